Background: an optimization exercise with open tools, aiming at small area. Do not read the settings as production practice. Only simulation tests tie the RTL to the original design; equivalence was not proved. The runs stand in the order in which they began. Some may have run side by side, so a run need not build on the results above it, and the first need not be the original design. Not every run is shown, and edits may drop behaviour that the tests do not exercise. In runs 11 to 13 the design's own scripts or RTL, not TritonCTS, make the clock network. The flow treats the clock pin as an ideal source. Dropping or thinning the clock tree relies on that and would not hold on a real chip.

**flow/run.sh**
```bash
#!/bin/bash
# synth_recipe.tcl (not shown) runs the flow's synth.tcl, then flattens the netlist and writes it again
# the make line also repeats each setting of config.mk as NAME=value (left out here)
make -C /OpenROAD-flow-scripts/flow DESIGN_CONFIG=/design/flow/config.mk WORK_HOME=/design/flow/orfs CLKGATE_MAP_FILE= SYNTH_SCRIPT=/design/flow/synth_recipe.tcl finish
```
**flow/config.mk**
```make
export PLATFORM = sky130hd
export DESIGN_NAME = toplevel
export DESIGN_NICKNAME = toplevel
export VERILOG_FILES = /design/flow/design.v
export SDC_FILE = /design/flow/constraint.sdc
export NUM_CORES = 4
export LEC_CHECK = 0
export ABC_AREA = 1
export CAP_MARGIN = 20
export CORE_MARGIN = 2
export CORE_UTILIZATION = 40
export SLEW_MARGIN = 20
```
**flow/constraint.sdc**
```tcl
create_clock -name core_clock -period 10.0 [get_ports {clk}]
set_input_delay 2.0000 -clock core_clock [delete_from_list [all_inputs] [get_ports {clk}]]
set_output_delay 2.0000 -clock core_clock [all_outputs]
set_load 0.01 [all_outputs]
```
**flow/design.v**
```verilog
module blinky(Reset, Clk, Leds);
    input Reset;
    input Clk;
    output reg [7:0] Leds;
    reg [31:0] counter;
    reg       InternalClock;
    parameter FreqDivider = 4999_9999;
    always @(posedge Clk or negedge Reset)
    begin
        if(!Reset) begin
            counter <= 0;
            InternalClock <= 0;
            Leds <= 0;
            end
        else if(counter >= FreqDivider) begin
            counter <= 0;
            InternalClock <= ~InternalClock;
            if(!InternalClock)
                Leds <= Leds + 8'h1;
            end
        else
            counter <= counter + 32'h1;
    end
endmodule
module _7segments(Reset, Clk, Val, Seg, Seg_En);
    localparam SEG_0 = 8'b11000000;
    localparam SEG_1 = 8'b11111001;
    localparam SEG_2 = 8'b10100100;
    localparam SEG_3 = 8'b10110000;
    localparam SEG_4 = 8'b10011001;
    localparam SEG_5 = 8'b10010010;
    localparam SEG_6 = 8'b10000010;
    localparam SEG_7 = 8'b11111000;
    localparam SEG_8 = 8'b10000000;
    localparam SEG_9 = 8'b10010000;
    function [7:0] SevenSegmentDecoder(input [3:0] bcd_code);
        case(bcd_code)
            4'h0: SevenSegmentDecoder = SEG_0;
            4'h1: SevenSegmentDecoder = SEG_1;
            4'h2: SevenSegmentDecoder = SEG_2;
            4'h3: SevenSegmentDecoder = SEG_3;
            4'h4: SevenSegmentDecoder = SEG_4;
            4'h5: SevenSegmentDecoder = SEG_5;
            4'h6: SevenSegmentDecoder = SEG_6;
            4'h7: SevenSegmentDecoder = SEG_7;
            4'h8: SevenSegmentDecoder = SEG_8;
            4'h9: SevenSegmentDecoder = SEG_9;
            default: SevenSegmentDecoder = SEG_9;
        endcase
    endfunction
    input Reset;
    input Clk;
    input  [15:0] Val;
    output reg [3:0] Seg_En;
    output reg [7:0] Seg;
    reg [31:0] counter;
    reg       InternalClock;
    localparam FreqDivider = 49;
    localparam SEVEN_SEG0 = 8'h0;
    localparam SEVEN_SEG1 = 8'h1;
    localparam SEVEN_SEG2 = 8'h2;
    localparam SEVEN_SEG3 = 8'h3;
    reg [7:0] current_seven_seg;
    wire InternalClockRise = (counter >= FreqDivider) && !InternalClock;
    always @(posedge Clk or negedge Reset)
    begin
        if(!Reset)
            begin
                counter <= 0;
                InternalClock <= 0;
            end
        else if(counter >= FreqDivider)
            begin
                InternalClock <= ~InternalClock;
                counter <= 0;
            end
        else
            counter <= counter + 32'h1;
    end
    always @(posedge Clk or negedge Reset)
    begin
        if(!Reset)
            begin
                Seg_En <= 4'b1111;
                Seg    <= 8'hff;
                current_seven_seg <= SEVEN_SEG0;
            end
        else if(InternalClockRise)
            case(current_seven_seg)
                SEVEN_SEG0:
                begin
                    Seg <= SevenSegmentDecoder(Val[3:0]);
                    Seg_En <= 4'b1110;
                    current_seven_seg <= SEVEN_SEG1;
                end
                SEVEN_SEG1:
                begin
                    if(Val[15:4] != 0) begin
                        Seg <= SevenSegmentDecoder(Val[7:4]);
                        Seg_En <= 4'b1101;
                        current_seven_seg <= SEVEN_SEG2;
                    end
                    else
                        current_seven_seg <= SEVEN_SEG0;
                end
                SEVEN_SEG2:
                begin
                    if(Val[15:8] != 0) begin
                        Seg <= SevenSegmentDecoder(Val[11:8]);
                        Seg_En <= 4'b1011;
                        current_seven_seg <= SEVEN_SEG3;
                    end
                    else
                        current_seven_seg <= SEVEN_SEG0;
                end
                SEVEN_SEG3:
                begin
                    if(Val[15:12] != 0) begin
                        Seg <= SevenSegmentDecoder(Val[15:12]);
                        Seg_En <= 4'b0111;
                        current_seven_seg <= SEVEN_SEG0;
                    end
                    else
                        current_seven_seg <= SEVEN_SEG0;
                end
            endcase
    end
endmodule
module bcd_counter(Reset, Clk, Sw, BCDCount);
    input Reset;
    input Clk;
    input [4:0] Sw;
    output reg [15:0] BCDCount;
    reg [15:0] _16bit_temp_bcd;
    reg [31:0] counter;
    reg [31:0] MaxCount;
    always @(posedge Clk or negedge Reset)
    begin
        if(!Reset)
            begin
                counter <= 0;
                _16bit_temp_bcd <= 0;
                BCDCount <= 0;
                MaxCount <= 9999;
            end
        else if (Sw != 0)begin
          if(Sw[1] == 1)
           MaxCount <= 9999;
          if(Sw[3] == 1)
           MaxCount <= 99;
          if(Sw[4] == 1)
           MaxCount <= 999;
        end            
        else if(counter >= MaxCount) begin
            _16bit_temp_bcd <= _16bit_temp_bcd + 16'h1;
            BCDCount <= _16bit_temp_bcd;
            counter <= 0;
        end
        else
            begin
                counter <= counter + 32'h1;
                if(_16bit_temp_bcd[3:0] > 9)
                    _16bit_temp_bcd <= _16bit_temp_bcd + 16'h6;
                if(_16bit_temp_bcd[7:4] > 9)
                    _16bit_temp_bcd <= _16bit_temp_bcd + 16'h60;
                if(_16bit_temp_bcd[11:8] > 9)
                    _16bit_temp_bcd <= _16bit_temp_bcd + 16'h600;
                if(_16bit_temp_bcd[15:12] > 9)
                    _16bit_temp_bcd <= _16bit_temp_bcd + 16'h6000;
            end
    end
endmodule
module UartTx(Reset, Clk, Tx);
input Reset,Clk;
output reg Tx;
    localparam CLK_RATE = 100000000;  
    localparam SERIAL_BAUD_RATE = 115200;
    localparam UartTxCounterMax = CLK_RATE/SERIAL_BAUD_RATE;
    localparam [7:0] UartTxData = "A";
    reg [31:0] UartTxBaudCounter;
    reg [7:0]  UartTxCurrentBitPosition;
    reg        UartTxIsActive;
    always @(posedge Clk or negedge Reset)
    begin
        if(!Reset)
            begin
                UartTxBaudCounter <= 0;
                Tx <= 1;
                UartTxCurrentBitPosition <= 0;
                UartTxIsActive <= 1;
            end
        else if(UartTxBaudCounter >= UartTxCounterMax)
            begin
                if(UartTxIsActive == 1)
                begin
                    case(UartTxCurrentBitPosition)
                        0: Tx <= 0;  
                        1: Tx <= UartTxData[UartTxCurrentBitPosition-1];
                        2: Tx <= UartTxData[UartTxCurrentBitPosition-1];
                        3: Tx <= UartTxData[UartTxCurrentBitPosition-1];
                        4: Tx <= UartTxData[UartTxCurrentBitPosition-1];
                        5: Tx <= UartTxData[UartTxCurrentBitPosition-1];
                        6: Tx <= UartTxData[UartTxCurrentBitPosition-1];
                        7: Tx <= UartTxData[UartTxCurrentBitPosition-1];
                        8: Tx <= UartTxData[UartTxCurrentBitPosition-1];
                        9: Tx <= 1;  
                        default: Tx <= 1;
                    endcase
                    UartTxCurrentBitPosition <= UartTxCurrentBitPosition + 8'h1;
                    if (UartTxCurrentBitPosition > 9)
                    begin
                        UartTxIsActive <= 0;
                        UartTxCurrentBitPosition <= 0;
                    end
                end
                UartTxBaudCounter <= 32'h0;
            end
        else
            UartTxBaudCounter <= UartTxBaudCounter + 32'h1;
    end    
endmodule
module UartRx(Reset, Clk, Rx, LLedEx);
    input Reset,Clk, Rx;
    output reg [23:0] LLedEx;
    localparam CLK_RATE = 100000000;  
    localparam SERIAL_BAUD_RATE = 115200;
    localparam UartRxCounterMax = (CLK_RATE/SERIAL_BAUD_RATE) - 10;
    reg [7:0]  UartRxData;
    reg [31:0] UartRxBaudCounter;
    reg [7:0]  UartRxCurrentBitPosition;
    reg        UartRxStartBitIsDetected;
    reg        UartRxIdleIsDetected;
    reg        UartRxStartbitValue;
    reg        UartRxStopbitValue;
    always @(posedge Clk or negedge Reset) begin
        if(!Reset) begin
            UartRxData <= 0;
            UartRxBaudCounter <= 0;
            UartRxCurrentBitPosition <= 0;
            UartRxStartBitIsDetected <= 0;
            UartRxIdleIsDetected <= 0;
            UartRxStartbitValue <= 0;
            UartRxStopbitValue <= 0;
            LLedEx <= 0;
        end
        else begin
        LLedEx[16] <= Rx;
        if(UartRxStartBitIsDetected == 1) begin
            if(UartRxBaudCounter >= UartRxCounterMax) begin
                case(UartRxCurrentBitPosition)
                    0: UartRxStartbitValue <= Rx;
                    1: UartRxData[UartRxCurrentBitPosition-1] <= Rx;
                    2: UartRxData[UartRxCurrentBitPosition-1] <= Rx;
                    3: UartRxData[UartRxCurrentBitPosition-1] <= Rx;
                    4: UartRxData[UartRxCurrentBitPosition-1] <= Rx;
                    5: UartRxData[UartRxCurrentBitPosition-1] <= Rx;
                    6: UartRxData[UartRxCurrentBitPosition-1] <= Rx;
                    7: UartRxData[UartRxCurrentBitPosition-1] <= Rx;
                    8: UartRxData[UartRxCurrentBitPosition-1] <= Rx;
                    9: UartRxStopbitValue <= Rx;
                endcase
                UartRxBaudCounter <= 0;
                UartRxCurrentBitPosition <= UartRxCurrentBitPosition + 8'h1;
                if((UartRxCurrentBitPosition > 9)) begin
                    LLedEx[0] <= UartRxStartbitValue;
                    LLedEx[1] <= UartRxData[0];
                    LLedEx[2] <= UartRxData[1];
                    LLedEx[3] <= UartRxData[2];
                    LLedEx[4] <= UartRxData[3];
                    LLedEx[5] <= UartRxData[4];
                    LLedEx[6] <= UartRxData[5];
                    LLedEx[7] <= UartRxData[6];
                    LLedEx[8] <= UartRxData[7];
                    LLedEx[9] <= UartRxStopbitValue;
                    UartRxStartBitIsDetected <= 0;
                    UartRxIdleIsDetected     <= 0;
                    UartRxCurrentBitPosition <= 0;
                end
            end
            else
                UartRxBaudCounter <= UartRxBaudCounter + 32'h1;
        end
        else if ((Rx == 1) && (UartRxIdleIsDetected == 0) && (UartRxCurrentBitPosition == 0))
            UartRxIdleIsDetected <= 1;
        else if ((Rx == 0) && (UartRxIdleIsDetected == 1) && (UartRxCurrentBitPosition == 0)) begin
            UartRxStartBitIsDetected <= 1;
            LLedEx[23] <= 1;
        end
        end
    end
endmodule
module UartCom(Reset, Clk, Tx, Rx, OutLed);
input Reset,Clk, Rx;
output Tx;
output [23:0] OutLed;
UartTx UartTxInst(Reset, Clk, Tx);
UartRx UartRxInst(Reset, Clk, Rx, OutLed);
endmodule
module toplevel(S, DIP, LedEx, SEG, AN, reset, clk, led, usb_tx, usb_rx);
    input reset;
    input clk;
    output [7:0] led;
    output [3:0] AN;
    output [7:0] SEG;
    output [23:0] LedEx;
    input [23:0] DIP;
    input [4:0] S;
    input usb_rx;
    output usb_tx;
    wire [4:0] S_State;
    wire [15:0] _16bit_bcd;
    assign S_State = ~S;  
    blinky #(.FreqDivider(999)) LEDsCount(.Reset(reset), .Clk(clk), .Leds(led));
    _7segments SevenSegmentDriver(.Reset(reset), .Clk(clk), .Val(_16bit_bcd), .Seg(SEG), .Seg_En(AN));
    bcd_counter BCDCounterRegister(.Reset(reset), .Clk(clk), .Sw(S), .BCDCount(_16bit_bcd));
    UartCom Uart(.Reset(reset), .Clk(clk), .Tx(usb_tx), .Rx(usb_rx), .OutLed(LedEx));
endmodule
```
==> flow_metrics.tcl, run 1 <==
set metrics [dict create \
    outcome "finished clean" \
    htree_num_levels 1 \
    synth_compound_gate_area_share_pct 8.18 \
    synth_area_per_cell_um2 8.82 \
    fin_util_pct 47.5 \
    cts_hold_buffers 0 \
    fillCellCount 2958 \
    setup_viol 0 \
    synthTopCellsByArea "dfrtp_1, nand2_1, ha_1" \
    synth_area_mm2 0.0126 \
    root_buffer "clkbuf_16" \
    die_w_um 181 \
    fin_skew_ps 9.02 \
    worst_slew_pin_slew_ps 963 \
    wirelength_um 22400 \
    ys_ff_latch 261 \
    antenna_found_initial 0 \
    die_h_um 181 \
    grt_pass1_wl_um 40500 \
    place_hpwl_um 15500 \
    yosysTopAreaCell "dfrtp_1" \
    synth_top_area_share_pct 49.0 \
    antenna_left 0 \
    period_needed_ps 4040 \
    routedWlPerCell_um 11.4 \
    setup_ws_ps 5960 \
    io_pins 77 \
    yosysWarnings 5 \
    cts_buffers 28 \
    first_iter_violations 399 \
    insertion_delay_ps 550 \
    cts_setup_buffers 0 \
    worstPathRequired_ps 10410 \
    slew_viol_final 0 \
    grt_max_degree 111 \
    endpoint_kind "register" \
    cp_max_fo 24 \
    drive_above_1_share_pct 6.88 \
    synth_edf_count 0 \
    clock_path_buffers 3 \
    synth_common_cells "nand2_1, dfrtp_1, inv_1, nor2_1, o21ai_0" \
    fin_tns_setup_ps 0 \
    yosysUniqueCellTypes 53 \
    synth_top_family_by_area "simple AND/OR/NAND/NOR gates" \
    core_mm2 0.0307 \
    syn_inst 1425 \
    synth_xor_area_share_pct 2.44 \
    cp_data_arrival_time_ps 4450 \
    synth_ff_type "dfrtp_1" \
    initial_utilization_pct 40.9 \
    clk_pin_slew_worst_paths_ps 60 \
    max-slew-margin-rel_pct 35.8 \
    row_count 64 \
    port_buffers 39 \
    gp_congestion 0.846 \
    viasPerCell 4.63 \
    hold_path_class "reg2reg" \
    drv_cap 0 \
    nNetsFinal 1651 \
    hold_viol_final 0 \
    post-route-drc-count 0 \
    clock_sinks 261 \
    dieArea_mm2 0.0328 \
    post-synth-top-count-cell "nand2_1" \
    diodes 0 \
    post-route-period-util_pct 40.4 \
    synth.area.mux_share_pct 0.0896 \
    vias 9095 \
    start_kind "primary input" \
    path_class "in2reg" \
    drt-pass1-iter-count 5 \
    post_cts_resized 0 \
    track_usage_pct 14.2 \
    fmax_ghz 0.248 \
    ys_seq_area_share_pct 52.1 \
    tritoncts "done" \
    synthAdderAreaFrac_pct 7.25 \
    post-place-ws_ps 5460 \
    grt_overflow 0 \
    grt_pass1_vias 8834 \
    synth-async-reset-ratio_pct 100 \
    synthSimpleGateAreaFrac_pct 22.7 \
    area_growth_pct 16.2 \
    rsz0062_at_grt "false" \
]
## cell type report
class / instances / area, µm² / share of cell area (%)
sequential: 261 / 6550 / 44.9
tap: 396 / 495 / 3.39
timing repair buffer: 41 / 414 / 2.84
multi-input combinational: 1023 / 5430 / 37.2
clock buffer: 38 / 788 / 5.40
inverter: 192 / 721 / 4.94
clock inverter: 14 / 203 / 1.39
## per-stage QoR
step | cells | hold WS [ps] | instance area, µm²
6_report | 1965 | 453 | 14600
3_3_place_gp | 1913 | 438 | 13600
2_1_floorplan | 1506 | 431 | 12900
4_1_cts | 1965 | 457 | 14600
3_5_place_dp | 1913 | 447 | 13600
5_1_grt | 1965 | 471 | 14600
## sequential cells by signal, indices dropped and copies added (netlist names), 2 cells and up
name / flops
Uart.UartRxInst.UartRxData: 8
Uart.UartRxInst.UartRxCurrentBitPosition: 8
Uart.UartTxInst.UartTxCurrentBitPosition: 8
SevenSegmentDriver.counter: 32
SevenSegmentDriver.Seg: 7
Uart.UartRxInst.UartRxBaudCounter: 32
BCDCounterRegister.MaxCount: 4
BCDCounterRegister._16bit_temp_bcd: 16
Uart.UartRxInst.LLedEx: 12
LEDsCount.counter: 32
LEDsCount.Leds: 8
BCDCounterRegister.counter: 32
BCDCounterRegister.BCDCount: 16
Uart.UartTxInst.UartTxBaudCounter: 32
SevenSegmentDriver.current_seven_seg: 2
SevenSegmentDriver.Seg_En: 4
## logic make-up (layout without fill, tap and decap cells)
family                   count (synthesis)  after routing
AND/OR/NAND/NOR                        651            651
AO/OA/AOI/OAI                          180            180
flip-flops                             261            261
XOR/XNOR                                35             35
buffers and inverters                  222            285
adder cells (fa/ha/maj)                 73             73
other                                    2             83
multiplexers                             1              1
## path summary, 6_finish.rpt
| check | cells after the start | from | to | slack [ps] |
|---|---|---|---|---|
| worst max-delay path | 11 | S[3] | BCDCounterRegister.counter[12] | 5960 |
| worst min-delay path | 2 | Uart.UartTxInst.UartTxIsActive | Uart.UartTxInst.UartTxIsActive | 450 |
| worst max register to register | 22 | Uart.UartRxInst.UartRxCurrentBitPosition[0] | Uart.UartRxInst.UartRxData[1] | 6550 |
| worst min register to register | 2 | Uart.UartTxInst.UartTxIsActive | Uart.UartTxInst.UartTxIsActive | 450 |
| max in group asynchronous | 2 | reset | LEDsCount.counter[7] | 7090 |
| min in group asynchronous | 1 | reset | LEDsCount.counter[3] | 1480 |
## cell usage in the layout (no fill, tap or decap), types with 28 or more instances in the layout
cell type,count
xor2_1,28
nand2_1,284
conb_1,83
dfrtp_1,246
a21oi_1,48
ha_1,72
o21ai_0,81
inv_1,184
nand3_1,72
clkdlybuf4s50_1,38
nor2_1,182
clkbuf_16,28
## routing by layer
layer	GRT usage, %	part of all wire (%)	up-vias
met3	1.94	2.9	37
li1	-	-	4735
met1	19.4	49	4215
met4	3.32	2.4	0
met5	0	0	-
met2	24.2	46	108
## critical path, cell delays in order
cell,delay [ps]
clkdlybuf4s50_1,430
nor2_1,200
nand3_2,430
nor4_1,590
nand2_1,130
nor2_1,230
inv_1,60
nor2_1,160
nand2_1,70
nor2_1,80
nor3_1,50
Power of run 1 is not shown: the default activity estimate is doubtful for this run.
==> run 2, diff against run 1 <==
==> flow/design.v (replaced) <==
module toplevel(S, DIP, LedEx, SEG, AN, reset, clk, led, usb_tx, usb_rx);
    input reset;
    input clk;
    output reg [7:0] led;
    output [3:0] AN;
    output [7:0] SEG;
    output [23:0] LedEx;
    input [23:0] DIP;
    input [4:0] S;
    input usb_rx;
    output reg usb_tx;
    localparam [6:0] C49 = 7'b0101011;
    localparam [6:0] C99 = 7'b1001011;
    localparam [6:0] C68 = 7'b0011101;
    localparam [6:0] C37 = 7'b0111010;
    localparam [6:0] C06 = 7'b0111111;
    localparam [6:0] C51 = 7'b0101100;
    localparam [6:0] C20 = 7'b0111101;
    localparam [6:0] C89 = 7'b1000010;
    localparam [9:0] B858 = 10'b0100000110;
    reg [6:0] c;         
    reg [4:0] C;         
    wire c_end  = (c == C99);
    wire c_mid  = (c == C49);
    always @(posedge clk or negedge reset)
        if (!reset) begin
            c <= 0;
            C <= 0;
            led <= 0;
        end else begin
            c <= c_end ? 7'd0 : {c[5:0], ~(c[6] ^ c[5])};
            if (c_end) begin
                C <= (C == 5'd19) ? 5'd0 : C + 5'd1;
                if (C == 5'd9)
                    led <= led + 8'h1;
            end
        end
    reg tx_done;
    wire tx_last = (led[2:0] == 3'd4) && (C == 5'd6)  && (c == C89);
    wire tx_edge = !tx_done && (
                   ((led[2:0] == 3'd0) && (C == 5'd8)  && (c == C68)) ||
                   ((led[2:0] == 3'd1) && (C == 5'd17) && (c == C37)) ||
                   ((led[2:0] == 3'd1) && (C == 5'd6)  && (c == C06)) ||
                   ((led[2:0] == 3'd3) && (C == 5'd9)  && (c == C51)) ||
                   ((led[2:0] == 3'd4) && (C == 5'd18) && (c == C20)) ||
                   tx_last);
    always @(posedge clk or negedge reset)
        if (!reset) begin
            usb_tx <= 1;
            tx_done <= 0;
        end else begin
            if (tx_edge)
                usb_tx <= ~usb_tx;
            if (tx_last)
                tx_done <= 1;
        end
    reg [15:0] bcd;      
    reg        fired;    
    reg [13:0] K;        
    reg [1:0]  mx;       
    wire active = (S == 5'd0);
    wire k_ge = (mx == 2'd1) ? (K >= 14'd99) : (mx == 2'd2) ? (K >= 14'd999) : (K >= 14'd9999);
    wire fire = active && k_ge;
    wire cy0 = fire & fired;
    wire cy1 = cy0 & (bcd[3:0] == 4'd9);
    wire cy2 = cy1 & (bcd[7:4] == 4'd9);
    wire cy3 = cy2 & (bcd[11:8] == 4'd9);
    function [3:0] dinc(input [3:0] d, input ci);
        dinc = !ci ? d : (d == 4'd9) ? 4'd0 : d + 4'd1;
    endfunction
    always @(posedge clk or negedge reset)
        if (!reset) begin
            bcd <= 0;
            fired <= 0;
            K <= 0;
            mx <= 0;
        end else begin
            if (!active) begin
                if (S[4])      mx <= 2'd2;
                else if (S[3]) mx <= 2'd1;
                else if (S[1]) mx <= 2'd0;
            end else if (fire) begin
                K <= 0;
                fired <= 1;
            end else
                K <= K + 14'd1;
            bcd <= {dinc(bcd[15:12], cy3), dinc(bcd[11:8], cy2), dinc(bcd[7:4], cy1), dinc(bcd[3:0], cy0)};
        end
    reg [3:0] dig;       
    reg [1:0] sidx;      
    reg       back;      
    wire [1:0] cur = back ? 2'd0 : sidx + 2'd1;
    wire show = (cur == 2'd0) ||
                (cur == 2'd1 && bcd[15:4] != 0) ||
                (cur == 2'd2 && bcd[15:8] != 0) ||
                (cur == 2'd3 && bcd[15:12] != 0);
    wire [3:0] curdig = (cur == 2'd0) ? bcd[3:0] : (cur == 2'd1) ? bcd[7:4] : (cur == 2'd2) ? bcd[11:8] : bcd[15:12];
    always @(posedge clk or negedge reset)
        if (!reset) begin
            dig <= 4'hf;
            sidx <= 2'd3;
            back <= 0;
        end else if (c_mid) begin
            if (show) begin
                dig <= curdig;
                sidx <= cur;
                back <= 0;
            end else
                back <= 1;
        end
    wire blank = (dig == 4'hf);
    assign AN = blank ? 4'b1111 : ~(4'b0001 << sidx);
    reg [7:0] seg_r;
    always @(*)
        case (dig)
            4'h0: seg_r = 8'hc0;
            4'h1: seg_r = 8'hf9;
            4'h2: seg_r = 8'ha4;
            4'h3: seg_r = 8'hb0;
            4'h4: seg_r = 8'h99;
            4'h5: seg_r = 8'h92;
            4'h6: seg_r = 8'h82;
            4'h7: seg_r = 8'hf8;
            4'h8: seg_r = 8'h80;
            4'h9: seg_r = 8'h90;
            default: seg_r = 8'hff;
        endcase
    assign SEG = seg_r;
    reg [3:0] rs;        
    reg [9:0] rb;        
    reg [9:0] sh;        
    reg [9:0] frame;
    reg       rx_d;
    reg       seen;
    wire rcv  = (rs >= 4'd2);
    wire tick = rcv && (rb == B858);
    always @(posedge clk)
        if (tick)
            sh <= {usb_rx, sh[9:1]};
    always @(posedge clk or negedge reset)
        if (!reset) begin
            rs <= 0;
            rb <= 0;
            frame <= 0;
            rx_d <= 0;
            seen <= 0;
        end else begin
            rx_d <= usb_rx;
            rb <= (!rcv || tick) ? 10'd0 : {rb[8:0], ~(rb[9] ^ rb[6])};
            if (rs == 4'd0) begin
                if (usb_rx) rs <= 4'd1;
            end else if (rs == 4'd1) begin
                if (!usb_rx) begin
                    rs <= 4'd2;
                    seen <= 1;
                end
            end else if (tick) begin
                if (rs == 4'd12) begin
                    rs <= 4'd0;
                    frame <= sh;
                end else
                    rs <= rs + 4'd1;
            end
        end
    assign LedEx = {seen, 6'd0, rx_d, 6'd0, frame};
endmodule
==> run 2 against run 1 <==
Net effect:
- clock skew shrank 4.3 ps
- flip-flop and latch count down 163
- final cell count fell by 58%
- critical path depth is 5 lower
- synthesized cell count is 58% lower
- die area is 57% lower
- global-route usage is 0.53 points higher
- critical endpoint is now SEG[3]
==> flow_metrics.tcl, run 2 <==
set metrics [dict create \
    startpoint "dig[1]" \
    holdPathStages 0 \
    worst_path_most_repeated_cell "inv_1" \
    drive_above_1_share_pct 9.86 \
    io_pins 77 \
    track_usage_pct 14.8 \
    viasPerCell 4.82 \
    antenna_found_initial 0 \
    crit_buf_inv 3 \
    synth_common_cells "nand2_1, inv_1, dfrtp_1, nor2_1, o21ai_0" \
    antenna_left 0 \
    cp_max_fo 5 \
    grt_max_degree 69 \
    die_w_um 119 \
    rr_worst_depth 10 \
    holdPathEnd "sh[2]" \
    row_count 41 \
    worstPathRequired_ps 8000 \
    period_needed_ps 4130 \
    largestRegisters "bcd: 16 flops, K: 14 flops" \
    met1_usage_pct 19.9 \
    worst_slew_pin_slew_ps 843 \
    post-route-drc-count 0 \
    synth_edf_count 10 \
    vias 3958 \
    max-slew-margin-rel_pct 43.8 \
    die_h_um 119 \
    yosysUniqueCellTypes 43 \
    root_buffer "clkbuf_16" \
    grt_pass1_wl_um 17200 \
    slew_viol_final 0 \
    setup_ws_ps 5870 \
    routedWlPerCell_um 11.9 \
    clock_sinks 98 \
    fmax_ghz 0.242 \
    ys_ff_latch 98 \
    insertion_delay_ps 350 \
    cts_hold_buffers 0 \
    slowest_delay_ps 560 \
    start_kind "register" \
    final_area_mm2 0.00606 \
    rsz0062_at_grt "false" \
    post_cts_resized 0 \
    tritoncts "done" \
    met3_usage_pct 3.14 \
    regMostFlops "bcd" \
    grt_overflow 0 \
    dieArea_mm2 0.0141 \
    syn_inst 603 \
    synthTopCellsByArea "dfrtp_1, nand2_1, inv_1" \
    outcome "finished clean" \
    wirelength_um 9750 \
    ys_seq_area_share_pct 47.6 \
    clk_pin_slew_worst_paths_ps 70 \
    fin_tns_setup_ps 0 \
    critPathTopFamily "buffers and inverters" \
    cts_buffers 9 \
    yosysWarnings 1 \
    place_hpwl_um 6940 \
    path_class "reg2out" \
    layout_commonest_cell "nand2_1" \
    clock_path_buffers 2 \
    placed_cell_area_mm2 0.00578 \
    core_mm2 0.0127 \
    gp_congestion 0.819 \
    setup_viol 0 \
    synth_area_per_cell_um2 8.74 \
    cpMaxStageDelayCell "dfstp_2" \
    worstReg2RegEnd "dig[1]" \
    cts_setup_buffers 0 \
    nNetsFinal 698 \
    port_buffers 39 \
    hold_viol_final 0 \
    htree_num_levels 3 \
    grt_pass1_vias 3789 \
    hp-start "sh[3]" \
    busiest_layer "met2" \
    post-route-period-util_pct 41.3 \
    post-place-ws_ps 6180 \
    r2r-start "sidx[0]" \
    drv_cap 0 \
    initial_utilization_pct 41.4 \
    synth_top_area_share_pct 38.5 \
    met2_usage_pct 23.4 \
    fin_skew_ps 4.70 \
    final_cell_mix "nand2_1, inv_1, dfrtp_1, nor2_1, o21ai_0" \
    first_iter_violations 183 \
    synth-async-reset-ratio_pct 89.8 \
    crit_chain "inv_1 > ha_1 > nand2_1 > inv_1 > o21ai_0 > clkdlybuf4s50_1" \
    diodes 0 \
    post-synth-top-count-cell "nand2_1" \
    drt-pass1-iter-count 4 \
    area_growth_pct 15.0 \
    hold_path_class "reg2reg" \
    largest_register_ffs 16 \
    reg2reg_slack_ps 7860 \
    cp_data_arrival_time_ps 2130 \
    endpoint_kind "output port" \
    synth_area_mm2 0.00527 \
    synth_ff_type "dfrtp_1" \
    yosysTopAreaCell "dfrtp_1" \
]
## run 2: cell types whose count changed in the layout (fill, tap and decap cells not counted), sizes merged, moves of 43 or more
cell   before  now
nand2     292   97
dfrtp     246   81
nor2      192   73
inv       191   95
conb       83   13
ha         72   22
o21ai      91   48
## run 2: final cells by class
class | instances | area, µm²
clock buffer | 10 | 229
clock inverter | 6 | 51.3
fill | 1245 | 6660
inverter | 93 | 349
multi-input combinational | 402 | 2310
sequential | 98 | 2510
tap | 172 | 215
timing repair buffer | 40 | 395
## run 2: cell families (layout without fill, tap and decap cells)
logic type	after synthesis	in the layout	share of synthesized area, %
AOI/OAI and AO/OA	78	78	8.05
xor gates and xnor gates	25	25	4.15
adders and majority gates	22	22	5.22
buffers and inverters	114	149	9.35
DFF	98	98	47.6
muxes	10	10	2.14
other	2	13	0.142
and+or+nand+nor	254	254	23.3
## run 2: worst max path at each step
stage,to,cells past startpoint
after floorplan,SEG[3],5
after global placement,K[10],9
after detailed placement,K[9],8
after CTS,SEG[3],6
after global routing,SEG[3],6
final,SEG[3],6
## run 2: routing by layer
metal	vias up	routed length (µm)
li1	1993	-
met3	14	353
met5	-	0
met2	63	4410
met1	1888	4810
met4	0	170
## run 2: stage by stage
step | util, % | hold slack (ps) | std cells
6_report | 47.6 | 451 | 821
4_1_cts | 47.6 | 444 | 821
2_1_floorplan | - | 422 | 614
3_5_place_dp | 45.4 | 432 | 805
5_1_grt | 47.6 | 462 | 821
3_3_place_gp | 45.4 | 424 | 805
Power of run 2 is not shown: the default activity estimate is doubtful for this run.
==> run 3, diff against run 2 <==
==> flow/design.v (replaced) <==
module toplevel(S, DIP, LedEx, SEG, AN, reset, clk, led, usb_tx, usb_rx);
    input reset;
    input clk;
    output reg [7:0] led;
    output [3:0] AN;
    output [7:0] SEG;
    output [23:0] LedEx;
    input [23:0] DIP;
    input [4:0] S;
    input usb_rx;
    output reg usb_tx;
    localparam [6:0] C49 = 7'b0101011;
    localparam [6:0] C99 = 7'b1001011;
    localparam [9:0] B858 = 10'b0100000110;
    reg [6:0] c;         
    reg [4:0] C;         
    wire c_end  = (c == C99);
    wire c_mid  = (c == C49);
    always @(posedge clk or negedge reset)
        if (!reset) begin
            c <= 0;
            C <= 0;
            led <= 0;
        end else begin
            c <= c_end ? 7'd0 : {c[5:0], ~(c[6] ^ c[5])};
            if (c_end) begin
                C <= (C[4] & C[1] & C[0]) ? 5'd0 : C + 5'd1;
                if (C[3] & ~C[2] & ~C[1] & C[0])
                    led <= led + 8'h1;
            end
        end
    reg tx_done;
    wire tx_edge = ~tx_done & ((c[0] & ~c[1] & c[3] & c[4] & ~c[5] & ~c[6] & ~C[0] & C[3] & ~led[0] & ~led[1] & ~led[2]) |
        (~c[0] & c[1] & ~c[2] & c[3] & c[4] & ~c[6] & C[0] & ~C[1] & C[4] & ~led[1] & ~led[2]) |
        (c[0] & c[1] & c[2] & c[3] & c[4] & c[5] & ~C[0] & C[1] & C[2] & ~C[3] & led[0] & ~led[1] & ~led[2]) |
        (~c[0] & ~c[1] & c[3] & ~c[4] & ~c[6] & C[0] & ~C[1] & ~C[2] & C[3] & led[0] & led[1] & ~led[2]) |
        (c[0] & ~c[1] & c[2] & c[3] & c[5] & ~c[6] & ~C[0] & C[1] & C[4] & ~led[0] & ~led[1]) |
        (~c[0] & ~c[3] & ~c[4] & ~c[5] & c[6] & ~C[0] & C[1] & C[2] & ~C[3] & ~led[0] & ~led[1] & led[2]));
    always @(posedge clk or negedge reset)
        if (!reset) begin
            usb_tx <= 1;
            tx_done <= 0;
        end else begin
            if (tx_edge)
                usb_tx <= ~usb_tx;
            if (led[3])
                tx_done <= 1;
        end
    reg [15:0] bcd;      
    reg        fired;    
    reg [13:0] K;        
    reg [1:0]  mx;       
    wire active = ~|S;
    wire ge99   = (|K[13:7]) | (K[6] & K[5] & (K[4] | K[3] | K[2] | (K[1] & K[0])));
    wire ge999  = (|K[13:10]) | (&K[9:5] & (K[4] | K[3] | (&K[2:0])));
    wire ge9999 = K[13] & K[10] & K[9] & K[8] & (&K[3:0]);
    wire fire = active & (mx[0] ? ge99 : mx[1] ? ge999 : ge9999);
    wire n0 = bcd[3] & bcd[0];       
    wire n1 = bcd[7] & bcd[4];
    wire n2 = bcd[11] & bcd[8];
    wire n3 = bcd[15] & bcd[12];
    wire cy0 = fire & fired;
    wire cy1 = cy0 & n0;
    wire cy2 = cy1 & n1;
    wire cy3 = cy2 & n2;
    function [3:0] dinc(input [3:0] d, input ci, input nine);
        dinc = !ci ? d : nine ? 4'd0 : d + 4'd1;
    endfunction
    always @(posedge clk or negedge reset)
        if (!reset) begin
            bcd <= 0;
            fired <= 0;
            K <= 0;
            mx <= 0;
        end else begin
            if (!active) begin
                if (S[4])      mx <= 2'd2;
                else if (S[3]) mx <= 2'd1;
                else if (S[1]) mx <= 2'd0;
            end
            K <= fire ? 14'd0 : K + {13'd0, active};
            fired <= fired | fire;
            bcd <= {dinc(bcd[15:12], cy3, n3), dinc(bcd[11:8], cy2, n2), dinc(bcd[7:4], cy1, n1), dinc(bcd[3:0], cy0, n0)};
        end
    reg [3:0] dig;       
    reg [1:0] sidx;      
    reg       back;      
    wire nz3 = |bcd[15:12];
    wire nz2 = nz3 | (|bcd[11:8]);
    wire nz1 = nz2 | (|bcd[7:4]);
    wire [1:0] cur = back ? 2'd0 : sidx + 2'd1;
    wire show = cur[1] ? (cur[0] ? nz3 : nz2) : (cur[0] ? nz1 : 1'b1);
    wire [3:0] curdig = cur[1] ? (cur[0] ? bcd[15:12] : bcd[11:8]) : (cur[0] ? bcd[7:4] : bcd[3:0]);
    always @(posedge clk or negedge reset)
        if (!reset) begin
            dig <= 4'hf;
            sidx <= 2'd3;
            back <= 0;
        end else if (c_mid) begin
            if (show) begin
                dig <= curdig;
                sidx <= cur;
            end
            back <= ~show;
        end
    wire blank = &dig;
    assign AN = {~(~blank & sidx == 2'd3), ~(~blank & sidx == 2'd2), ~(~blank & sidx == 2'd1), ~(~blank & sidx == 2'd0)};
    reg [7:0] seg_r;
    always @(*)
        case (dig)
            4'h0: seg_r = 8'hc0;
            4'h1: seg_r = 8'hf9;
            4'h2: seg_r = 8'ha4;
            4'h3: seg_r = 8'hb0;
            4'h4: seg_r = 8'h99;
            4'h5: seg_r = 8'h92;
            4'h6: seg_r = 8'h82;
            4'h7: seg_r = 8'hf8;
            4'h8: seg_r = 8'h80;
            4'h9: seg_r = 8'h90;
            default: seg_r = 8'hff;
        endcase
    assign SEG = seg_r;
    reg [3:0] rs;        
    reg [9:0] rb;        
    reg [9:0] sh;        
    reg [9:0] frame;
    reg       rx_d;
    reg       seen;
    wire rcv  = |rs[3:1];
    wire tick = rcv & (rb == B858);
    always @(posedge clk) begin
        rb <= (!rcv || tick) ? 10'd0 : {rb[8:0], ~(rb[9] ^ rb[6])};
        if (tick)
            sh <= {usb_rx, sh[9:1]};
    end
    always @(posedge clk or negedge reset)
        if (!reset) begin
            rs <= 0;
            frame <= 0;
            rx_d <= 0;
            seen <= 0;
        end else begin
            rx_d <= usb_rx;
            if (rs == 4'd0) begin
                if (usb_rx) rs <= 4'd1;
            end else if (rs == 4'd1) begin
                if (!usb_rx) begin
                    rs <= 4'd2;
                    seen <= 1;
                end
            end else if (tick) begin
                if (rs[3] & rs[2]) begin
                    rs <= 4'd0;
                    frame <= sh;
                end else
                    rs <= rs + 4'd1;
            end
        end
    assign LedEx = {seen, 6'd0, rx_d, 6'd0, frame};
endmodule
==> run 3 against run 2 <==
Net effect:
- still clean
- global-route usage down 0.43 points
- flip-flop and latch count unchanged
- sequential share of layout area up 0.83 points
- highest routed layer unchanged
==> flow_metrics.tcl, run 3 <==
set metrics [dict create \
    cpMaxStageDelayCell "clkdlybuf4s50_1" \
    post-route-period-util_pct 41.2 \
    placed_cell_area_mm2 0.00554 \
    core_mm2 0.0125 \
    place_hpwl_um 6450 \
    port_buffers 39 \
    setup_viol 0 \
    io_pins 77 \
    diodes 0 \
    rr_worst_depth 7 \
    layout_commonest_cell "nand2_1" \
    cts_buffers 9 \
    fillCellCount 1207 \
    synth_ff_type "dfrtp_1" \
    outcome "finished clean" \
    placed_cells 781 \
    yosysWarnings 1 \
    topRoutingLayerUsed "met4" \
    worst_slew_pin_slew_ps 995 \
    wirelength_um 8990 \
    hold_path_class "reg2reg" \
    clk_pin_slew_worst_paths_ps 70 \
    hp-start "rb[5]" \
    reg2reg_slack_ps 7810 \
    fin_tns_setup_ps 0 \
    ys_seq_area_share_pct 48.8 \
    fin_util_pct 46.7 \
    largest_register_ffs 16 \
    worst_path_most_repeated_cell "nor2_1" \
    synth_area_per_cell_um2 8.72 \
    crit_chain "clkdlybuf4s50_1 > or2_1 > nor2_1 > inv_1 > nor2_2 > nand2_2 > inv_1 > ha_1 > ha_1 > nand2_1 > nor2_1 > nand2_1 > nor2_1 > nand2_1 > nor3_1 > nor2_1 > nor3b_1" \
    tritoncts "done" \
    stdcell_count 797 \
    die_h_um 116 \
    r2r-start "rb[6]" \
    post_cts_resized 0 \
    synth_common_cells "nand2_1, inv_1, dfrtp_1, nor2_1, o21ai_0" \
    regMostFlops "bcd" \
    die_w_um 116 \
    rsz0062_at_grt "false" \
    endpoint_kind "register" \
    track_usage_pct 14.3 \
    drv_cap 0 \
    slew_viol_final 0 \
    final_cell_mix "nand2_1, inv_1, dfrtp_1, nor2_1, clkdlybuf4s50_1" \
    area_growth_pct 15.4 \
    gp_congestion 0.815 \
    path_class "in2reg" \
    cp_data_arrival_time_ps 4370 \
    startpoint "S[3]" \
    drive_above_1_share_pct 9.44 \
    grt_pass1_vias 3528 \
    root_buffer "clkbuf_16" \
    start_kind "primary input" \
    vias 3647 \
    worstReg2RegEnd "rs[3]" \
    regArea_mm2 0.00246 \
    initial_utilization_pct 40.5 \
    synth_area_mm2 0.00505 \
    yosysTopAreaCell "dfrtp_1" \
    grt_max_degree 79 \
    synthTopCellsByArea "dfrtp_1, nand2_1, inv_1" \
    post-synth-top-count-cell "nand2_1" \
    final_area_mm2 0.00582 \
    synth-async-reset-ratio_pct 79.6 \
    holdPathEnd "rb[6]" \
    crit_buf_inv 3 \
    max-slew-margin-rel_pct 33.4 \
    first_iter_violations 158 \
    fmax_ghz 0.243 \
    routedWlPerCell_um 11.3 \
    cts_setup_buffers 0 \
    grt_pass1_wl_um 15500 \
    synth_edf_count 10 \
    largestRegisters "bcd: 16 flops, K: 14 flops" \
    period_needed_ps 4120 \
    antenna_left 0 \
    wl_met3_um 243 \
    hold_viol_final 0 \
    viasPerCell 4.58 \
    nNetsFinal 675 \
    fin_skew_ps 9.60 \
    synth_top_area_share_pct 35.2 \
    slowest_delay_ps 420 \
    cp_max_fo 3 \
    critPathTopFamily "simple AND/OR/NAND/NOR gates" \
    antenna_found_initial 0 \
    drt-pass1-iter-count 4 \
    htree_num_levels 3 \
    post-route-drc-count 0 \
    clock_sinks 98 \
    dieArea_mm2 0.0135 \
    yosysUniqueCellTypes 45 \
    wl_met1_um 4340 \
    syn_inst 579 \
    insertion_delay_ps 340 \
    multi_input_area_mm2 0.00212 \
    ys_ff_latch 98 \
    dr_wl_met2_um 4340 \
    cts_hold_buffers 0 \
    clock_path_buffers 2 \
    row_count 41 \
    holdPathStages 2 \
    grt_overflow 0 \
    worstPathRequired_ps 10250 \
]
[run 3: cell types whose count changed after synthesis, moves of 7 or more]
| cell | before | now |
|---|---|---|
| nor2_1 | 67 | 59 |
| xor2_1 | 21 | 14 |
| dfxtp_1 | 0 | 10 |
| o21ai_0 | 45 | 31 |
| dfrtp_1 | 81 | 71 |
| nand3_1 | 37 | 23 |
| nand2_1 | 94 | 107 |
[run 3: logic make-up after synthesis]
group                    share of synthesized area, %
AND/OR/NAND/NOR                                  21.6
adder cells (fa/ha/maj)                          5.70
multiplexers                                     2.23
other                                           0.149
AO/OA/AOI/OAI                                    8.28
buffers and inverters                            9.99
XOR/XNOR                                         3.27
flip-flops                                       48.8
[run 3: layout make-up]
cell class / instances / share of cell area (%)
Timing Repair Buffer: 39 / 6.73
Tap cell: 172 / 3.70
Clock inverter: 7 / 0.860
Clock buffer: 9 / 3.87
Multi-Input combinational cell: 377 / 36.4
Inverter: 95 / 6.13
Sequential cell: 98 / 42.3
[run 3: tightest hold or removal path: cells and delay by family (launching register included)]
family / cells / cell delay [ps]
flops: 1 / 310
simple gates: 1 / 30
buf+inv: 1 / 50
[run 3: worst max path at each step]
stage | slack, ps | end | depth (start not counted)
floorplan | 6210 | K[12] | 16
global placement | 5560 | K[12] | 17
detailed placement | 5520 | K[12] | 17
CTS | 5870 | K[12] | 17
global route | 5590 | K[12] | 17
finish | 5880 | K[12] | 17
[run 3: stage by stage]
stage                     worst slack (ps)  hold WS (ps)
after floorplan                       6210           408
after global placement                5560           406
after detailed placement              5520           409
after CTS                             5870           431
after global routing                  5590           437
final                                 5880           427
[run 3: routing by layer]
metal	vias up	global-route usage (%)
li1	1903	-
met1	1693	18.6
met2	47	24.0
met3	4	3.79
met4	0	3.81
met5	-	0
Power of run 3 is not shown: the default activity estimate is doubtful for this run.
==> run 4, diff against run 3 <==
--- a/flow/config.mk
+++ b/flow/config.mk
@@ -10,3 +10,4 @@
 export CORE_MARGIN = 2
 export CORE_UTILIZATION = 40
+export CTS_BUF_LIST = sky130_fd_sc_hd__clkbuf_8
 export SLEW_MARGIN = 20
==> run 4 against run 3 <==
Net effect:
- still clean
- flip-flop and latch count is the same
- first-iteration DRC count shrank 3.2%
- hold slack gained 4.6 ps
- critical path type is now reg2out
- critical endpoint is now SEG[3]
- highest routed layer unchanged
==> flow_metrics.tcl, run 4 <==
set metrics [dict create \
    drt-pass1-iter-count 4 \
    track_usage_pct 14.2 \
    cp_data_arrival_time_ps 2120 \
    post-route-drc-count 0 \
    multi_input_area_mm2 0.00212 \
    layout_commonest_cell "nand2_1" \
    core_mm2 0.0125 \
    rsz0062_at_grt "false" \
    synth_top_area_share_pct 35.2 \
    grt_max_degree 79 \
    grt_pass1_vias 3549 \
    nNetsFinal 675 \
    row_count 41 \
    drv_cap 0 \
    gp_congestion 0.815 \
    synth_area_per_cell_um2 8.72 \
    root_buffer "clkbuf_8" \
    cts_hold_buffers 0 \
    grt_pass1_wl_um 15500 \
    viasPerCell 4.57 \
    clk_pin_slew_worst_paths_ps 100 \
    period_needed_ps 4120 \
    synthTopCellsByArea "dfrtp_1, nand2_1, inv_1" \
    worst_slew_pin_slew_ps 981 \
    antenna_left 0 \
    fmax_ghz 0.242 \
    routedWlPerCell_um 11.1 \
    largestRegisters "bcd: 16 flops, K: 14 flops" \
    cts_setup_buffers 0 \
    antenna_found_initial 0 \
    cts_buffers 9 \
    setup_viol 0 \
    yosysTopAreaCell "dfrtp_1" \
    fin_skew_ps 10.1 \
    place_hpwl_um 6450 \
    synth_common_cells "nand2_1, inv_1, dfrtp_1, nor2_1, o21ai_0" \
    first_iter_violations 153 \
    placed_cells 781 \
    grt_overflow 0 \
    clock_sinks 98 \
    syn_inst 579 \
    post-route-period-util_pct 41.2 \
    vias 3645 \
    regMostFlops "bcd" \
    initial_utilization_pct 40.5 \
    start_kind "register" \
    rr_worst_depth 7 \
    synth_ff_type "dfrtp_1" \
    ys_ff_latch 98 \
    max-slew-margin-rel_pct 34.3 \
    io_pins 77 \
    final_cell_mix "nand2_1, inv_1, dfrtp_1, nor2_1, clkdlybuf4s50_1" \
    post_cts_resized 0 \
    wirelength_um 8850 \
    htree_num_levels 3 \
    stdcell_count 797 \
    port_buffers 39 \
    slew_viol_final 0 \
    diodes 0 \
    post-synth-top-count-cell "nand2_1" \
    synth_area_mm2 0.00505 \
    tritoncts "done" \
    yosysUniqueCellTypes 45 \
    synth_edf_count 10 \
    outcome "finished clean" \
    path_class "reg2out" \
    hold_viol_final 0 \
    die_h_um 116 \
    drive_above_1_share_pct 9.44 \
    worstPathRequired_ps 8000 \
    endpoint_kind "output port" \
    largest_register_ffs 16 \
    synth-async-reset-ratio_pct 79.6 \
    dieArea_mm2 0.0135 \
    fillCellCount 1213 \
    regArea_mm2 0.00246 \
    area_growth_pct 13.4 \
    die_w_um 116 \
    fin_tns_setup_ps 0 \
    ys_seq_area_share_pct 48.8 \
    yosysWarnings 1 \
    hold_path_class "reg2reg" \
    clock_path_buffers 2 \
    insertion_delay_ps 360 \
    cp_max_fo 4 \
    holdPathStages 2 \
]
## run 4: critical path: stages (launching register included)
cell	delay, ps
dfstp_2	570
inv_1	90
ha_1	300
nand2_1	80
inv_1	40
o21ai_0	140
clkdlybuf4s50_1	550
## run 4: path summary, 6_finish.rpt
kind                       startpoint       end  slack [ps]
min reg2reg                     rb[5]     rb[6]         430
max in group asynchronous       reset    bcd[7]        7860
max reg2reg                     rb[6]     rs[3]        7810
min                             rb[5]     rb[6]         430
max                            dig[0]    SEG[3]        5880
min in group asynchronous       reset  frame[5]        1640
## run 4: routing by layer
metal / part of all wire, % / wire, µm / GRT usage [%] / vias up
li1: - / - / - / 1903
met5: 0 / 0 / 0 / -
met2: 47 / 4160 / 23.7 / 42
met1: 49 / 4310 / 18.5 / 1687
met3: 2.3 / 207 / 2.23 / 13
met4: 1.9 / 165 / 5.87 / 0
## run 4: cells by family after synthesis
| kind of cell | count (synthesis) | synth area share [%] |
|---|---|---|
| buffers and inverters | 115 | 9.99 |
| muxes | 10 | 2.23 |
| DFF | 98 | 48.8 |
| other | 2 | 0.149 |
| xor gates and xnor gates | 18 | 3.27 |
| and+or+nand+nor | 239 | 21.6 |
| AOI/OAI and AO/OA | 74 | 8.28 |
| adders and majority gates | 23 | 5.70 |
## run 4: final cells by class
cell class / instances / area share [%]
Sequential cell: 98 / 43.0
Multi-Input combinational cell: 377 / 37.1
Clock buffer: 9 / 2.17
Clock inverter: 7 / 0.875
Tap cell: 172 / 3.76
Inverter: 95 / 6.23
Timing Repair Buffer: 39 / 6.85
## run 4: per-stage QoR
step	util, %	setup WS, ps	hold slack [ps]	area (µm²)
finish	45.9	5880	431	5720
global route	45.9	5620	439	5720
CTS	45.9	5850	436	5720
floorplan	-	6210	408	5090
global placement	44.5	5560	406	5540
detailed placement	44.5	5520	409	5540
Power of run 4 is not shown: the default activity estimate is doubtful for this run.
==> run 5, diff against run 4 <==
==> flow/flow/run.sh (new file) <==
#!/bin/bash
# Own flow: the standard layout with three changes
#  - synthesis without the half/full-adder extraction and with a stronger area-only ABC script
#    (flow/abc_area.script); registers are mapped exactly as in the standard synthesis
#  - after floorplan every logic cell is swapped for its smallest size (flow/downsize.tcl)
#  - ports are buffered with sky130_fd_sc_hd__buf_1
set -euo pipefail
W=$(pwd)
cp -r "$FLOW_HOME/scripts" "$W/myscripts"
cp "$W/flow/abc_area.script" "$W/myscripts/abc_area.script"
bash standard.sh synth SCRIPTS_DIR="$W/myscripts" ADDER_MAP_FILE= > "$W/synth.log" 2>&1
bash standard.sh finish "POST_FLOORPLAN_TCL=$W/flow/downsize.tcl" "BUFFER_PORTS_ARGS=-buffer_cell sky130_fd_sc_hd__buf_1" > "$W/layout.log" 2>&1
==> flow/flow/abc_area.script (new file) <==
strash
&get -n
&deepsyn -T 30
&put
dch -f
amap
topo
==> flow/flow/downsize.tcl (new file) <==
# Swap every logic cell for the smallest cell of the same function (timing is far from critical);
# later repair steps upsize where slew or capacitance need it.
set db [ord::get_db]
set lib [lindex [$db getLibs] 0]
set n 0
foreach inst [[ord::get_db_block] getInsts] {
  set m [$inst getMaster]
  set name [$m getName]
  if {![regexp {^(sky130_fd_sc_hd__\w+?)_(\d+)$} $name -> base drive]} { continue }
  if {[string match "*tap*" $base] || [string match "*conb*" $base] || [string match "*fill*" $base] || [string match "*decap*" $base]} { continue }
  set best $m
  foreach d {0 1 2} {
    set cand [$db findMaster "${base}_$d"]
    if {$cand eq "NULL" || $cand eq ""} { continue }
    if {[$cand getWidth] < [$best getWidth]} { set best $cand }
  }
  if {$best ne $m} {
    set lc [get_lib_cells */[$best getName]]
    if {[llength $lc] == 0 || [get_property [lindex $lc 0] dont_use]} { continue }
    replace_cell [get_cells [$inst getName]] [lindex $lc 0]
    incr n
  }
}
puts "downsize: replaced $n cells"
==> flow/standard.sh (new file) <==
#!/bin/bash
# synth_recipe.tcl (not shown) runs the flow's synth.tcl, then flattens the netlist and writes it again
# the make line also repeats each setting of config.mk as NAME=value (left out here)
make -C /OpenROAD-flow-scripts/flow DESIGN_CONFIG=/design/flow/config.mk WORK_HOME=/design/flow/orfs CLKGATE_MAP_FILE= SYNTH_SCRIPT=/design/flow/synth_recipe.tcl "${@:-finish}"
--- a/flow/config.mk
+++ b/flow/config.mk
@@ -10,4 +10,3 @@
 export CORE_MARGIN = 2
 export CORE_UTILIZATION = 40
-export CTS_BUF_LIST = sky130_fd_sc_hd__clkbuf_8
 export SLEW_MARGIN = 20
removed: flow/run.sh
==> run 5 against run 4 <==
Net effect:
- critical path depth grew 16
- setup slack worse by 1400 ps
- register-to-register slack worse by 1300 ps
- synthesized area is 18% lower
- critical path type is now in2reg
==> flow_metrics.tcl, run 5 <==
set metrics [dict create \
    core_mm2 0.0101 \
    placed_cells 587 \
    tritoncts "done" \
    hold_path_class "reg2reg" \
    nNetsFinal 494 \
    vias 2992 \
    drt-pass1-iter-count 5 \
    gp_congestion 0.822 \
    reg2reg_slack_ps 6560 \
    worstPathRequired_ps 10280 \
    area_growth_pct 10.3 \
    fillCellCount 1005 \
    layout_commonest_cell "nor2_1" \
    cts_hold_buffers 0 \
    ys_ff_latch 98 \
    viasPerCell 4.96 \
    die_h_um 105 \
    syn_inst 419 \
    clk_pin_slew_worst_paths_ps 90 \
    period_needed_ps 5560 \
    stdcell_count 603 \
    grt_overflow 0 \
    fin_util_pct 44.8 \
    first_iter_violations 127 \
    post-route-drc-count 0 \
    final_cell_mix "nor2_1, dfrtp_1, clkinv_1, buf_1" \
    yosysTopAreaCell "dfrtp_1" \
    clock_path_buffers 2 \
    fin_tns_setup_ps 0 \
    regMostFlops "bcd" \
    io_pins 77 \
    setup_viol 0 \
    port_buffers 39 \
    yosysUniqueCellTypes 39 \
    synth_top_area_share_pct 43.1 \
    cts_setup_buffers 0 \
    place_hpwl_um 5220 \
    yosysWarnings 1 \
    path_class "in2reg" \
    drv_cap 0 \
    crit_buf_inv 3 \
    synth_edf_count 10 \
    outcome "finished clean" \
    wirelength_um 7290 \
    slowest_delay_ps 340 \
    r2r-start "K[0]" \
    ys_seq_area_share_pct 59.8 \
    track_usage_pct 14.1 \
    cts_buffers 9 \
    rr_worst_depth 18 \
    rsz0062_at_grt "false" \
    initial_utilization_pct 40.6 \
    post-place-ws_ps 4100 \
    worst_path_most_repeated_cell "nor2_1" \
    grt_max_degree 79 \
    critPathTopFamily "simple AND/OR/NAND/NOR gates" \
    worstReg2RegEnd "bcd[15]" \
    holdPathEnd "rb[2]" \
    holdPathStages 2 \
    post-synth-top-count-cell "nor2_1" \
    synth_common_cells "nor2_1, dfrtp_1, clkinv_1, nand2_1, nor3_1" \
    hp-start "rb[1]" \
    root_buffer "clkbuf_8" \
    start_kind "primary input" \
    fin_skew_ps 13.2 \
    fmax_ghz 0.180 \
    post_cts_resized 0 \
    cp_data_arrival_time_ps 5840 \
    diodes 0 \
    endpoint_kind "register" \
    drive_above_1_share_pct 4.50 \
    row_count 37 \
    crit_chain "buf_1 > or2_0 > nor4_1 > clkinv_1 > nor2b_1 > nand2_1 > nor2_1 > and2_0 > nand3_1 > o22ai_1 > o21ai_0 > nor2_1 > nand2_1 > nor2_1 > clkinv_1 > nor2_1 > nand2_1 > nor2_1 > nand2_1 > nor2_1 > nand3_1 > o22ai_1" \
    max-slew-margin-rel_pct 36.2 \
    worst_slew_pin_slew_ps 957 \
    synth-async-reset-ratio_pct 79.6 \
    dieArea_mm2 0.0111 \
    cp_max_fo 4 \
    synth_area_per_cell_um2 9.83 \
    setup_ws_ps 4440 \
    antenna_found_initial 0 \
    insertion_delay_ps 360 \
    largest_register_ffs 16 \
    synth_ff_type "dfrtp_1" \
    clock_sinks 98 \
    hold_viol_final 0 \
    post-route-period-util_pct 55.6 \
    synth_area_mm2 0.00412 \
    antenna_left 0 \
    largestRegisters "bcd: 16 flops, K: 14 flops" \
    synthTopCellsByArea "dfrtp_1, nor2_1, edfxtp_1" \
    grt_pass1_wl_um 12700 \
    die_w_um 105 \
    routedWlPerCell_um 12.1 \
    cpMaxStageDelayCell "nor4_1" \
    grt_pass1_vias 2843 \
    slew_viol_final 0 \
    htree_num_levels 3 \
]
==> run 5: changes by cell type in the layout (fill, tap and decap cells not counted), moves of 11 or more <==
| cell | before | now |
|---|---|---|
| xor2_1 | 14 | 0 |
| buf_1 | 0 | 38 |
| nand3_1 | 23 | 6 |
| ha_1 | 23 | 0 |
| clkinv_1 | 1 | 52 |
| o21a_1 | 1 | 12 |
| inv_1 | 90 | 0 |
| nand2_1 | 107 | 22 |
| o21ai_0 | 31 | 12 |
| clkdlybuf4s50_1 | 38 | 0 |
| nor2_1 | 59 | 82 |
==> run 5: layer usage <==
layer / global-route usage, % / part of all wire (%) / vias to the layer above
met1: 17.4 / 47 / 1429
met5: 0 / 0 / -
met3: 4.51 / 4.7 / 10
met2: 23.2 / 47 / 53
li1: - / - / 1500
met4: 4.76 / 1.4 / 0
==> run 5: worst max-delay path by stage <==
stage / startpoint / to / slack [ps] / cells past startpoint
final: S[3] / bcd[15] / 4440 / 22
after CTS: S[3] / bcd[15] / 4460 / 22
after detailed placement: S[3] / bcd[15] / 4100 / 22
after global placement: S[3] / bcd[15] / 4220 / 22
after floorplan: S[3] / bcd[14] / 4870 / 21
after global routing: S[3] / bcd[14] / 3820 / 22
==> run 5: tightest hold or removal path, stage by stage, from the launching register on <==
cell and delay (ps):
dfxtp_1 310, clkinv_1 50, nor2_1 40
==> run 5: logic make-up after synthesis <==
logic type	count (synthesis)	synth area share (%)
AOI/OAI and AO/OA	80	13.6
DFF	98	59.8
and+or+nand+nor	170	18.8
buffers and inverters	69	7.66
other	2	0.182
==> run 5: area by class of cell <==
class,count,area [µm²],area share (%)
multi-input cells,263,1380,30.4
clock inverters,5,55.1,1.21
repair buffers,39,150,3.31
flip-flops and latches,98,2460,54.2
well taps,136,170,3.75
clock buffers,11,131,2.89
inverters,51,191,4.21
==> run 5: metrics by stage <==
step,cell area (µm²),hold slack (ps)
global route,4540,450
global placement,4360,410
CTS,4540,434
detailed placement,4360,419
floorplan,4160,403
finish,4540,430
Power of run 5 is not shown: the default activity estimate is doubtful for this run.
==> run 6, diff against run 5 <==
--- a/flow/design.v
+++ b/flow/design.v
@@ -31,10 +31,11 @@
         end
     reg tx_done;
-    wire tx_edge = ~tx_done & ((c[0] & ~c[1] & c[3] & c[4] & ~c[5] & ~c[6] & ~C[0] & C[3] & ~led[0] & ~led[1] & ~led[2]) |
-        (~c[0] & c[1] & ~c[2] & c[3] & c[4] & ~c[6] & C[0] & ~C[1] & C[4] & ~led[1] & ~led[2]) |
-        (c[0] & c[1] & c[2] & c[3] & c[4] & c[5] & ~C[0] & C[1] & C[2] & ~C[3] & led[0] & ~led[1] & ~led[2]) |
-        (~c[0] & ~c[1] & c[3] & ~c[4] & ~c[6] & C[0] & ~C[1] & ~C[2] & C[3] & led[0] & led[1] & ~led[2]) |
-        (c[0] & ~c[1] & c[2] & c[3] & c[5] & ~c[6] & ~C[0] & C[1] & C[4] & ~led[0] & ~led[1]) |
-        (~c[0] & ~c[3] & ~c[4] & ~c[5] & c[6] & ~C[0] & C[1] & C[2] & ~C[3] & ~led[0] & ~led[1] & led[2]));
+    wire tx_u868 = c[0] & ~c[1] & c[3] & c[4] & ~c[5] & ~c[6] & ~C[0] & C[3] & ~led[0] & ~led[1] & ~led[2];
+    wire tx_u1737 = ~c[0] & c[1] & ~c[2] & c[3] & c[4] & ~c[6] & C[0] & ~C[1] & C[4] & led[0] & ~led[1];
+    wire tx_u2606 = c[0] & c[1] & c[2] & c[3] & c[4] & c[5] & ~C[0] & C[1] & C[2] & ~C[3] & led[0] & ~led[1];
+    wire tx_u6951 = ~c[0] & ~c[1] & c[3] & ~c[4] & ~c[6] & C[0] & ~C[1] & ~C[2] & C[3] & led[0] & led[1];
+    wire tx_u7820 = c[0] & ~c[1] & c[2] & c[3] & c[5] & ~c[6] & ~C[0] & C[1] & C[4] & led[2];
+    wire tx_u8689 = ~c[0] & ~c[3] & ~c[4] & ~c[5] & c[6] & C[1] & C[2] & ~C[3] & led[2];
+    wire tx_edge = ~tx_done & (tx_u868 | tx_u1737 | tx_u2606 | tx_u6951 | tx_u7820 | tx_u8689);
     always @(posedge clk or negedge reset)
         if (!reset) begin
@@ -44,9 +45,8 @@
             if (tx_edge)
                 usb_tx <= ~usb_tx;
-            if (led[3])
+            if (tx_edge & tx_u8689)
                 tx_done <= 1;
         end
     reg [15:0] bcd;      
-    reg        fired;    
     reg [13:0] K;        
     reg [1:0]  mx;       
@@ -60,5 +60,5 @@
     wire n2 = bcd[11] & bcd[8];
     wire n3 = bcd[15] & bcd[12];
-    wire cy0 = fire & fired;
+    wire cy0 = fire;
     wire cy1 = cy0 & n0;
     wire cy2 = cy1 & n1;
@@ -67,8 +67,8 @@
         dinc = !ci ? d : nine ? 4'd0 : d + 4'd1;
     endfunction
+    wire [3:0] d0 = (bcd[3] & bcd[1]) ? 4'd0 : bcd[3:0] + 4'd1;    
     always @(posedge clk or negedge reset)
         if (!reset) begin
-            bcd <= 0;
-            fired <= 0;
+            bcd <= 16'h000a;
             K <= 0;
             mx <= 0;
@@ -80,6 +80,5 @@
             end
             K <= fire ? 14'd0 : K + {13'd0, active};
-            fired <= fired | fire;
-            bcd <= {dinc(bcd[15:12], cy3, n3), dinc(bcd[11:8], cy2, n2), dinc(bcd[7:4], cy1, n1), dinc(bcd[3:0], cy0, n0)};
+            bcd <= {dinc(bcd[15:12], cy3, n3), dinc(bcd[11:8], cy2, n2), dinc(bcd[7:4], cy1, n1), (cy0 ? (n0 ? 4'd0 : d0) : bcd[3:0])};
         end
     reg [3:0] dig;       
@@ -89,25 +88,24 @@
     wire nz2 = nz3 | (|bcd[11:8]);
     wire nz1 = nz2 | (|bcd[7:4]);
-    wire [1:0] cur = back ? 2'd0 : sidx + 2'd1;
+    wire blank = &dig;
+    wire [1:0] cur = (back | blank) ? 2'd0 : sidx + 2'd1;
     wire show = cur[1] ? (cur[0] ? nz3 : nz2) : (cur[0] ? nz1 : 1'b1);
     wire [3:0] curdig = cur[1] ? (cur[0] ? bcd[15:12] : bcd[11:8]) : (cur[0] ? bcd[7:4] : bcd[3:0]);
     always @(posedge clk or negedge reset)
-        if (!reset) begin
+        if (!reset)
             dig <= 4'hf;
-            sidx <= 2'd3;
-            back <= 0;
-        end else if (c_mid) begin
-            if (show) begin
-                dig <= curdig;
+        else if (c_mid & show)
+            dig <= curdig;
+    always @(posedge clk)
+        if (c_mid) begin
+            if (show)
                 sidx <= cur;
-            end
             back <= ~show;
         end
-    wire blank = &dig;
     assign AN = {~(~blank & sidx == 2'd3), ~(~blank & sidx == 2'd2), ~(~blank & sidx == 2'd1), ~(~blank & sidx == 2'd0)};
     reg [7:0] seg_r;
     always @(*)
         case (dig)
-            4'h0: seg_r = 8'hc0;
+            4'h0, 4'ha: seg_r = 8'hc0;
             4'h1: seg_r = 8'hf9;
             4'h2: seg_r = 8'ha4;
--- a/flow/flow/run.sh
+++ b/flow/flow/run.sh
@@ -5,4 +5,6 @@
 #  - after floorplan every logic cell is swapped for its smallest size (flow/downsize.tcl)
 #  - ports are buffered with sky130_fd_sc_hd__buf_1
+#  - clock tree synthesis adds no dummy loads
+#  - constant outputs share the synthesis's single tie cell
 set -euo pipefail
 W=$(pwd)
@@ -10,3 +12,4 @@
 cp "$W/flow/abc_area.script" "$W/myscripts/abc_area.script"
 bash standard.sh synth SCRIPTS_DIR="$W/myscripts" ADDER_MAP_FILE= > "$W/synth.log" 2>&1
-bash standard.sh finish "POST_FLOORPLAN_TCL=$W/flow/downsize.tcl" "BUFFER_PORTS_ARGS=-buffer_cell sky130_fd_sc_hd__buf_1" > "$W/layout.log" 2>&1
+bash standard.sh finish "POST_FLOORPLAN_TCL=$W/flow/downsize.tcl" "BUFFER_PORTS_ARGS=-buffer_cell sky130_fd_sc_hd__buf_1" \
+  "CTS_ARGS=-sink_clustering_enable -repair_clock_nets -dont_use_dummy_load" SKIP_REPAIR_TIE_FANOUT=1 > "$W/layout.log" 2>&1
==> run 6 against run 5 <==
Net effect:
- still clean
- fmax grew 27%
- count of clock-buffer cells in the layout shrank 2
- first-iteration DRC count shrank 5.5%
- utilization shrank 0.91 points
- largest cell class unchanged
==> flow_metrics.tcl, run 6 <==
set metrics [dict create \
    setup_ws_ps 5630 \
    stdcell_count 592 \
    fin_tns_setup_ps 0 \
    synth-async-reset-ratio_pct 76.3 \
    max-slew-margin-rel_pct 37.6 \
    grt_max_degree 75 \
    cp_max_fo 5 \
    placed_cells 583 \
    die_w_um 105 \
    synth_edf_count 13 \
    die_h_um 105 \
    vias 2912 \
    area_growth_pct 8.05 \
    antenna_left 0 \
    nNetsFinal 490 \
    antenna_found_initial 0 \
    worstPathRequired_ps 10240 \
    post-route-period-util_pct 43.7 \
    viasPerCell 4.92 \
    fmax_ghz 0.229 \
    cts_hold_buffers 0 \
    yosysTopAreaCell "dfrtp_1" \
    clk_pin_slew_worst_paths_ps 80 \
    hold_path_class "reg2reg" \
    wirelength_um 7010 \
    hold_viol_final 0 \
    ys_seq_area_share_pct 59.5 \
    gp_congestion 0.820 \
    final_area_mm2 0.00445 \
    placed_cell_area_mm2 0.00432 \
    synth_area_mm2 0.00412 \
    fillCellCount 1005 \
    drive_above_1_share_pct 4.17 \
    worst_slew_pin_slew_ps 932 \
    initial_utilization_pct 40.6 \
    largestRegisters "bcd: 16 flops, K: 14 flops" \
    cts_buffers 9 \
    yosysWarnings 1 \
    layout_commonest_cell "nor2_1" \
    synth_top_area_share_pct 40.7 \
    post-synth-top-count-cell "nor2_1" \
    yosysUniqueCellTypes 42 \
    setup_viol 0 \
    port_buffers 39 \
    regArea_mm2 0.00245 \
    slew_viol_final 0 \
    largest_register_ffs 16 \
    dieArea_mm2 0.0111 \
    tritoncts "done" \
    synth_area_per_cell_um2 9.69 \
    synthTopCellsByArea "dfrtp_1, edfxtp_1, nor2_1" \
    period_needed_ps 4370 \
    start_kind "primary input" \
    path_class "in2reg" \
    post_cts_resized 0 \
    post-route-drc-count 0 \
    synth_common_cells "nor2_1, dfrtp_1, clkinv_1, nand2_1, nor3_1" \
    place_hpwl_um 5050 \
    syn_inst 425 \
    synth_ff_type "dfrtp_1" \
    insertion_delay_ps 370 \
    track_usage_pct 13.9 \
    diodes 0 \
    grt_pass1_vias 2826 \
    outcome "finished clean" \
    post-place-ws_ps 5230 \
    cp_data_arrival_time_ps 4600 \
    row_count 37 \
    cts_setup_buffers 0 \
    htree_num_levels 3 \
    clock_sinks 97 \
    core_mm2 0.0101 \
    root_buffer "clkbuf_8" \
    first_iter_violations 120 \
    routedWlPerCell_um 11.8 \
    fin_skew_ps 38.1 \
    grt_overflow 0 \
    rsz0062_at_grt "false" \
    ys_ff_latch 97 \
    endpoint_kind "register" \
    io_pins 77 \
    drt-pass1-iter-count 4 \
    grt_pass1_wl_um 12700 \
    multi_input_area_mm2 0.00135 \
    drv_cap 0 \
    clock_path_buffers 2 \
    final_cell_mix "nor2_1, dfrtp_1, clkinv_1, buf_1, nand2_1" \
    regMostFlops "bcd" \
]
==> run 6: cell types whose count changed after synthesis, moves of 4 or more <==
cell and delta:
nand2_1 +15, a222oi_1 -4, dfrtp_1 -4, o22ai_1 +4, nor2_1 -7
==> run 6: final timing paths <==
kind                       cells after the start   start  endpoint  slack [ps]
max                                           13    S[1]   bcd[14]        5630
min                                            0    c[5]      c[6]         390
max reg2reg                                   11  dig[0]    dig[0]        6920
min reg2reg                                    0    c[5]      c[6]         390
max in group asynchronous                      2   reset      K[5]        7540
min in group asynchronous                      2   reset    led[7]        1870
==> run 6: kinds of logic after synthesis <==
family	synth area share, %
other cells	0.182
compound gates	13.4
flops	59.5
simple gates	19.0
buf+inv	7.84
==> run 6: cell type report <==
type	count	share of cell area, %
Inverter	53	4.47
Multi-Input combinational cell	257	30.3
Tap cell	136	3.82
Sequential cell	97	55.1
Clock buffer	9	2.78
Timing Repair Buffer	40	3.49
==> run 6: critical path: stages <==
cell	delay (ps)
buf_1	100
nor3_1	170
nor3b_1	440
o221ai_1	360
nor2_1	280
and3_1	260
nand2_1	110
nor2_1	200
nand2_1	130
nor2_1	230
o21ai_0	170
nor2_1	110
a21oi_1	50
==> run 6: per-layer routing <==
layer	track usage [%]	vias up	part of all wire, %
li1	-	1499	-
met1	18.6	1352	51
met2	22.4	48	44
met3	2.23	13	3.3
met4	6.29	0	2.1
met5	0	-	0
==> run 6: stage by stage <==
stage	util [%]	hold slack, ps
CTS	43.8	399
global placement	42.6	374
detailed placement	42.6	383
finish	43.9	392
floorplan	-	403
global route	43.9	406
Power of run 6 is not shown: the default activity estimate is doubtful for this run.
==> run 7, diff against run 6 <==
--- a/flow/flow/run.sh
+++ b/flow/flow/run.sh
@@ -1,4 +1,4 @@
 #!/bin/bash
-# Own flow: the standard layout with three changes
+# Own flow: the standard layout with these changes
 #  - synthesis without the half/full-adder extraction and with a stronger area-only ABC script
 #    (flow/abc_area.script); registers are mapped exactly as in the standard synthesis
==> run 7 against run 6 <==
Net effect:
- synthesized area did not move
- synthesized cell count unchanged
- die area did not move
- fmax stayed put
- via count did not move
- hold slack unchanged
- clock skew unchanged
- count of clock-buffer cells in the layout stayed put
- global-route usage stayed put
- setup slack unchanged
- largest cell class unchanged
- highest routed layer unchanged
==> flow_metrics.tcl, run 7 <==
set metrics [dict create \
    gp_congestion 0.820 \
    post_cts_resized 0 \
    final_area_mm2 0.00445 \
    synth_area_per_cell_um2 9.69 \
    worst_slew_pin_slew_ps 932 \
    post-route-period-util_pct 43.7 \
    synth_ff_type "dfrtp_1" \
    slowest_delay_ps 440 \
    first_iter_violations 120 \
    clock_sinks 97 \
    root_buffer "clkbuf_8" \
    fin_skew_ps 38.1 \
    endpoint_kind "register" \
    row_count 37 \
    placed_cell_area_mm2 0.00432 \
    insertion_delay_ps 370 \
    final_cell_mix "nor2_1, dfrtp_1, clkinv_1, buf_1, nand2_1" \
    yosysWarnings 1 \
    hold-worst-slack_ps 392 \
    grt_max_degree 75 \
    grt_pass1_wl_um 12700 \
    r2r-start "dig[0]" \
    drv_cap 0 \
    stdcell_count 592 \
    synth-async-reset-ratio_pct 76.3 \
    initial_utilization_pct 40.6 \
    largest_register_ffs 16 \
    place_hpwl_um 5050 \
    antenna_left 0 \
    grt_overflow 0 \
    cpMaxStageDelayCell "nor3b_1" \
    period_needed_ps 4370 \
    hold_path_class "reg2reg" \
    drive_above_1_share_pct 4.17 \
    setup_viol 0 \
    viasPerCell 4.92 \
    fin_tns_setup_ps 0 \
    nNetsFinal 490 \
    synthTopCellsByArea "dfrtp_1, edfxtp_1, nor2_1" \
    vias 2912 \
    cts_setup_buffers 0 \
    tritoncts "done" \
    io_pins 77 \
    antenna_found_initial 0 \
    startpoint "S[1]" \
    grt_pass1_vias 2826 \
    cts_buffers 9 \
    hold_viol_final 0 \
    htree_num_levels 3 \
    synth_edf_count 13 \
    regMostFlops "bcd" \
    ys_seq_area_share_pct 59.5 \
    track_usage_pct 13.9 \
    routedWlPerCell_um 11.8 \
    post-synth-top-count-cell "nor2_1" \
    crit_buf_inv 1 \
    cts_hold_buffers 0 \
    worst_path_most_repeated_cell "nor2_1" \
    clock_path_buffers 2 \
    max-slew-margin-rel_pct 37.6 \
    fmax_ghz 0.229 \
    placed_cells 583 \
    largestRegisters "bcd: 16 flops, K: 14 flops" \
    wirelength_um 7010 \
    outcome "finished clean" \
    drt-pass1-iter-count 4 \
    cp_data_arrival_time_ps 4600 \
    path_class "in2reg" \
    area_growth_pct 8.05 \
    port_buffers 39 \
    rsz0062_at_grt "false" \
    slew_viol_final 0 \
    synth_top_area_share_pct 40.7 \
    dieArea_mm2 0.0111 \
    yosysUniqueCellTypes 42 \
    hp-start "c[5]" \
    yosysTopAreaCell "dfrtp_1" \
    diodes 0 \
    die_w_um 105 \
    core_mm2 0.0101 \
    critPathTopFamily "simple AND/OR/NAND/NOR gates" \
    layout_commonest_cell "nor2_1" \
    worstPathRequired_ps 10240 \
    post-route-drc-count 0 \
    start_kind "primary input" \
    crit_chain "buf_1 > nor3_1 > nor3b_1 > o221ai_1 > nor2_1 > and3_1 > nand2_1 > nor2_1 > nand2_1 > nor2_1 > o21ai_0 > nor2_1 > a21oi_1" \
    clk_pin_slew_worst_paths_ps 80 \
    synth_area_mm2 0.00412 \
    die_h_um 105 \
    syn_inst 425 \
    cp_max_fo 5 \
    synth_common_cells "nor2_1, dfrtp_1, clkinv_1, nand2_1, nor3_1" \
    ys_ff_latch 97 \
]
==> run 7: cell counts after synthesis <==
No cell type changed its count.
==> run 7: stage by stage <==
step | setup WS, ps | util (%)
finish | 5630 | 43.9
global route | 5200 | 43.9
CTS | 5600 | 43.8
detailed placement | 5230 | 42.6
global placement | 5250 | 42.6
floorplan | 5870 | -
==> run 7: layout make-up <==
cell class	count	area, µm²
well taps	136	170
flip-flops and latches	97	2450
inverters	53	199
multi-input cells	257	1350
fillers	1005	5690
clock buffers	9	124
repair buffers	40	155
==> run 7: layer usage <==
metal	part of all wire (%)	global-route usage, %	vias to the layer above
li1	-	-	1499
met1	51	18.6	1352
met2	44	22.4	48
met3	3.3	2.23	13
met4	2.1	6.29	0
met5	0	0	-
==> run 7: path summary, 6_finish.rpt <==
check                      slack, ps       to  cells past startpoint
hold / removal                   390     c[6]                      0
max in group asynchronous       7540     K[5]                      2
hold reg to reg                  390     c[6]                      0
setup / recovery                5630  bcd[14]                     13
setup reg to reg                6920   dig[0]                     11
min in group asynchronous       1870   led[7]                      2
==> run 7: logic make-up after synthesis <==
logic type             synth area share, %
DFF                                   59.5
and+or+nand+nor                       19.0
AOI/OAI and AO/OA                     13.4
buffers and inverters                 7.84
other                                0.182
Power of run 7 is not shown: the default activity estimate is doubtful for this run.
==> run 8, diff against run 7 <==
--- a/flow/design.v
+++ b/flow/design.v
@@ -10,18 +10,17 @@
     input usb_rx;
     output reg usb_tx;
-    localparam [6:0] C49 = 7'b0101011;
-    localparam [6:0] C99 = 7'b1001011;
-    localparam [9:0] B858 = 10'b0100000110;
+    localparam [6:0] C00 = 7'b0011100;
+    localparam [9:0] B000 = 10'b1111010000;
     reg [6:0] c;         
     reg [4:0] C;         
-    wire c_end  = (c == C99);
-    wire c_mid  = (c == C49);
+    wire c_mid = c[0] & c[1] & c[2] & ~c[3] & ~c[4] & c[5];
+    wire c_end = ~c[0] & c[1] & c[2] & c[3] & ~c[4] & ~c[5];
     always @(posedge clk or negedge reset)
         if (!reset) begin
-            c <= 0;
+            c <= C00;
             C <= 0;
             led <= 0;
         end else begin
-            c <= c_end ? 7'd0 : {c[5:0], ~(c[6] ^ c[5])};
+            c <= {c[5:0], ~(c[6] ^ c[5]) ^ c_end};
             if (c_end) begin
                 C <= (C[4] & C[1] & C[0]) ? 5'd0 : C + 5'd1;
@@ -31,10 +30,10 @@
         end
     reg tx_done;
-    wire tx_u868 = c[0] & ~c[1] & c[3] & c[4] & ~c[5] & ~c[6] & ~C[0] & C[3] & ~led[0] & ~led[1] & ~led[2];
-    wire tx_u1737 = ~c[0] & c[1] & ~c[2] & c[3] & c[4] & ~c[6] & C[0] & ~C[1] & C[4] & led[0] & ~led[1];
-    wire tx_u2606 = c[0] & c[1] & c[2] & c[3] & c[4] & c[5] & ~C[0] & C[1] & C[2] & ~C[3] & led[0] & ~led[1];
-    wire tx_u6951 = ~c[0] & ~c[1] & c[3] & ~c[4] & ~c[6] & C[0] & ~C[1] & ~C[2] & C[3] & led[0] & led[1];
-    wire tx_u7820 = c[0] & ~c[1] & c[2] & c[3] & c[5] & ~c[6] & ~C[0] & C[1] & C[4] & led[2];
-    wire tx_u8689 = ~c[0] & ~c[3] & ~c[4] & ~c[5] & c[6] & C[1] & C[2] & ~C[3] & led[2];
+    wire tx_u868 = c[0] & ~c[1] & c[2] & c[3] & c[4] & ~c[5] & ~C[0] & C[3] & ~led[0] & ~led[1] & ~led[2];
+    wire tx_u1737 = c[0] & c[2] & c[3] & c[4] & ~c[5] & ~c[6] & C[0] & ~C[1] & C[4] & led[0] & ~led[1];
+    wire tx_u2606 = c[0] & ~c[1] & ~c[4] & c[5] & ~c[6] & ~C[0] & C[1] & C[2] & ~C[3] & led[0] & ~led[1];
+    wire tx_u6951 = ~c[0] & c[1] & c[2] & c[3] & c[4] & ~c[5] & ~c[6] & C[0] & ~C[1] & ~C[2] & C[3] & led[0] & led[1];
+    wire tx_u7820 = ~c[0] & c[1] & c[2] & ~c[3] & c[5] & c[6] & ~C[0] & C[1] & C[4] & led[2];
+    wire tx_u8689 = ~c[1] & c[2] & ~c[3] & ~c[4] & ~c[6] & C[1] & C[2] & ~C[3] & led[2];
     wire tx_edge = ~tx_done & (tx_u868 | tx_u1737 | tx_u2606 | tx_u6951 | tx_u7820 | tx_u8689);
     always @(posedge clk or negedge reset)
@@ -49,10 +48,11 @@
         end
     reg [15:0] bcd;      
-    reg [13:0] K;        
+    reg [6:0]  Ka, Kb;   
     reg [1:0]  mx;       
     wire active = ~|S;
-    wire ge99   = (|K[13:7]) | (K[6] & K[5] & (K[4] | K[3] | K[2] | (K[1] & K[0])));
-    wire ge999  = (|K[13:10]) | (&K[9:5] & (K[4] | K[3] | (&K[2:0])));
-    wire ge9999 = K[13] & K[10] & K[9] & K[8] & (&K[3:0]);
+    wire b99    = Kb[6] & Kb[5] & Kb[1] & Kb[0];                     
+    wire ge99   = (|Ka) | b99;
+    wire ge999  = Ka[6] | Ka[5] | Ka[4] | (Ka[3] & (Ka[2] | Ka[1] | (Ka[0] & b99)));
+    wire ge9999 = Ka[6] & Ka[5] & Ka[1] & Ka[0] & b99;
     wire fire = active & (mx[0] ? ge99 : mx[1] ? ge999 : ge9999);
     wire n0 = bcd[3] & bcd[0];       
@@ -71,5 +71,6 @@
         if (!reset) begin
             bcd <= 16'h000a;
-            K <= 0;
+            Ka <= 0;
+            Kb <= 0;
             mx <= 0;
         end else begin
@@ -79,5 +80,6 @@
                 else if (S[1]) mx <= 2'd0;
             end
-            K <= fire ? 14'd0 : K + {13'd0, active};
+            Kb <= (fire | (active & b99)) ? 7'd0 : Kb + {6'd0, active};
+            Ka <= fire ? 7'd0 : Ka + {6'd0, active & b99};
             bcd <= {dinc(bcd[15:12], cy3, n3), dinc(bcd[11:8], cy2, n2), dinc(bcd[7:4], cy1, n1), (cy0 ? (n0 ? 4'd0 : d0) : bcd[3:0])};
         end
@@ -127,7 +129,8 @@
     reg       seen;
     wire rcv  = |rs[3:1];
-    wire tick = rcv & (rb == B858);
+    wire rb_end = ~rb[0] & ~rb[1] & ~rb[2] & rb[3] & ~rb[4] & rb[5] & rb[6] & rb[7] & rb[8];   
+    wire tick = rcv & rb_end;
     always @(posedge clk) begin
-        rb <= (!rcv || tick) ? 10'd0 : {rb[8:0], ~(rb[9] ^ rb[6])};
+        rb <= !rcv ? B000 : {rb[8:0], ~(rb[9] ^ rb[6]) ^ rb_end};
         if (tick)
             sh <= {usb_rx, sh[9:1]};
==> run 8 against run 7 <==
Net effect:
- register-to-register slack lost 170 ps
- die area shrank 1.1%
- hold slack gained 11 ps
- sequential share of layout area grew 0.46 points
- non-clock buffer count grew 2
- via count shrank 0.55%
- clock skew shrank 7.3 ps
- global-route usage grew 0.39 points
- synthesized area shrank 1.2%
- setup slack lost 530 ps
- fmax shrank 11%
- critical path type unchanged
- largest cell class unchanged
==> flow_metrics.tcl, run 8 <==
set metrics [dict create \
    yosysUniqueCellTypes 38 \
    post_cts_resized 0 \
    synth_compound_gate_area_share_pct 13.3 \
    path_class "in2reg" \
    nNetsFinal 480 \
    busiest_layer "met2" \
    setup_viol 0 \
    wirelength_um 7420 \
    hold_path_class "reg2reg" \
    area_growth_pct 8.61 \
    reg2reg_slack_ps 6750 \
    htree_num_levels 3 \
    ys_seq_area_share_pct 60.3 \
    slew_viol_final 0 \
    cts_hold_buffers 0 \
    synthAdderAreaFrac_pct 0 \
    start_kind "primary input" \
    die_h_um 105 \
    final_cell_mix "nor2_1, dfrtp_1, clkinv_1, buf_1, nand2_1" \
    max-slew-margin-rel_pct 38.9 \
    routedWlPerCell_um 12.8 \
    cp_max_fo 5 \
    period_needed_ps 4900 \
    fin_skew_ps 30.8 \
    worstPathRequired_ps 10250 \
    antenna_left 0 \
    first_iter_violations 87 \
    yosysWarnings 1 \
    met1_usage_pct 18.4 \
    endpoint_kind "register" \
    ys_ff_latch 97 \
    largest_register_ffs 16 \
    drt-pass1-iter-count 4 \
    fin_tns_setup_ps 0 \
    post-route-period-util_pct 49.0 \
    io_pins 77 \
    drv_cap 0 \
    cts_buffers 9 \
    track_usage_pct 14.3 \
    dieArea_mm2 0.0110 \
    worst_slew_pin_slew_ps 916 \
    cp_data_arrival_time_ps 5150 \
    grt_pass1_vias 2936 \
    regMostFlops "bcd" \
    insertion_delay_ps 360 \
    hold_viol_final 0 \
    viasPerCell 5.00 \
    place_hpwl_um 5310 \
    met3_usage_pct 2.68 \
    synth_edf_count 13 \
    vias 2896 \
    outcome "finished clean" \
    synth_ff_type "dfrtp_1" \
    gp_congestion 0.840 \
    synth_area_mm2 0.00407 \
    post-place-ws_ps 4660 \
    fmax_ghz 0.204 \
    clk_pin_slew_worst_paths_ps 100 \
    port_buffers 39 \
    placed_cells 570 \
    clock_sinks 97 \
    row_count 36 \
    met2_usage_pct 23.8 \
    tritoncts "done" \
    synthSimpleGateAreaFrac_pct 18.7 \
    grt_pass1_wl_um 12900 \
    stdcell_count 579 \
    clock_path_buffers 2 \
    antenna_found_initial 0 \
    yosysTopAreaCell "dfrtp_1" \
    root_buffer "clkbuf_8" \
    synth_area_per_cell_um2 9.92 \
    grt_max_degree 75 \
    cts_setup_buffers 0 \
    post-synth-top-count-cell "nor2_1" \
    synth-async-reset-ratio_pct 76.3 \
    setup_ws_ps 5100 \
    synth.area.mux_share_pct 0 \
    syn_inst 410 \
    rsz0062_at_grt "false" \
    drive_above_1_share_pct 5.16 \
    synth_common_cells "nor2_1, dfrtp_1, clkinv_1, nand2_1, nor3_1" \
    diodes 0 \
    synth_top_area_share_pct 39.4 \
    initial_utilization_pct 41.4 \
    layout_commonest_cell "nor2_1" \
    synth_xor_area_share_pct 0 \
    die_w_um 105 \
    post-route-drc-count 0 \
    grt_overflow 0 \
    synthTopCellsByArea "dfrtp_1, edfxtp_1, nor2_1" \
    synth_top_family_by_area "simple AND/OR/NAND/NOR gates" \
    core_mm2 0.00982 \
]
==> run 8: changes by cell type in the layout (fill, tap and decap cells not counted), sizes merged, moves of 4 or more <==
| cell | delta |
|---|---|
| nand3 | +6 |
| o21ai | +4 |
| nand2 | -16 |
| a31oi | -6 |
==> run 8: logic make-up (layout without fill, tap and decap cells) <==
logic type	count (synthesis)	in the layout
buf+inv	66	102
flops	97	97
simple gates	165	165
compound gates	80	80
other cells	2	2
==> run 8: final cells by class <==
| cell class | count | area, µm² |
|---|---|---|
| Tap cell | 133 | 166 |
| Multi-Input combinational cell | 247 | 1310 |
| Clock buffer | 9 | 124 |
| Fill cell | 1006 | 5400 |
| Sequential cell | 97 | 2450 |
| Inverter | 51 | 191 |
| Timing Repair Buffer | 42 | 173 |
==> run 8: through the flow <==
step	utilization, %	hold WS, ps	instance area [µm²]
after floorplan	-	369	4070
after CTS	45.0	402	4420
after global routing	45.0	412	4420
after global placement	43.7	381	4300
after detailed placement	43.7	378	4300
final	45.0	403	4420
==> run 8: worst max-delay path, cell delays in order <==
cell and delay, ps:
buf_1 80, or2_0 240, nor4_1 360, and3_1 330
nand3_1 120, clkinv_1 80, nand2_1 90, o21ai_0 250
nand2_1 160, nor2_1 170, nand2_1 90, nor2_1 150
clkinv_1 100, nor2_1 200, nand2_1 120, nor2_1 230
clkinv_1 130, nor2_1 140, o22ai_1 90
==> run 8: worst paths after layout <==
kind / start / to / cells after the start
max: S[3] / bcd[14] / 19
min: c[2] / c[3] / 0
max reg2reg: dig[1] / dig[0] / 12
min reg2reg: c[2] / c[3] / 0
max in group asynchronous: reset / led[5] / 1
min in group asynchronous: reset / Ka[6] / 1
==> run 8: per-layer routing <==
| layer | vias to the layer above | part of all wire (%) | wire [µm] |
|---|---|---|---|
| met5 | - | 0 | 0 |
| met4 | 0 | 1.8 | 133 |
| met3 | 10 | 3.3 | 248 |
| met2 | 42 | 47 | 3460 |
| met1 | 1375 | 48 | 3580 |
| li1 | 1469 | - | - |
Power of run 8 is not shown: the default activity estimate is doubtful for this run.
==> run 9, diff against run 8 <==
--- a/flow/design.v
+++ b/flow/design.v
@@ -16,24 +16,25 @@
     wire c_mid = c[0] & c[1] & c[2] & ~c[3] & ~c[4] & c[5];
     wire c_end = ~c[0] & c[1] & c[2] & c[3] & ~c[4] & ~c[5];
+    wire C_end = C[4] & C[1] & C[0];     
     always @(posedge clk or negedge reset)
         if (!reset) begin
             c <= C00;
-            C <= 0;
+            C <= 5'd10;
             led <= 0;
         end else begin
             c <= {c[5:0], ~(c[6] ^ c[5]) ^ c_end};
             if (c_end) begin
-                C <= (C[4] & C[1] & C[0]) ? 5'd0 : C + 5'd1;
-                if (C[3] & ~C[2] & ~C[1] & C[0])
+                C <= C_end ? 5'd0 : C + 5'd1;
+                if (C_end)
                     led <= led + 8'h1;
             end
         end
     reg tx_done;
-    wire tx_u868 = c[0] & ~c[1] & c[2] & c[3] & c[4] & ~c[5] & ~C[0] & C[3] & ~led[0] & ~led[1] & ~led[2];
-    wire tx_u1737 = c[0] & c[2] & c[3] & c[4] & ~c[5] & ~c[6] & C[0] & ~C[1] & C[4] & led[0] & ~led[1];
-    wire tx_u2606 = c[0] & ~c[1] & ~c[4] & c[5] & ~c[6] & ~C[0] & C[1] & C[2] & ~C[3] & led[0] & ~led[1];
-    wire tx_u6951 = ~c[0] & c[1] & c[2] & c[3] & c[4] & ~c[5] & ~c[6] & C[0] & ~C[1] & ~C[2] & C[3] & led[0] & led[1];
-    wire tx_u7820 = ~c[0] & c[1] & c[2] & ~c[3] & c[5] & c[6] & ~C[0] & C[1] & C[4] & led[2];
-    wire tx_u8689 = ~c[1] & c[2] & ~c[3] & ~c[4] & ~c[6] & C[1] & C[2] & ~C[3] & led[2];
+    wire tx_u868 = c[0] & ~c[1] & c[2] & c[3] & c[4] & ~c[5] & ~C[0] & C[1] & C[4] & usb_tx;
+    wire tx_u1737 = c[0] & c[1] & c[2] & c[4] & C[0] & C[1] & C[2] & ~C[3] & ~led[1] & ~usb_tx;
+    wire tx_u2606 = ~c[4] & ~c[6] & ~C[0] & ~C[3] & led[0] & usb_tx;
+    wire tx_u6951 = ~c[0] & c[1] & c[2] & c[3] & ~c[5] & C[0] & C[1] & C[4] & led[0] & led[1] & ~usb_tx;
+    wire tx_u7820 = c[1] & c[2] & c[5] & C[3] & led[2] & usb_tx;
+    wire tx_u8689 = ~c[1] & c[2] & ~c[3] & ~c[4] & ~c[6] & C[4] & led[2];
     wire tx_edge = ~tx_done & (tx_u868 | tx_u1737 | tx_u2606 | tx_u6951 | tx_u7820 | tx_u8689);
     always @(posedge clk or negedge reset)
@@ -109,5 +110,5 @@
     always @(*)
         case (dig)
-            4'h0, 4'ha: seg_r = 8'hc0;
+            4'h0: seg_r = 8'hc0;
             4'h1: seg_r = 8'hf9;
             4'h2: seg_r = 8'ha4;
@@ -119,4 +120,9 @@
             4'h8: seg_r = 8'h80;
             4'h9: seg_r = 8'h90;
+            4'ha: seg_r = 8'hc0;
+            4'hb: seg_r = 8'hf0;
+            4'hc: seg_r = 8'h9d;
+            4'hd: seg_r = 8'h97;
+            4'he: seg_r = 8'hc7;
             default: seg_r = 8'hff;
         endcase
==> flow/flow/run.sh (replaced) <==
#!/bin/bash
# Own flow: the standard layout with these changes
#  - synthesis without the half/full-adder extraction, once with each area-only ABC script
#    flow/abc_*.script; the netlist with the smallest cell area is kept. Registers are mapped
#    exactly as in the standard synthesis (ABC only maps the logic between them)
#  - after floorplan every logic cell is swapped for its smallest size (flow/downsize.tcl)
#  - ports are buffered with sky130_fd_sc_hd__buf_1
#  - clock tree synthesis adds no dummy loads
#  - constant outputs share the synthesis's single tie cell
set -euo pipefail
W=$(pwd)
R="$W/orfs/results/sky130hd/toplevel/base"
REP="$W/orfs/reports/sky130hd/toplevel/base"
LOGS="$W/orfs/logs/sky130hd/toplevel/base"
cp -r "$FLOW_HOME/scripts" "$W/myscripts"
best=""
bestarea=""
n=0
for s in "$W"/flow/abc_*.script; do
  n=$((n + 1))
  cp "$s" "$W/myscripts/abc_area.script"
  if [[ $n -eq 1 ]]; then
    bash standard.sh synth SCRIPTS_DIR="$W/myscripts" ADDER_MAP_FILE= > "$W/synth_$n.log" 2>&1
  else
    bash standard.sh do-yosys SCRIPTS_DIR="$W/myscripts" ADDER_MAP_FILE= > "$W/synth_$n.log" 2>&1
  fi
  cp "$LOGS/1_2_yosys.log" "$W/yosys_$n.log"
  cp "$R/1_2_yosys.v" "$W/netlist_$n.v"
  area=$(grep "Chip area for module" "$REP/synth_stat.txt" | tail -1 | awk '{print $NF}')
  echo "$(basename "$s"): $area" | tee -a "$W/synth_choice.log"
  if [[ -z "$bestarea" ]] || awk -v a="$area" -v b="$bestarea" 'BEGIN { exit !(a < b) }'; then
    best=$n
    bestarea=$area
  fi
done
echo "kept netlist $best ($bestarea)" | tee -a "$W/synth_choice.log"
cp "$W/netlist_$best.v" "$R/1_2_yosys.v"
rm -f "$R/1_synth.odb" "$R/1_synth.sdc"
bash standard.sh synth SCRIPTS_DIR="$W/myscripts" ADDER_MAP_FILE= > "$W/synth_final.log" 2>&1
bash standard.sh finish "POST_FLOORPLAN_TCL=$W/flow/downsize.tcl" "BUFFER_PORTS_ARGS=-buffer_cell sky130_fd_sc_hd__buf_1" \
  "CTS_ARGS=-sink_clustering_enable -repair_clock_nets -dont_use_dummy_load" SKIP_REPAIR_TIE_FANOUT=1 > "$W/layout.log" 2>&1
==> flow/flow/abc_1.script (new file) <==
strash
&get -n
&deepsyn -T 30
&put
dch -f
amap
topo
==> flow/flow/abc_2.script (new file) <==
strash
&get -n
&deepsyn -T 30
&put
strash
dch -f
amap
strash
dch -f
amap
topo
==> flow/flow/abc_3.script (new file) <==
strash
dch -f
amap
topo
==> flow/flow/abc_4.script (new file) <==
strash
&get -n
&deepsyn -T 30
&put
dch -f
map -a
topo
removed: flow/flow/abc_area.script
==> run 9 against run 8 <==
Net effect:
- clock skew down 4.1 ps
- synthesized area down 0.52%
- final cell count down 0.86%
- global-route usage down 0.46 points
- non-clock buffer count down 3
- flip-flop and latch count unchanged
- wire length down 6.5%
- first-iteration DRC count up 63%
- critical path type unchanged
- critical endpoint unchanged
==> flow_metrics.tcl, run 9 <==
set metrics [dict create \
    period_needed_ps 5360 \
    vias 2830 \
    worstPathRequired_ps 10240 \
    antenna_found_initial 0 \
    fin_tns_setup_ps 0 \
    wl_met1_um 3330 \
    setup_viol 0 \
    fillCellCount 1008 \
    yosysWarnings 1 \
    clock_path_buffers 2 \
    row_count 36 \
    multi_input_area_mm2 0.00133 \
    cp_data_arrival_time_ps 5600 \
    port_buffers 39 \
    drv_cap 0 \
    max-slew-margin-rel_pct 39.0 \
    worst_slew_pin_slew_ps 915 \
    tritoncts "done" \
    rsz0062_at_grt "false" \
    wl_met3_um 299 \
    grt_max_degree 75 \
    hold_viol_final 0 \
    io_pins 77 \
    start_kind "primary input" \
    root_buffer "clkbuf_8" \
    area_growth_pct 8.22 \
    drive_above_1_share_pct 5.22 \
    post_cts_resized 0 \
    clk_pin_slew_worst_paths_ps 90 \
    setup_ws_ps 4640 \
    viasPerCell 4.93 \
    cts_hold_buffers 0 \
    regArea_mm2 0.00246 \
    regMostFlops "bcd" \
    die_w_um 105 \
    nNetsFinal 475 \
    post-route-drc-count 0 \
    hold_path_class "reg2reg" \
    final_cell_mix "nor2_1, dfrtp_1, clkinv_1, buf_1, nor3_1" \
    dieArea_mm2 0.0109 \
    wirelength_um 6940 \
    outcome "finished clean" \
    grt_pass1_vias 2747 \
    topRoutingLayerUsed "met4" \
    core_mm2 0.00982 \
    drt-pass1-iter-count 4 \
    largest_register_ffs 16 \
    syn_inst 408 \
    track_usage_pct 13.8 \
    synth_area_mm2 0.00405 \
    slew_viol_final 0 \
    layout_commonest_cell "nor2_1" \
    hp-start "c[3]" \
    diodes 0 \
    cts_buffers 9 \
    r2r-start "dig[1]" \
    fmax_ghz 0.186 \
    post-route-period-util_pct 53.6 \
    cts_setup_buffers 0 \
    clock_sinks 97 \
    htree_num_levels 3 \
    startpoint "S[1]" \
    post-place-ws_ps 4310 \
    path_class "in2reg" \
    first_iter_violations 142 \
    die_h_um 105 \
    routedWlPerCell_um 12.1 \
    fin_skew_ps 26.7 \
    endpoint_kind "register" \
    initial_utilization_pct 41.2 \
    synth_area_per_cell_um2 9.92 \
    place_hpwl_um 4950 \
    antenna_left 0 \
    cp_max_fo 7 \
    grt_overflow 0 \
    grt_pass1_wl_um 12500 \
    fin_util_pct 44.6 \
    gp_congestion 0.786 \
    insertion_delay_ps 370 \
    dr_wl_met2_um 3220 \
]
## run 9: worst paths after layout
check | endpoint | slack [ps] | cells after the start
min reg2reg | c[4] | 340 | 0
max reg2reg | dig[0] | 6510 | 15
min | c[4] | 340 | 0
max in group asynchronous | led[3] | 7620 | 1
min in group asynchronous | frame[1] | 1770 | 1
max | bcd[14] | 4640 | 17
## run 9: metal layers
metal | up-vias | track usage (%)
met1 | 1333 | 18.5
met3 | 8 | 3.93
li1 | 1447 | -
met4 | 0 | 4.00
met2 | 42 | 22.2
met5 | - | 0
## run 9: worst max-delay path, stage by stage
cell	delay, ps
buf_1	80
or2_0	230
nor4_1	440
and3_1	330
and3_1	210
and2_0	230
and2_0	250
a31oi_1	250
nor2_1	260
and3_1	260
nand2_1	100
nor2_1	210
nand2_1	130
nor2_1	250
o21ai_0	190
nor2_1	120
a21oi_1	50
## run 9: area by class of cell
| cell class | count | share of cell area [%] |
|---|---|---|
| repair buffers | 39 | 3.43 |
| well taps | 133 | 3.80 |
| clock buffers | 9 | 2.83 |
| flip-flops and latches | 97 | 56.1 |
| multi-input cells | 254 | 30.2 |
| inverters | 42 | 3.60 |
## run 9: metrics by stage
stage	hold WS, ps	std cells	area, µm²
2_1_floorplan	356	408	4050
3_3_place_gp	366	565	4250
3_5_place_dp	360	565	4260
4_1_cts	342	574	4380
5_1_grt	344	574	4380
6_report	344	574	4380
Power of run 9 is not shown: the default activity estimate is doubtful for this run.
==> run 10, diff against run 9 <==
==> flow/flow/abc_3.script (replaced) <==
strash
&get -n
&deepsyn -T 30
&put
&get -n
&dch -f
&nf -a -R 1000
&put
topo
==> flow/flow/abc_4.script (replaced) <==
strash
&get -n
&deepsyn -T 30
&dch -f
&nf -a -p -R 1000
&put
topo
==> flow/flow/abc_5.script (new file) <==
strash
&get -n
&deepsyn -T 30
&put
dch -f
amap
&get -n
&st
&dch -f
&nf -a -R 1000
&put
topo
==> run 10 against run 9 <==
Net effect:
- final cell count shrank 3.1%
- non-clock buffer count rose by 1
- register-to-register slack improved by 210 ps
- synthesized cell count down 4.7%
- die area decreased by 0.63%
- count of clock-buffer cells in the layout is the same
- via count is 0.39% higher
==> flow_metrics.tcl, run 10 <==
set metrics [dict create \
    outcome "finished clean" \
    cts_setup_buffers 0 \
    grt_overflow 0 \
    path_class "in2reg" \
    start_kind "primary input" \
    cts_buffers 9 \
    post-route-period-util_pct 54.7 \
    endpoint_kind "register" \
    port_buffers 39 \
    drv_cap 0 \
    setup_viol 0 \
    drt-pass1-iter-count 4 \
    htree_num_levels 3 \
    grt_pass1_vias 2697 \
    tritoncts "done" \
    antenna_left 0 \
    synth_area_per_cell_um2 10.3 \
    place_hpwl_um 4830 \
    slew_viol_final 0 \
    grt_max_degree 75 \
    io_pins 77 \
    post-route-drc-count 0 \
    row_count 36 \
    worstPathRequired_ps 10280 \
    period_needed_ps 5470 \
    clock_path_buffers 2 \
    cp_data_arrival_time_ps 5750 \
    routedWlPerCell_um 12.8 \
    area_growth_pct 8.34 \
    cp_max_fo 9 \
    root_buffer "clkbuf_8" \
    hold_viol_final 0 \
    syn_inst 389 \
    hold_path_class "reg2reg" \
    wirelength_um 7130 \
    post_cts_resized 0 \
    dieArea_mm2 0.0109 \
    viasPerCell 5.11 \
    hold-worst-slack_ps 384 \
    diodes 0 \
    antenna_found_initial 0 \
    initial_utilization_pct 41.1 \
    vias 2841 \
    fin_skew_ps 24.6 \
    rsz0062_at_grt "false" \
    die_h_um 104 \
    clk_pin_slew_worst_paths_ps 80 \
    worst_slew_pin_slew_ps 955 \
    first_iter_violations 95 \
    gp_congestion 0.851 \
    drive_above_1_share_pct 5.44 \
    final_cell_mix "dfrtp_1, nand2_1, nor2_1, buf_1, a21oi_1" \
    layout_commonest_cell "dfrtp_1" \
    post-place-ws_ps 4240 \
    cts_hold_buffers 0 \
    core_mm2 0.00977 \
    max-slew-margin-rel_pct 35.4 \
    nNetsFinal 457 \
    fin_tns_setup_ps 0 \
    fmax_ghz 0.183 \
    grt_pass1_wl_um 12400 \
    setup_ws_ps 4530 \
    regMostFlops "bcd" \
    track_usage_pct 13.8 \
    yosysWarnings 1 \
    largest_register_ffs 16 \
    die_w_um 104 \
    fin_util_pct 44.6 \
    clock_sinks 97 \
    insertion_delay_ps 360 \
    synth_area_mm2 0.00402 \
]
## run 10: area by class of cell
class                   count  area (µm²)
fillers                   940        5420
flip-flops and latches     97        2460
multi-input cells         270        1430
well taps                 133         166
repair buffers             40         158
clock buffers               9         124
inverters                   7        26.3
## run 10: worst paths after layout
check | from | endpoint | slack (ps) | cells past startpoint
min reg2reg | c[2] | c[3] | 380 | 0
max in group asynchronous | reset | frame[5] | 7620 | 1
min in group asynchronous | reset | bcd[15] | 1770 | 1
max reg2reg | Ka[6] | bcd[10] | 6720 | 12
min | c[2] | c[3] | 380 | 0
max | S[1] | bcd[14] | 4530 | 15
## run 10: stage by stage
| stage | instances | area (µm²) |
|---|---|---|
| 2_1_floorplan | 389 | 4020 |
| 3_3_place_gp | 547 | 4230 |
| 3_5_place_dp | 547 | 4230 |
| 4_1_cts | 556 | 4360 |
| 5_1_grt | 556 | 4360 |
| 6_report | 556 | 4360 |
## run 10: routing by layer
metal	track usage, %	wire [µm]
met4	8.20	147
met1	18.5	3470
met2	21.0	3260
met5	0	0
met3	2.44	240
## run 10: critical path, stage by stage
cell and delay (ps):
buf_1 80, nor2_1 120, nor4b_1 790, and3_1 330
and3_1 230, and3_1 280, nand3_1 130, nand2_1 270
and2_0 300, and3_1 300, and3_1 320, nand3_1 170
nor3_1 240, nor2_1 60, a21oi_1 110
Power of run 10 is not shown: the default activity estimate is doubtful for this run.
==> run 11, diff against run 10 <==
--- a/flow/flow/run.sh
+++ b/flow/flow/run.sh
@@ -6,5 +6,6 @@
 #  - after floorplan every logic cell is swapped for its smallest size (flow/downsize.tcl)
 #  - ports are buffered with sky130_fd_sc_hd__buf_1
-#  - clock tree synthesis adds no dummy loads
+#  - the clock tree is built by flow/mantree.tcl: four clock buffers fed by the clock port, each
+#    driving one cluster of the flip-flops (clustered by position)
 #  - constant outputs share the synthesis's single tie cell
 set -euo pipefail
@@ -39,3 +40,3 @@
 bash standard.sh synth SCRIPTS_DIR="$W/myscripts" ADDER_MAP_FILE= > "$W/synth_final.log" 2>&1
 bash standard.sh finish "POST_FLOORPLAN_TCL=$W/flow/downsize.tcl" "BUFFER_PORTS_ARGS=-buffer_cell sky130_fd_sc_hd__buf_1" \
-  "CTS_ARGS=-sink_clustering_enable -repair_clock_nets -dont_use_dummy_load" SKIP_REPAIR_TIE_FANOUT=1 > "$W/layout.log" 2>&1
+  "PRE_CTS_TCL=$W/flow/mantree.tcl" SKIP_REPAIR_TIE_FANOUT=1 > "$W/layout.log" 2>&1
==> flow/flow/mantree.tcl (new file) <==
# Manual clock tree: split the flip-flop clock pins on net clk into groups by position and drive
# each group from one clock buffer fed by the clock port.
set ngroups [expr {[info exists ::env(MT_GROUPS)] ? $::env(MT_GROUPS) : 4}]
set bufcell [expr {[info exists ::env(MT_BUF)] ? $::env(MT_BUF) : "sky130_fd_sc_hd__clkbuf_16"}]
set block [ord::get_db_block]
set clknet [$block findNet clk]
set sinks {}
foreach it [$clknet getITerms] {
  set inst [$it getInst]
  set bb [$inst getBBox]
  lappend sinks [list $it [expr {([$bb xMin] + [$bb xMax]) / 2}] [expr {([$bb yMin] + [$bb yMax]) / 2}]]
}
set n [llength $sinks]
# k-means on positions, seeded by sorting on x
set sorted [lsort -real -index 1 $sinks]
set cent {}
for {set g 0} {$g < $ngroups} {incr g} {
  set s [lindex $sorted [expr {int(($g + 0.5) * $n / $ngroups)}]]
  lappend cent [list [lindex $s 1] [lindex $s 2]]
}
for {set iter 0} {$iter < 30} {incr iter} {
  set sx [lrepeat $ngroups 0.0]; set sy [lrepeat $ngroups 0.0]; set sc [lrepeat $ngroups 0]
  set assign {}
  foreach s $sinks {
    set best 0; set bd 1e30
    for {set g 0} {$g < $ngroups} {incr g} {
      set c [lindex $cent $g]
      set d [expr {abs([lindex $s 1] - [lindex $c 0]) + abs([lindex $s 2] - [lindex $c 1])}]
      if {$d < $bd} { set bd $d; set best $g }
    }
    lappend assign $best
    lset sx $best [expr {[lindex $sx $best] + [lindex $s 1]}]
    lset sy $best [expr {[lindex $sy $best] + [lindex $s 2]}]
    lset sc $best [expr {[lindex $sc $best] + 1}]
  }
  set newc {}
  for {set g 0} {$g < $ngroups} {incr g} {
    if {[lindex $sc $g] == 0} { lappend newc [lindex $cent $g]; continue }
    lappend newc [list [expr {[lindex $sx $g] / [lindex $sc $g]}] [expr {[lindex $sy $g] / [lindex $sc $g]}]]
  }
  set cent $newc
}
set master [[ord::get_db] findMaster $bufcell]
for {set g 0} {$g < $ngroups} {incr g} {
  set buf [odb::dbInst_create $block $master "clkbuf_man_$g"]
  set net [odb::dbNet_create $block "clknet_man_$g"]
  $net setSigType CLOCK
  [$buf findITerm A] connect $clknet
  [$buf findITerm X] connect $net
  set c [lindex $cent $g]
  $buf setLocation [expr {int([lindex $c 0])}] [expr {int([lindex $c 1])}]
  $buf setPlacementStatus PLACED
  set k 0
  foreach s $sinks a $assign {
    if {$a != $g} { continue }
    set it [lindex $s 0]
    $it disconnect
    $it connect $net
    incr k
  }
  puts "mantree: group $g: $k sinks at $c"
}
# the tree is built: the clock_tree_synthesis call that follows in cts.tcl only marks the clock
# as propagated
rename clock_tree_synthesis {}
proc clock_tree_synthesis {args} {
  puts "mantree: clock tree built by hand, clock_tree_synthesis skipped"
  set_propagated_clock [all_clocks]
}
==> run 11 against run 10 <==
Net effect:
- via count shrank 0.63%
- utilization shrank 0.24 points
- cell area decreased by 0.55%
- synthesized area is the same
- sequential share of layout area increased by 0.31 points
- final cell count down 0.90%
==> flow_metrics.tcl, run 11 <==
set metrics [dict create \
    initial_utilization_pct 41.1 \
    nNetsFinal 452 \
    cp_data_arrival_time_ps 5740 \
    wirelength_um 7010 \
    topRoutingLayerUsed "met4" \
    insertion_delay_ps 160 \
    yosysWarnings 1 \
    post-route-drc-count 0 \
    wl_met3_um 217 \
    grt_pass1_vias 2678 \
    die_h_um 104 \
    antenna_left 0 \
    first_iter_violations 82 \
    wl_met1_um 3410 \
    post_cts_resized 0 \
    syn_inst 389 \
    gp_congestion 0.851 \
    drive_above_1_share_pct 4.31 \
    clk_pin_slew_worst_paths_ps 90 \
    regArea_mm2 0.00246 \
    period_needed_ps 5680 \
    outcome "finished clean" \
    reg2reg_slack_ps 6680 \
    io_pins 77 \
    post-route-period-util_pct 56.8 \
    fillCellCount 935 \
    worstReg2RegEnd "bcd[10]" \
    drt-pass1-iter-count 4 \
    synth_area_per_cell_um2 10.3 \
    port_buffers 39 \
    grt_pass1_wl_um 12100 \
    synth_area_mm2 0.00402 \
    dieArea_mm2 0.0109 \
    place_hpwl_um 4830 \
    fin_skew_ps 26.1 \
    die_w_um 104 \
    r2r-start "Ka[6]" \
    layout_commonest_cell "dfrtp_1" \
    path_class "in2reg" \
    startpoint "S[1]" \
    hold_path_class "reg2reg" \
    final_cell_mix "dfrtp_1, nand2_1, nor2_1, buf_1, a21oi_1" \
    dr_wl_met2_um 3250 \
    drv_cap 0 \
    endpoint_kind "register" \
    multi_input_area_mm2 0.00143 \
    cts_hold_buffers 0 \
    endpoint "bcd[14]" \
    fmax_ghz 0.176 \
    hold_viol_final 0 \
    setup_viol 0 \
    row_count 36 \
    worstPathRequired_ps 10060 \
    track_usage_pct 12.6 \
    area_growth_pct 7.75 \
    antenna_found_initial 0 \
    largest_register_ffs 16 \
    grt_max_degree 75 \
    routedWlPerCell_um 12.7 \
    grt_overflow 0 \
    regMostFlops "bcd" \
    max-slew-margin-rel_pct 36.1 \
    rr_worst_depth 12 \
    vias 2823 \
    worst_slew_pin_slew_ps 946 \
    cts_setup_buffers 0 \
    rsz0062_at_grt "false" \
    diodes 0 \
    fin_tns_setup_ps 0 \
    slew_viol_final 0 \
    core_mm2 0.00977 \
    start_kind "primary input" \
    viasPerCell 5.12 \
    cp_max_fo 9 \
]
[run 11: critical path, stage by stage]
cell and delay, ps:
buf_1 80, nor2_1 120, nor4b_1 780, and3_1 330, and3_1 230, and3_1 280
nand3_1 130, nand2_1 270, and2_0 300, and3_1 300, and3_1 320, nand3_1 170
nor3_1 230, nor2_1 60, a21oi_1 110
[run 11: layout make-up]
| cell class | count | area share [%] |
|---|---|---|
| buffer | 4 | 2.31 |
| tap | 133 | 3.84 |
| timing repair buffer | 40 | 3.64 |
| inverter | 7 | 0.606 |
| multi-input combinational | 270 | 32.9 |
| sequential | 97 | 56.7 |
[run 11: routing by layer]
layer  track usage [%]  vias up
li1                  -     1398
met1              17.7     1368
met2              21.7       46
met3             0.815       11
met4              2.41        0
met5                 0        -
[run 11: through the flow]
stage / worst slack, ps / utilization, % / cells / instance area, µm² / hold WS, ps
global placement: 4350 / 43.3 / 547 / 4230 / 376
detailed placement: 4240 / 43.3 / 547 / 4230 / 375
finish: 4320 / 44.3 / 551 / 4330 / 369
global route: 3870 / 44.3 / 551 / 4330 / 371
CTS: 4380 / 44.3 / 551 / 4330 / 364
floorplan: 5000 / - / 389 / 4020 / 365
[run 11: worst min-delay path by stage]
stage | from | to | slack [ps] | cells past startpoint
after floorplan | c[2] | c[3] | 370 | 0
after global placement | c[2] | c[3] | 380 | 0
after detailed placement | c[2] | c[3] | 370 | 0
after CTS | c[3] | c[4] | 360 | 0
after global routing | c[3] | c[4] | 370 | 0
final | c[3] | c[4] | 370 | 0
Power of run 11 is not shown: the default activity estimate is doubtful for this run.
==> run 12, diff against run 11 <==
--- a/flow/flow/run.sh
+++ b/flow/flow/run.sh
@@ -7,5 +7,6 @@
 #  - ports are buffered with sky130_fd_sc_hd__buf_1
 #  - the clock tree is built by flow/mantree.tcl: four clock buffers fed by the clock port, each
-#    driving one cluster of the flip-flops (clustered by position)
+#    driving one cluster of the flip-flops (clustered by position; clkbuf_16, or clkbuf_8 for a
+#    cluster of at most 16)
 #  - constant outputs share the synthesis's single tie cell
 set -euo pipefail
--- a/flow/flow/mantree.tcl
+++ b/flow/flow/mantree.tcl
@@ -41,6 +41,9 @@
   set cent $newc
 }
-set master [[ord::get_db] findMaster $bufcell]
+set small [[ord::get_db] findMaster sky130_fd_sc_hd__clkbuf_8]
 for {set g 0} {$g < $ngroups} {incr g} {
+  # a cluster of at most 16 flip-flops gets the smaller buffer
+  set master [[ord::get_db] findMaster $bufcell]
+  if {[lindex $sc $g] <= 16} { set master $small }
   set buf [odb::dbInst_create $block $master "clkbuf_man_$g"]
   set net [odb::dbNet_create $block "clknet_man_$g"]
==> run 12 against run 11 <==
Net effect:
- still clean
- setup slack gained 43 ps
- wire length shrank 0.19%
- final cell count is the same
- global-route usage shrank 0.054 points
- sequential share of layout area grew 0.15 points
- cell area shrank 0.26%
- utilization shrank 0.12 points
- die area is the same
- fmax grew 0.76%
- synthesized cell count is the same
- critical path depth is the same
- critical path type unchanged
==> flow_metrics.tcl, run 12 <==
set metrics [dict create \
    synth_area_per_cell_um2 10.3 \
    cpMaxStageDelayCell "nor4b_1" \
    slowest_delay_ps 760 \
    reg2reg_slack_ps 6700 \
    regArea_mm2 0.00246 \
    dieArea_mm2 0.0109 \
    grt_pass1_wl_um 12100 \
    layout_commonest_cell "dfrtp_1" \
    place_hpwl_um 4830 \
    critPathTopFamily "simple AND/OR/NAND/NOR gates" \
    grt_pass1_vias 2636 \
    initial_utilization_pct 41.1 \
    fmax_ghz 0.177 \
    crit_buf_inv 1 \
    hp-start "c[2]" \
    row_count 36 \
    r2r-start "Ka[6]" \
    cp_data_arrival_time_ps 5720 \
    rsz0062_at_grt "false" \
    startpoint "S[1]" \
    crit_cells 15 \
    cts_hold_buffers 0 \
    slew_viol_final 0 \
    syn_inst 389 \
    first_iter_violations 90 \
    largest_register_ffs 16 \
    fin_skew_ps 5.17 \
    max-slew-margin-rel_pct 37.6 \
    gp_congestion 0.851 \
    post-route-drc-count 0 \
    hold_path_class "reg2reg" \
    regMostFlops "bcd" \
    insertion_delay_ps 160 \
    grt_max_degree 75 \
    vias 2812 \
    period_needed_ps 5630 \
    multi_input_area_mm2 0.00143 \
    track_usage_pct 12.5 \
    worst_path_most_repeated_cell "and3_1" \
    nNetsFinal 452 \
    wirelength_um 7000 \
    fin_tns_setup_ps 0 \
    post_cts_resized 0 \
    area_growth_pct 7.47 \
    endpoint_kind "register" \
    antenna_found_initial 0 \
    synth_area_mm2 0.00402 \
    hold_viol_final 0 \
    clk_pin_slew_worst_paths_ps 100 \
    viasPerCell 5.10 \
    die_w_um 104 \
    crit_chain "buf_1 > nor2_1 > nor4b_1 > and3_1 > and3_1 > and3_1 > nand3_1 > nand2_1 > and2_0 > and3_1 > and3_1 > nand3_1 > nor3_1 > nor2_1 > a21oi_1" \
    cp_max_fo 9 \
    drv_cap 0 \
    drt-pass1-iter-count 4 \
    grt_overflow 0 \
    drive_above_1_share_pct 4.31 \
    fillCellCount 939 \
    start_kind "primary input" \
    routedWlPerCell_um 12.7 \
    final_cell_mix "dfrtp_1, nand2_1, nor2_1, buf_1, a21oi_1" \
    rr_worst_depth 12 \
    die_h_um 104 \
    outcome "finished clean" \
    worstPathRequired_ps 10090 \
    post-place-ws_ps 4240 \
    io_pins 77 \
    antenna_left 0 \
    setup_viol 0 \
    yosysWarnings 1 \
    worst_slew_pin_slew_ps 936 \
    diodes 0 \
    core_mm2 0.00977 \
    setup_ws_ps 4370 \
    port_buffers 39 \
    cts_setup_buffers 0 \
    post-route-period-util_pct 56.3 \
    worstReg2RegEnd "bcd[10]" \
    endpoint "bcd[14]" \
    path_class "in2reg" \
]
run 12: layer usage:
metal,GRT usage [%],part of all wire (%),wire (µm)
met5,0,0,0
met4,2.22,1.5,106
met3,0.940,3.2,226
met2,21.4,46,3230
met1,17.8,49,3440
run 12: final cells by class:
cell class	count	share of cell area [%]
Timing Repair Buffer	40	3.65
Multi-Input combinational cell	270	33.0
Tap cell	133	3.85
Buffer	4	2.06
Inverter	7	0.608
Sequential cell	97	56.9
run 12: metrics by stage:
stage	utilization (%)	instance area (µm²)	hold slack (ps)	cells
2_1_floorplan	-	4020	365	389
3_3_place_gp	43.3	4230	376	547
3_5_place_dp	43.3	4230	375	547
4_1_cts	44.2	4320	393	551
5_1_grt	44.2	4320	404	551
6_report	44.2	4320	390	551
run 12: how the worst min path moves through the flow:
stage	end	cells after the start	slack, ps
global route	c[3]	0	400
floorplan	c[3]	0	370
detailed placement	c[3]	0	370
finish	c[3]	0	390
global placement	c[3]	0	380
CTS	c[3]	0	390
Power of run 12 is not shown: the default activity estimate is doubtful for this run.
==> run 13, diff against run 12 <==
--- a/flow/flow/run.sh
+++ b/flow/flow/run.sh
@@ -6,5 +6,5 @@
 #  - after floorplan every logic cell is swapped for its smallest size (flow/downsize.tcl)
 #  - ports are buffered with sky130_fd_sc_hd__buf_1
-#  - the clock tree is built by flow/mantree.tcl: four clock buffers fed by the clock port, each
+#  - the clock tree is built by flow/mantree.tcl: three clock buffers fed by the clock port, each
 #    driving one cluster of the flip-flops (clustered by position; clkbuf_16, or clkbuf_8 for a
 #    cluster of at most 16)
--- a/flow/flow/mantree.tcl
+++ b/flow/flow/mantree.tcl
@@ -1,5 +1,5 @@
 # Manual clock tree: split the flip-flop clock pins on net clk into groups by position and drive
 # each group from one clock buffer fed by the clock port.
-set ngroups [expr {[info exists ::env(MT_GROUPS)] ? $::env(MT_GROUPS) : 4}]
+set ngroups [expr {[info exists ::env(MT_GROUPS)] ? $::env(MT_GROUPS) : 3}]
 set bufcell [expr {[info exists ::env(MT_BUF)] ? $::env(MT_BUF) : "sky130_fd_sc_hd__clkbuf_16"}]
 set block [ord::get_db_block]
--- a/flow/config.mk
+++ b/flow/config.mk
@@ -9,4 +9,4 @@
 export CAP_MARGIN = 20
 export CORE_MARGIN = 2
-export CORE_UTILIZATION = 40
+export CORE_UTILIZATION = 50
 export SLEW_MARGIN = 20
==> run 13 against run 12 <==
Net effect:
- sequential share of layout area increased by 0.70 points
- flip-flop and latch count unchanged
- setup slack improved by 130 ps
- synthesized area unchanged
- largest cell class unchanged
- hold slack improved by 2.2 ps
- highest routed layer unchanged
- register-to-register slack improved by 50 ps
- via count decreased by 0.68%
==> flow_metrics.tcl, run 13 <==
set metrics [dict create \
    outcome "finished clean" \
    worstPathRequired_ps 10090 \
    gp_congestion 0.830 \
    track_usage_pct 16.2 \
    area_growth_pct 6.16 \
    dieArea_mm2 0.00878 \
    routedWlPerCell_um 13.3 \
    post-route-period-util_pct 55.0 \
    crit_chain "buf_1 > nor2_1 > nor4b_1 > and3_1 > and3_1 > and3_1 > nand3_1 > nand2_1 > and2_0 > and3_1 > and3_1 > nand3_1 > nor3_1 > nor2_1 > a21oi_1" \
    hp-start "c[2]" \
    endpoint_kind "register" \
    hold_path_class "reg2reg" \
    slowest_delay_ps 680 \
    antenna_found_initial 0 \
    slew_viol_final 0 \
    fin_util_pct 55.0 \
    r2r-start "Ka[6]" \
    syn_inst 389 \
    endpoint "bcd[14]" \
    port_buffers 39 \
    fin_skew_ps 16.1 \
    start_kind "primary input" \
    rr_worst_depth 12 \
    synth_area_mm2 0.00402 \
    critPathTopFamily "simple AND/OR/NAND/NOR gates" \
    cp_data_arrival_time_ps 5600 \
    max-slew-margin-rel_pct 38.1 \
    viasPerCell 5.38 \
    nNetsFinal 451 \
    initial_utilization_pct 51.8 \
    drt-pass1-iter-count 4 \
    regMostFlops "bcd" \
    antenna_left 0 \
    grt_pass1_wl_um 12100 \
    place_hpwl_um 4880 \
    io_pins 77 \
    yosysWarnings 1 \
    startpoint "S[1]" \
    cpMaxStageDelayCell "nor4b_1" \
    post-route-drc-count 0 \
    first_iter_violations 110 \
    core_mm2 0.00777 \
    setup_viol 0 \
    rsz0062_at_grt "false" \
    grt_max_degree 75 \
    insertion_delay_ps 180 \
    grt_pass1_vias 2699 \
    largest_register_ffs 16 \
    final_cell_mix "dfrtp_1, nand2_1, nor2_1, buf_1, a21oi_1" \
    fin_tns_setup_ps 0 \
    wirelength_um 6900 \
    post_cts_resized 0 \
    cts_hold_buffers 0 \
    synth_area_per_cell_um2 10.3 \
    fmax_ghz 0.182 \
    hold_viol_final 0 \
    worstReg2RegEnd "bcd[10]" \
    worst_slew_pin_slew_ps 928 \
    diodes 0 \
    path_class "in2reg" \
    die_h_um 93.7 \
    worst_path_most_repeated_cell "and3_1" \
    crit_buf_inv 1 \
    period_needed_ps 5500 \
    grt_overflow 0 \
    reg2reg_slack_ps 6750 \
    clk_pin_slew_worst_paths_ps 120 \
    cts_setup_buffers 0 \
    drive_above_1_share_pct 4.08 \
    row_count 32 \
    drv_cap 0 \
    crit_cells 15 \
    cp_max_fo 9 \
    die_w_um 93.7 \
    vias 2793 \
    layout_commonest_cell "dfrtp_1" \
]
[run 13: how the worst min path moves through the flow]
stage | endpoint | slack (ps) | depth (start not counted)
2_1_floorplan | c[3] | 370 | 0
3_3_place_gp | c[3] | 380 | 0
3_5_place_dp | c[3] | 380 | 0
4_1_cts | c[3] | 390 | 0
5_1_grt | c[3] | 400 | 0
6_report | c[3] | 390 | 0
[run 13: stage by stage]
step | hold slack [ps] | instance area [µm²] | worst slack, ps | cells
after floorplan | 365 | 4020 | 5000 | 389
after global placement | 377 | 4190 | 4310 | 516
after global routing | 402 | 4270 | 3950 | 519
after CTS | 394 | 4270 | 4450 | 519
after detailed placement | 375 | 4190 | 4300 | 516
final | 392 | 4270 | 4500 | 519
[run 13: per-layer routing]
| metal | vias to the layer above | wire [µm] | share of wire [%] | global-route usage [%] |
|---|---|---|---|---|
| met4 | 0 | 57 | 0.83 | 1.57 |
| met3 | 4 | 234 | 3.4 | 1.20 |
| met5 | - | 0 | 0 | 0 |
| li1 | 1391 | - | - | - |
| met2 | 54 | 3210 | 46 | 28.0 |
| met1 | 1344 | 3400 | 49 | 23.6 |
[run 13: final cells by class]
cell class / count / area [µm²]
sequential: 97 / 2460
buffer: 3 / 75.1
inverter: 7 / 26.3
multi-input combinational: 270 / 1430
timing repair buffer: 40 / 158
fill: 729 / 3500
tap: 102 / 128
Power of run 13 is not shown: the default activity estimate is doubtful for this run.

## afterwards: timing with drivers on the ports
The results above use ideal ports. As a check the final layouts listed here were re-extracted and re-timed, cells and wires unchanged.
Step 1, drivers: a clkbuf_16 drives clk and a buf_2 each remaining input, both assumed.
Step 2 adds t to the input delays and takes it off the output delays; t is the mean of the earliest and latest rising clock arrival at the registers after step 1. Input paths then give back, and output paths get back, about the clock's delay inside the block.
Three values: no drivers, after step 1, after step 2; two values: the first two.
| run | t, ns | setup slack, ns | clock arrival spread, ns | slew at the worst register clock pin (ns) |
|---|---|---|---|---|
| run 1 | 0.590 | 5.963 / 5.990 / 5.400 | 0.012 / 0.012 | 0.06 / 0.06 |
| run 2 | 0.381 | 5.872 / 5.835 / 6.165 | 0.006 / 0.007 | 0.07 / 0.07 |
| run 3 | 0.372 | 5.878 / 5.872 / 5.516 | 0.010 / 0.011 | 0.07 / 0.07 |
| run 4 | 0.394 | 5.876 / 5.843 / 5.524 | 0.012 / 0.011 | 0.10 / 0.10 |
| run 5 | 0.382 | 4.438 / 4.448 / 4.067 | 0.013 / 0.013 | 0.09 / 0.09 |
| run 6 | 0.377 | 5.635 / 5.637 / 5.260 | 0.039 / 0.039 | 0.11 / 0.11 |
| run 7 | 0.377 | 5.635 / 5.637 / 5.260 | 0.039 / 0.039 | 0.11 / 0.11 |
| run 8 | 0.377 | 5.104 / 5.116 / 4.740 | 0.031 / 0.031 | 0.10 / 0.10 |
| run 9 | 0.383 | 4.637 / 4.647 / 4.264 | 0.027 / 0.027 | 0.09 / 0.09 |
| run 10 | 0.378 | 4.529 / 4.541 / 4.163 | 0.024 / 0.025 | 0.09 / 0.09 |
| run 11 | 0.225 | 4.323 / 4.382 / 4.157 | 0.026 / 0.026 | 0.10 / 0.10 |
| run 12 | 0.229 | 4.366 / 4.418 / 4.190 | 0.005 / 0.005 | 0.10 / 0.10 |
| run 13 | 0.235 | 4.497 / 4.543 / 4.307 | 0.023 / 0.023 | 0.12 / 0.12 |
After both steps setup and hold are still met in every run listed. For run 1, which loses most, drivers alone change the setup slack by +0.027 ns; drivers and shift together by -0.563 ns.
